What follows belongs to an exercise in optimizing a design on an open flow for small area; a production flow would make more cautious choices. Only simulation tests tie the RTL to the original design; equivalence was not proved. Order is by start time. A run may have started before the one above it ended, and the first run may already hold edits. Not every run is shown, and edits may drop behaviour that the tests do not exercise. Power figures rest on the tool's default switching activity, not on a simulated workload.

$ cat flow/design.v
localparam [2:0] PRIORITY_123 = 0;
localparam [2:0] PRIORITY_132 = 1;
localparam [2:0] PRIORITY_213 = 2;
localparam [2:0] PRIORITY_231 = 3;
localparam [2:0] PRIORITY_312 = 4;
localparam [2:0] PRIORITY_321 = 5;
localparam [1:0] ORIG_PORT_1_ID = 1;
localparam [1:0] ORIG_PORT_2_ID = 2;
localparam [1:0] ORIG_PORT_3_ID = 3;
localparam [1:0] ORIG_PORT_INVALID_ID = 0;
`timescale 1ns/1ps
module bank_sram_16x16_1rw1r (
    input               clk,
    input               clk_en,
    input   [9:0]       r_addr,
    input               r_valid,
    output  reg [15:0]  r_data_out,
    input   [9:0]       rw_addr,
    input   [15:0]      rw_data_in,
    input               rw_w_en, 
    input               rw_valid,
    output  reg [15:0]  rw_data_out
);
    reg [15:0] mem [0:15];
    always @ (posedge clk) begin
        if (clk_en) begin
            if (rw_valid & rw_w_en)
                mem[rw_addr[3:0]] <= rw_data_in;
            if (rw_valid & ~rw_w_en)
                rw_data_out <= mem[rw_addr[3:0]];
            if (r_valid)
                r_data_out <= mem[r_addr[3:0]];
        end
    end
endmodule
`timescale 1ns/1ps
module priority_fsm(
    input   wire            port1_valid,
    input   wire            port2_valid,
    input   wire            port3_valid,
    input   wire            clk,
    input   wire            reset_n,
    input   wire            halt, 
    output  reg     [2:0]   port_priority
);
localparam [2:0] PRIORITY_123 = 0;
localparam [2:0] PRIORITY_132 = 1;
localparam [2:0] PRIORITY_213 = 2;
localparam [2:0] PRIORITY_231 = 3;
localparam [2:0] PRIORITY_312 = 4;
localparam [2:0] PRIORITY_321 = 5;
localparam [1:0] ORIG_PORT_1_ID = 1;
localparam [1:0] ORIG_PORT_2_ID = 2;
localparam [1:0] ORIG_PORT_3_ID = 3;
localparam [1:0] ORIG_PORT_INVALID_ID = 0;
reg [2:0]  port_priority_nxt;
always @ (posedge clk, negedge reset_n) begin
    if(~reset_n) begin
        port_priority <= PRIORITY_123;
    end
    else if(~halt) begin
        port_priority <= port_priority_nxt;
    end
end
always @ (*) begin
    case({port1_valid, port2_valid, port3_valid})
        3'b000, 3'b111: begin
            port_priority_nxt = port_priority;
        end
        3'b001 :  begin
            case(port_priority)
                PRIORITY_123, PRIORITY_132, PRIORITY_312  :  port_priority_nxt = PRIORITY_312;
                PRIORITY_213, PRIORITY_231, PRIORITY_321 :  port_priority_nxt = PRIORITY_321;
                default : port_priority_nxt = port_priority;
            endcase
        end
        3'b010 : begin
            case(port_priority)
                PRIORITY_123, PRIORITY_132, PRIORITY_213  : port_priority_nxt = PRIORITY_213;
                PRIORITY_231, PRIORITY_321, PRIORITY_312 : port_priority_nxt = PRIORITY_231;
                default : port_priority_nxt = port_priority;
            endcase
        end
        3'b100 : begin
            case(port_priority)
                PRIORITY_123, PRIORITY_213, PRIORITY_231  : port_priority_nxt = PRIORITY_123;
                PRIORITY_132, PRIORITY_312, PRIORITY_321 : port_priority_nxt = PRIORITY_132;
                default : port_priority_nxt = port_priority;
            endcase
        end
        3'b110 : begin
            case(port_priority)
                PRIORITY_123, PRIORITY_312, PRIORITY_132 : port_priority_nxt = PRIORITY_123;
                PRIORITY_213, PRIORITY_321, PRIORITY_231 : port_priority_nxt = PRIORITY_213; 
                default : port_priority_nxt = port_priority;
            endcase
        end
        3'b101 : begin
            case(port_priority)
                PRIORITY_123, PRIORITY_132, PRIORITY_213 : port_priority_nxt = PRIORITY_132;
                PRIORITY_231, PRIORITY_321, PRIORITY_312 : port_priority_nxt = PRIORITY_312; 
                default : port_priority_nxt = port_priority;
            endcase
        end
        3'b011 : begin
            case(port_priority)
                PRIORITY_231, PRIORITY_213, PRIORITY_123 : port_priority_nxt = PRIORITY_231;
                PRIORITY_321, PRIORITY_312, PRIORITY_132 : port_priority_nxt = PRIORITY_321; 
                default : port_priority_nxt = port_priority;
            endcase
        end
        default : port_priority_nxt = port_priority;
    endcase
end
endmodule
`timescale 1ns/1ps
module port_prioritizer #(parameter WIDTH=8) (
    input   wire    [WIDTH-1:0]     port1_data,
    input   wire                    port1_valid,
    input   wire    [WIDTH-1:0]     port2_data,
    input   wire                    port2_valid,
    input   wire    [WIDTH-1:0]     port3_data,
    input   wire                    port3_valid,
    input   wire    [2:0]           port_priority,
    output  reg     [WIDTH-1:0]     priority1_data,
    output  reg                     priority1_valid,
    output  reg     [1:0]           priority1_orig_pid,  
    output  reg     [WIDTH-1:0]     priority2_data,
    output  reg                     priority2_valid,
    output  reg     [1:0]           priority2_orig_pid, 
    output  reg     [WIDTH-1:0]     priority3_data,
    output  reg                     priority3_valid,
    output  reg     [1:0]           priority3_orig_pid
);
localparam [2:0] PRIORITY_123 = 0;
localparam [2:0] PRIORITY_132 = 1;
localparam [2:0] PRIORITY_213 = 2;
localparam [2:0] PRIORITY_231 = 3;
localparam [2:0] PRIORITY_312 = 4;
localparam [2:0] PRIORITY_321 = 5;
localparam [1:0] ORIG_PORT_1_ID = 1;
localparam [1:0] ORIG_PORT_2_ID = 2;
localparam [1:0] ORIG_PORT_3_ID = 3;
localparam [1:0] ORIG_PORT_INVALID_ID = 0;
always @ (*) begin
    case (port_priority)
        PRIORITY_123 : begin
            priority1_data = port1_data;
            priority1_valid = port1_valid;
            priority1_orig_pid = ORIG_PORT_1_ID;
            priority2_data = port2_data;
            priority2_valid = port2_valid;
            priority2_orig_pid = ORIG_PORT_2_ID;
            priority3_data = port3_data;
            priority3_valid = port3_valid;
            priority3_orig_pid = ORIG_PORT_3_ID;
        end
        PRIORITY_132 : begin
            priority1_data = port1_data;
            priority1_valid = port1_valid;
            priority1_orig_pid = ORIG_PORT_1_ID;
            priority2_data = port3_data;
            priority2_valid = port3_valid;
            priority2_orig_pid = ORIG_PORT_3_ID;
            priority3_data = port2_data;
            priority3_valid = port2_valid;
            priority3_orig_pid = ORIG_PORT_2_ID;
        end
        PRIORITY_213 : begin
            priority1_data = port2_data;
            priority1_valid = port2_valid;
            priority1_orig_pid = ORIG_PORT_2_ID;
            priority2_data = port1_data;
            priority2_valid = port1_valid;
            priority2_orig_pid = ORIG_PORT_1_ID;
            priority3_data = port3_data;
            priority3_valid = port3_valid;
            priority3_orig_pid = ORIG_PORT_3_ID;
        end 
        PRIORITY_231 : begin
            priority1_data = port2_data;
            priority1_valid = port2_valid;
            priority1_orig_pid = ORIG_PORT_2_ID;
            priority2_data = port3_data;
            priority2_valid = port3_valid;
            priority2_orig_pid = ORIG_PORT_3_ID;
            priority3_data = port1_data;
            priority3_valid = port1_valid;
            priority3_orig_pid = ORIG_PORT_1_ID;
        end 
        PRIORITY_312 : begin
            priority1_data = port3_data;
            priority1_valid = port3_valid;
            priority1_orig_pid = ORIG_PORT_3_ID;
            priority2_data = port1_data;
            priority2_valid = port1_valid;
            priority2_orig_pid = ORIG_PORT_1_ID;
            priority3_data = port2_data;
            priority3_valid = port2_valid;
            priority3_orig_pid = ORIG_PORT_2_ID;
        end 
        PRIORITY_321 : begin
            priority1_data = port3_data;
            priority1_valid = port3_valid;
            priority1_orig_pid = ORIG_PORT_3_ID;
            priority2_data = port2_data;
            priority2_valid = port2_valid;
            priority2_orig_pid = ORIG_PORT_2_ID;
            priority3_data = port1_data;
            priority3_valid = port1_valid;
            priority3_orig_pid = ORIG_PORT_1_ID;
        end 
        default : begin
            priority1_data = port1_data;
            priority1_valid = port1_valid;
            priority1_orig_pid = ORIG_PORT_1_ID;
            priority2_data = port2_data;
            priority2_valid = port2_valid;
            priority2_orig_pid = ORIG_PORT_2_ID;
            priority3_data = port3_data;
            priority3_valid = port3_valid;
            priority3_orig_pid = ORIG_PORT_3_ID;
        end
    endcase
end
endmodule
`timescale 1ns/1ps
module port_deprioritizer #(parameter WIDTH = 8) (
    input   wire    [1:0]           port1_orig_id,
    input   wire    [1:0]           port2_orig_id,
    input   wire    [1:0]           port3_orig_id,
    input   wire    [WIDTH-1:0]     port1_data_in,
    input   wire    [WIDTH-1:0]     port2_data_in,
    input   wire    [WIDTH-1:0]     port3_data_in,
    input   wire                    port1_valid_in,
    input   wire                    port2_valid_in,
    input   wire                    port3_valid_in,
    output  wire    [WIDTH-1:0]     port1_data_out,
    output  wire    [WIDTH-1:0]     port2_data_out,
    output  wire    [WIDTH-1:0]     port3_data_out,
    output  wire                    port1_valid_out,
    output  wire                    port2_valid_out,
    output  wire                    port3_valid_out
);
localparam [2:0] PRIORITY_123 = 0;
localparam [2:0] PRIORITY_132 = 1;
localparam [2:0] PRIORITY_213 = 2;
localparam [2:0] PRIORITY_231 = 3;
localparam [2:0] PRIORITY_312 = 4;
localparam [2:0] PRIORITY_321 = 5;
localparam [1:0] ORIG_PORT_1_ID = 1;
localparam [1:0] ORIG_PORT_2_ID = 2;
localparam [1:0] ORIG_PORT_3_ID = 3;
localparam [1:0] ORIG_PORT_INVALID_ID = 0;
    reg [WIDTH-1:0] pre_port1_data_from_pid1;  
    reg [WIDTH-1:0] pre_port2_data_from_pid1;  
    reg [WIDTH-1:0] pre_port3_data_from_pid1;  
    reg pre_port1_valid_from_pid1;
    reg pre_port2_valid_from_pid1;
    reg pre_port3_valid_from_pid1;
    always @(*) begin
        case (port1_orig_id) 
        ORIG_PORT_1_ID : begin
            pre_port1_data_from_pid1    = port1_data_in;
            pre_port2_data_from_pid1    = 0;
            pre_port3_data_from_pid1    = 0;
            pre_port1_valid_from_pid1   = port1_valid_in;
            pre_port2_valid_from_pid1   = 0;
            pre_port3_valid_from_pid1   = 0;
        end 
        ORIG_PORT_2_ID : begin
            pre_port1_data_from_pid1    = 0;
            pre_port2_data_from_pid1    = port1_data_in;
            pre_port3_data_from_pid1    = 0;
            pre_port1_valid_from_pid1   = 0;
            pre_port2_valid_from_pid1   = port1_valid_in;
            pre_port3_valid_from_pid1   = 0;
        end 
        ORIG_PORT_3_ID : begin
            pre_port1_data_from_pid1    = 0;
            pre_port2_data_from_pid1    = 0;
            pre_port3_data_from_pid1    = port1_data_in;
            pre_port1_valid_from_pid1   = 0;
            pre_port2_valid_from_pid1   = 0;
            pre_port3_valid_from_pid1   = port1_valid_in;
        end 
        ORIG_PORT_INVALID_ID : begin
            pre_port1_data_from_pid1    = 0;
            pre_port2_data_from_pid1    = 0;
            pre_port3_data_from_pid1    = 0;
            pre_port1_valid_from_pid1   = 0;
            pre_port2_valid_from_pid1   = 0;
            pre_port3_valid_from_pid1   = 0;
        end 
        default : begin
            pre_port1_data_from_pid1    = 0;
            pre_port2_data_from_pid1    = 0;
            pre_port3_data_from_pid1    = 0;
            pre_port1_valid_from_pid1   = 0;
            pre_port2_valid_from_pid1   = 0;
            pre_port3_valid_from_pid1   = 0;
        end
        endcase
    end
    reg [WIDTH-1:0] pre_port1_data_from_pid2;  
    reg [WIDTH-1:0] pre_port2_data_from_pid2;  
    reg [WIDTH-1:0] pre_port3_data_from_pid2;  
    reg pre_port1_valid_from_pid2;
    reg pre_port2_valid_from_pid2;
    reg pre_port3_valid_from_pid2;
    always @(*) begin
        case (port2_orig_id) 
        ORIG_PORT_1_ID : begin
            pre_port1_data_from_pid2    = port2_data_in;
            pre_port2_data_from_pid2    = 0;
            pre_port3_data_from_pid2    = 0;
            pre_port1_valid_from_pid2   = port2_valid_in;
            pre_port2_valid_from_pid2   = 0;
            pre_port3_valid_from_pid2   = 0;
        end 
        ORIG_PORT_2_ID : begin
            pre_port1_data_from_pid2    = 0;
            pre_port2_data_from_pid2    = port2_data_in;
            pre_port3_data_from_pid2    = 0;
            pre_port1_valid_from_pid2   = 0;
            pre_port2_valid_from_pid2   = port2_valid_in;
            pre_port3_valid_from_pid2   = 0;
        end 
        ORIG_PORT_3_ID : begin
            pre_port1_data_from_pid2    = 0;
            pre_port2_data_from_pid2    = 0;
            pre_port3_data_from_pid2    = port2_data_in;
            pre_port1_valid_from_pid2   = 0;
            pre_port2_valid_from_pid2   = 0;
            pre_port3_valid_from_pid2   = port2_valid_in;
        end 
        ORIG_PORT_INVALID_ID : begin
            pre_port1_data_from_pid2    = 0;
            pre_port2_data_from_pid2    = 0;
            pre_port3_data_from_pid2    = 0;
            pre_port1_valid_from_pid2   = 0;
            pre_port2_valid_from_pid2   = 0;
            pre_port3_valid_from_pid2   = 0;
        end 
        default : begin
            pre_port1_data_from_pid2    = 0;
            pre_port2_data_from_pid2    = 0;
            pre_port3_data_from_pid2    = 0;
            pre_port1_valid_from_pid2   = 0;
            pre_port2_valid_from_pid2   = 0;
            pre_port3_valid_from_pid2   = 0;
        end
        endcase
    end
    reg [WIDTH-1:0] pre_port1_data_from_pid3;  
    reg [WIDTH-1:0] pre_port2_data_from_pid3;  
    reg [WIDTH-1:0] pre_port3_data_from_pid3;  
    reg pre_port1_valid_from_pid3;
    reg pre_port2_valid_from_pid3;
    reg pre_port3_valid_from_pid3;
    always @(*) begin
        case (port3_orig_id) 
        ORIG_PORT_1_ID : begin
            pre_port1_data_from_pid3    = port3_data_in;
            pre_port2_data_from_pid3    = 0;
            pre_port3_data_from_pid3    = 0;
            pre_port1_valid_from_pid3   = port3_valid_in;
            pre_port2_valid_from_pid3   = 0;
            pre_port3_valid_from_pid3   = 0;
        end 
        ORIG_PORT_2_ID : begin
            pre_port1_data_from_pid3    = 0;
            pre_port2_data_from_pid3    = port3_data_in;
            pre_port3_data_from_pid3    = 0;
            pre_port1_valid_from_pid3   = 0;
            pre_port2_valid_from_pid3   = port3_valid_in;
            pre_port3_valid_from_pid3   = 0;
        end 
        ORIG_PORT_3_ID : begin
            pre_port1_data_from_pid3    = 0;
            pre_port2_data_from_pid3    = 0;
            pre_port3_data_from_pid3    = port3_data_in;
            pre_port1_valid_from_pid3   = 0;
            pre_port2_valid_from_pid3   = 0;
            pre_port3_valid_from_pid3   = port3_valid_in;
        end 
        ORIG_PORT_INVALID_ID : begin
            pre_port1_data_from_pid3    = 0;
            pre_port2_data_from_pid3    = 0;
            pre_port3_data_from_pid3    = 0;
            pre_port1_valid_from_pid3   = 0;
            pre_port2_valid_from_pid3   = 0;
            pre_port3_valid_from_pid3   = 0;
        end 
        default : begin
            pre_port1_data_from_pid3    = 0;
            pre_port2_data_from_pid3    = 0;
            pre_port3_data_from_pid3    = 0;
            pre_port1_valid_from_pid3   = 0;
            pre_port2_valid_from_pid3   = 0;
            pre_port3_valid_from_pid3   = 0;
        end
        endcase
    end
    assign port1_data_out = pre_port1_data_from_pid1 | pre_port1_data_from_pid2 | pre_port1_data_from_pid3;
    assign port2_data_out = pre_port2_data_from_pid1 | pre_port2_data_from_pid2 | pre_port2_data_from_pid3; 
    assign port3_data_out = pre_port3_data_from_pid1 | pre_port3_data_from_pid2 | pre_port3_data_from_pid3; 
    assign port1_valid_out = pre_port1_valid_from_pid1 | pre_port1_valid_from_pid2 | pre_port1_valid_from_pid3;
    assign port2_valid_out = pre_port2_valid_from_pid1 | pre_port2_valid_from_pid2 | pre_port2_valid_from_pid3;
    assign port3_valid_out = pre_port3_valid_from_pid1 | pre_port3_valid_from_pid2 | pre_port3_valid_from_pid3;
endmodule
`timescale 1ns / 1ps
module validity_mask(
    input   wire    [1:0]       BANK_ID,
    input   wire    [1:0]       port1_req_tag_in,
    input   wire    [1:0]       port2_req_tag_in,
    input   wire    [1:0]       port3_req_tag_in,
    input   wire    [11:0]      port1_addr,
    input   wire    [11:0]      port2_addr,
    input   wire    [11:0]      port3_addr,
    input   wire    [15:0]      port1_data_in,
    input   wire    [15:0]      port2_data_in,
    input   wire    [15:0]      port3_data_in,
    input   wire    [0:0]       port1_wen,
    input   wire    [0:0]       port2_wen,
    input   wire    [0:0]       port3_wen,
    input   wire    [0:0]       port1_valid,
    input   wire    [0:0]       port2_valid,
    input   wire    [0:0]       port3_valid,
    output  reg     [1:0]       masked_port1_req_tag_in,
    output  reg     [1:0]       masked_port2_req_tag_in,
    output  reg     [1:0]       masked_port3_req_tag_in,
    output  reg     [9:0]       masked_port1_addr,
    output  reg     [9:0]       masked_port2_addr,
    output  reg     [9:0]       masked_port3_addr,
    output  reg     [15:0]      masked_port1_data_in,
    output  reg     [15:0]      masked_port2_data_in,
    output  reg     [15:0]      masked_port3_data_in,
    output  reg     [0:0]       masked_port1_wen,
    output  reg     [0:0]       masked_port2_wen,
    output  reg     [0:0]       masked_port3_wen,
    output  reg     [0:0]       masked_port1_valid,
    output  reg     [0:0]       masked_port2_valid,
    output  reg     [0:0]       masked_port3_valid
);
wire port1_match = (port1_addr[1:0] === BANK_ID) & port1_valid;
wire port2_match = (port2_addr[1:0] === BANK_ID) & port2_valid;
wire port3_match = (port3_addr[1:0] === BANK_ID) & port3_valid;
always @ (*) begin
    case (port1_match)
        1'b1        :   begin
            masked_port1_req_tag_in = port1_req_tag_in;
            masked_port1_addr       = port1_addr[11:2];   
            masked_port1_data_in    = port1_data_in;
            masked_port1_wen        = port1_wen;
            masked_port1_valid      = port1_valid;  
        end    
        default     :   begin
            masked_port1_req_tag_in = 0;
            masked_port1_addr       = 0;
            masked_port1_data_in    = 0;
            masked_port1_wen        = 0;
            masked_port1_valid      = 0;
        end 
    endcase
    case (port2_match)
        1'b1        :   begin
            masked_port2_req_tag_in = port2_req_tag_in;
            masked_port2_addr       = port2_addr[11:2];   
            masked_port2_data_in    = port2_data_in;
            masked_port2_wen        = port2_wen;
            masked_port2_valid      = port2_valid;  
        end    
        default     :   begin
            masked_port2_req_tag_in = 0;
            masked_port2_addr       = 0;
            masked_port2_data_in    = 0;
            masked_port2_wen        = 0;
            masked_port2_valid      = 0;
        end 
    endcase
    case (port3_match)
        1'b1        :   begin
            masked_port3_req_tag_in = port3_req_tag_in;
            masked_port3_addr       = port3_addr[11:2];   
            masked_port3_data_in    = port3_data_in;
            masked_port3_wen        = port3_wen;
            masked_port3_valid      = port3_valid;  
        end    
        default     :   begin
            masked_port3_req_tag_in = 0;
            masked_port3_addr       = 0;
            masked_port3_data_in    = 0;
            masked_port3_wen        = 0;
            masked_port3_valid      = 0;
        end 
    endcase
end
endmodule
`timescale 1ns / 1ps
module validity_filter #(parameter WIDTH=8) (
    input   wire    [WIDTH-1:0]     port1_in,
    input   wire    [1:0]           port1_req_tag_in,
    input   wire                    port1_in_valid,
    input   wire    [WIDTH-1:0]     port2_in,
    input   wire    [1:0]           port2_req_tag_in,
    input   wire                    port2_in_valid,
    input   wire    [WIDTH-1:0]     port3_in,
    input   wire    [1:0]           port3_req_tag_in,
    input   wire                    port3_in_valid,
    output  reg     [1:0]           port1_id,
    output  reg     [1:0]           port1_req_tag_out,                 
    output  reg     [WIDTH-1:0]     port1_out,
    output  reg                     port1_out_valid,
    output  reg     [1:0]           port2_id,
    output  reg     [1:0]           port2_req_tag_out,
    output  reg     [WIDTH-1:0]     port2_out,
    output  reg                     port2_out_valid,
    output  reg     [1:0]           port3_id,
    output  reg     [1:0]           port3_req_tag_out,
    output  reg     [WIDTH-1:0]     port3_out,
    output  reg                     port3_out_valid    
);
localparam PORT_ID_1       = 1;
localparam PORT_ID_2       = 2;    
localparam PORT_ID_3       = 3;
localparam PORT_ID_INVALID = 0;
    always @ (*) begin
        casez({port1_in_valid, port2_in_valid, port3_in_valid})
            3'b1??  :   begin
                port1_out           = port1_in;
                port1_out_valid     = port1_in_valid;
                port1_id            = PORT_ID_1;
                port1_req_tag_out   = port1_req_tag_in;
            end
            3'b01?  : begin
                port1_out           = port2_in;
                port1_out_valid     = port2_in_valid;
                port1_id            = PORT_ID_2;
                port1_req_tag_out   = port2_req_tag_in;
            end
            3'b001 : begin
                port1_out           = port3_in;
                port1_out_valid     = port3_in_valid;
                port1_id            = PORT_ID_3;
                port1_req_tag_out   = port3_req_tag_in;
            end
            default : begin
                port1_out           = 0;
                port1_out_valid     = 0;
                port1_id            = 0;
                port1_req_tag_out   = 0;
            end    
        endcase
        casez({port1_in_valid, port2_in_valid, port3_in_valid})
            3'b11?  :   begin
                port2_out           = port2_in;
                port2_out_valid     = port2_in_valid;
                port2_id            = PORT_ID_2;
                port2_req_tag_out   = port2_req_tag_in;
            end
            3'b011, 3'b101  : begin
                port2_out           = port3_in;
                port2_out_valid     = port3_in_valid;
                port2_id            = PORT_ID_3;
                port2_req_tag_out   = port3_req_tag_in;
            end
            default : begin
                port2_out           = 0;
                port2_out_valid     = 0;
                port2_id            = 0;
                port2_req_tag_out   = 0;
            end    
        endcase
        case(&({port1_in_valid, port2_in_valid, port3_in_valid}))
            1'b1    :   begin
                port3_out           = port3_in;
                port3_out_valid     = port3_in_valid;
                port3_id            = PORT_ID_3;
                port3_req_tag_out   = port3_req_tag_in;
            end
            default : begin
                port3_out           = 0;
                port3_out_valid     = 0;
                port3_id            = 0;
                port3_req_tag_out   = 0;
            end
        endcase
    end
endmodule
`timescale 1ns / 1ps
module queue_steerer(
    input   wire    [1:0]       port1_req_tag_in,
    input   wire    [1:0]       port2_req_tag_in,
    input   wire    [1:0]       port3_req_tag_in,
    input   wire    [1:0]       port1_id,
    input   wire    [1:0]       port2_id,
    input   wire    [1:0]       port3_id,
    input   wire    [9:0]       port1_addr,
    input   wire    [9:0]       port2_addr,
    input   wire    [9:0]       port3_addr,
    input   wire    [15:0]      port1_datain,
    input   wire    [15:0]      port2_datain,
    input   wire    [15:0]      port3_datain,
    input   wire    [0:0]       port1_wen,
    input   wire    [0:0]       port2_wen,
    input   wire    [0:0]       port3_wen,
    input   wire    [0:0]       port1_valid,
    input   wire    [0:0]       port2_valid,
    input   wire    [0:0]       port3_valid,
    output  wire     [9:0]       rw1_addr,
    output  wire     [9:0]       rw2_addr,
    output  wire     [9:0]       rw3_addr,
    output  wire     [9:0]       r1_addr,
    output  wire     [9:0]       r2_addr,
    output  wire     [15:0]      rw1_datain,
    output  wire     [15:0]      rw2_datain,
    output  wire     [15:0]      rw3_datain,
    output  wire     [15:0]      r1_datain,
    output  wire     [15:0]      r2_datain,
    output  wire     [0:0]      rw1_wen,
    output  wire     [0:0]      rw2_wen,
    output  wire     [0:0]      rw3_wen,
    output  wire     [0:0]      r1_wen,
    output  wire     [0:0]      r2_wen,
    output  wire     [0:0]      rw1_valid,
    output  wire     [0:0]      rw2_valid,
    output  wire     [0:0]      rw3_valid,
    output  wire     [0:0]      r1_valid,
    output  wire     [0:0]      r2_valid,
    output  reg      [1:0]      rw1_port_id,
    output  reg      [1:0]      rw2_port_id,
    output  reg      [1:0]      rw3_port_id,
    output  reg      [1:0]      r1_port_id,
    output  reg      [1:0]      r2_port_id,
    output  wire     [1:0]      rw1_req_tag_out,
    output  wire     [1:0]      rw2_req_tag_out,
    output  wire     [1:0]      rw3_req_tag_out,
    output  wire     [1:0]      r1_req_tag_out,
    output  wire     [1:0]      r2_req_tag_out
  );
  wire [29:0] port1_in;
  wire [29:0] port2_in;
  wire [29:0] port3_in;
  assign port1_in = {port1_addr, port1_datain, port1_wen, port1_valid, port1_req_tag_in};
  assign port2_in = {port2_addr, port2_datain, port2_wen, port2_valid, port2_req_tag_in};
  assign port3_in = {port3_addr, port3_datain, port3_wen, port3_valid, port3_req_tag_in};
  reg [29:0] rw1_out;
  reg [29:0] rw2_out;
  reg [29:0] rw3_out;
  reg [29:0] r1_out;
  reg [29:0] r2_out;
  assign {rw1_addr, rw1_datain, rw1_wen, rw1_valid, rw1_req_tag_out}   = rw1_out;
  assign {rw2_addr, rw2_datain, rw2_wen, rw2_valid, rw2_req_tag_out}   = rw2_out;
  assign {rw3_addr, rw3_datain, rw3_wen, rw3_valid, rw3_req_tag_out}   = rw3_out;
  assign {r1_addr, r1_datain, r1_wen, r1_valid, r1_req_tag_out}       = r1_out;
  assign {r2_addr, r2_datain, r2_wen, r2_valid, r2_req_tag_out}       = r2_out;
  always @ (*)
  begin
    case({
             port1_wen,
             port2_wen,
             port3_wen
           })
      3'b000 :
      begin
        rw1_out         = port1_in;
        rw1_port_id     = port1_id;
        rw2_out         = 0;
        rw2_port_id     = 0;
        rw3_out         = 0;
        rw3_port_id     = 0;
        r1_out          = port2_in;
        r1_port_id      = port2_id;
        r2_out          = port3_in;
        r2_port_id      = port3_id;
      end
      3'b100 :
      begin
        rw1_out         = port1_in;
        rw1_port_id     = port1_id;
        rw2_out         = 0;
        rw2_port_id     = 0;
        rw3_out         = 0;
        rw3_port_id     = 0;
        r1_out          = port2_in;
        r1_port_id      = port2_id;
        r2_out          = port3_in;
        r2_port_id      = port3_id;
      end
      3'b001 :
      begin
        rw1_out         = port3_in;
        rw1_port_id     = port3_id;
        rw2_out         = 0;
        rw2_port_id     = 0;
        rw3_out         = 0;
        rw3_port_id     = 0;
        r1_out          = port1_in;
        r1_port_id      = port1_id;
        r2_out          = port2_in;
        r2_port_id      = port2_id;
      end
      3'b010 :
      begin
        rw1_out         = port2_in;
        rw1_port_id     = port2_id;
        rw2_out         = 0;
        rw2_port_id     = 0;
        rw3_out         = 0;
        rw3_port_id     = 0;
        r1_out          = port1_in;
        r1_port_id      = port1_id;
        r2_out          = port3_in;
        r2_port_id      = port3_id;
      end
      3'b011 :
      begin
        rw1_out         = port2_in;
        rw1_port_id     = port2_id;
        rw2_out         = port3_in;
        rw2_port_id     = port3_id;
        rw3_out         = 0;
        rw3_port_id     = 0;
        r1_out          = port1_in;
        r1_port_id      = port1_id;
        r2_out          = 0;
        r2_port_id      = 0;
      end
      3'b101 :
      begin
        rw1_out         = port1_in;
        rw1_port_id     = port1_id;
        rw2_out         = port3_in;
        rw2_port_id     = port3_id;
        rw3_out         = 0;
        rw3_port_id     = 0;
        r1_out          = port2_in;
        r1_port_id      = port2_id;
        r2_out          = 0;
        r2_port_id      = 0;
      end
      3'b110 :
      begin
        rw1_out         = port1_in;
        rw1_port_id     = port1_id;
        rw2_out         = port2_in;
        rw2_port_id     = port2_id;
        rw3_out         = 0;
        rw3_port_id     = 0;
        r1_out          = port3_in;
        r1_port_id      = port3_id;
        r2_out          = 0;
        r2_port_id      = 0;
      end
      3'b111 :
      begin
        rw1_out         = port1_in;
        rw1_port_id     = port1_id;
        rw2_out         = port2_in;
        rw2_port_id     = port2_id;
        rw3_out         = port3_in;
        rw3_port_id     = port3_id;
        r1_out          = 0;
        r1_port_id      = 0;
        r2_out          = 0;
        r2_port_id      = 0;
      end
      default:
      begin
        rw1_out         = 0;
        rw1_port_id     = 0;
        rw2_out         = 0;
        rw2_port_id     = 0;
        rw3_out         = 0;
        rw3_port_id     = 0;
        r1_out          = 0;
        r1_port_id      = 0;
        r2_out          = 0;
        r2_port_id      = 0;
      end
    endcase
  end
endmodule
`timescale 1ns / 1ps
module port_r_serializer #(parameter WIDTH=8)(
    input   wire    [WIDTH-1:0]     entry1_data,
    input   wire                    entry1_valid,
    input   wire    [WIDTH-1:0]     entry2_data,
    input   wire                    entry2_valid,
    input   wire                    clk,
    input   wire                    reset_n,                 
    input   wire                    clk_en,  
    output  reg     [WIDTH-1:0]     sout_data,
    output  reg                     sout_valid,
    output  reg                     freeze_inputs  
);
reg     [WIDTH-1:0] queue1_data;
reg                 queue1_valid;
reg [0:0] state;
reg [0:0] state_nxt;
always @ (posedge clk, negedge reset_n) begin
    if(~reset_n) begin
        queue1_data     <= 0;
        queue1_valid    <= 0;
    end
    else if (~clk_en) begin  
    end
    else if (state === 0 & state_nxt === 1) begin  
        queue1_data     <= entry2_data;
        queue1_valid    <= entry2_valid;
    end
    else if (state === 1) begin  
        queue1_data     <= 0;
        queue1_valid    <= 0;
    end
    else begin
        queue1_data     <= 0;
        queue1_valid    <= 0;
    end
end
always @ (*) begin
    case(state) 
        0 : begin
            sout_data = entry1_data;
            sout_valid = entry1_valid;
            freeze_inputs = 0;  
        end
        1 : begin                     
            sout_data = queue1_data;
            sout_valid = queue1_valid;
            freeze_inputs = 1;  
        end
        default : begin
            sout_data = entry1_data;
            sout_valid = entry1_valid;
            freeze_inputs = 0; 
        end 
    endcase
end
always @ (posedge clk, negedge reset_n) begin
    if(~reset_n) begin
        state <= 0;
    end
    else if (clk_en) begin
        state <= state_nxt;
    end
end
always @ (*) begin
    case(state) 
        0 : begin
            state_nxt = entry2_valid ? 1 : 0;             
        end
        1 : begin
            state_nxt = 0;          
        end
        default : state_nxt = 0;
    endcase
end
endmodule
`timescale 1ns / 1ps
module port_rw_serializer #(parameter WIDTH=8) (
    input   wire    [WIDTH-1:0]     entry1_data,
    input   wire                    entry1_valid,
    input   wire    [WIDTH-1:0]     entry2_data,
    input   wire                    entry2_valid,
    input   wire    [WIDTH-1:0]     entry3_data,
    input   wire                    entry3_valid,
    input   wire                    clk,
    input   wire                    reset_n,                 
    input   wire                    clk_en,  
    output  reg     [WIDTH-1:0]     sout_data,
    output  reg                     sout_valid,
    output  reg                     freeze_inputs  
);
reg     [WIDTH-1:0] queue1_data;
reg                 queue1_valid;
reg     [WIDTH-1:0] queue2_data;
reg                 queue2_valid;
reg [0:0] state;
reg [0:0] state_nxt;
always @ (posedge clk, negedge reset_n) begin
    if(~reset_n) begin
        queue1_data     <= 0;
        queue1_valid    <= 0;
        queue2_data     <= 0;
        queue2_valid    <= 0;
    end
    else if (~clk_en) begin  
    end
    else if (state === 0 & state_nxt === 1) begin  
        queue1_data     <= entry2_data;
        queue1_valid    <= entry2_valid;
        queue2_data     <= entry3_data;
        queue2_valid    <= entry3_valid;
    end
    else if (state === 1) begin  
        queue1_data     <= queue2_data;
        queue1_valid    <= queue2_valid;
        queue2_data     <= 0;
        queue2_valid    <= 0;
    end
    else begin
        queue1_data     <= 0;
        queue1_valid    <= 0;
        queue2_data     <= 0;
        queue2_valid    <= 0;
    end
end
always @ (*) begin
    case(state) 
        0 : begin
            sout_data = entry1_data;
            sout_valid = entry1_valid;
            freeze_inputs = 0;  
        end
        1 : begin                     
            sout_data = queue1_data;
            sout_valid = queue1_valid;
            freeze_inputs = 1;  
        end
        default : begin
            sout_data = entry1_data;
            sout_valid = entry1_valid;
            freeze_inputs = 0;  
        end 
    endcase
end
always @ (posedge clk, negedge reset_n) begin
    if(~reset_n) begin
        state <= 0;
    end
    else if (clk_en) begin
        state <= state_nxt;
    end
end
always @ (*) begin
    case(state) 
        0 : begin
            state_nxt = entry2_valid ? 1 : 0;             
        end
        1 : begin
            state_nxt = queue2_valid ? 1 : 0;          
        end
        default : state_nxt = 0;
    endcase
end
endmodule
`timescale 1ns / 1ps
module port_deserializer #(parameter WIDTH=8) (
    input   wire    [WIDTH-1:0]     sin_data,
    input   wire                    sin_valid,
    input   wire    [1:0]           entry_id,
    output  reg    [WIDTH-1:0]     port1_data,
    output  reg                    port1_valid,
    output  reg    [WIDTH-1:0]     port2_data,
    output  reg                    port2_valid,
    output  reg    [WIDTH-1:0]     port3_data,
    output  reg                    port3_valid
);
always @ (*) begin
    casez (entry_id)
        1 : begin
            port1_data  = sin_data;
            port1_valid = sin_valid;
            port2_data  = 0;
            port2_valid = 0;
            port3_data  = 0;
            port3_valid = 0;
        end
        2 : begin
            port1_data  = 0;
            port1_valid = 0;
            port2_data  = sin_data;
            port2_valid = sin_valid;
            port3_data  = 0;
            port3_valid = 0;
        end
        3 : begin
            port1_data  = 0;
            port1_valid = 0;
            port2_data  = 0;
            port2_valid = 0;
            port3_data  = sin_data;
            port3_valid = sin_valid;
        end
        default: begin
            port1_data  = 0;
            port1_valid = 0;
            port2_data  = 0;
            port2_valid = 0;
            port3_data  = 0;
            port3_valid = 0;
        end
    endcase
end
endmodule
`timescale 1ns / 1ps
module bank_out_arb(
        input   wire    [15:0]      rw1_data,
        input   wire    [15:0]      rw2_data,
        input   wire    [15:0]      rw3_data,
        input   wire                rw1_valid,
        input   wire                rw2_valid,
        input   wire                rw3_valid,
        input   wire    [1:0]       rw1_req_tag,
        input   wire    [1:0]       rw2_req_tag,
        input   wire    [1:0]       rw3_req_tag,
        input   wire    [15:0]      r1_data,
        input   wire    [15:0]      r2_data,
        input   wire    [15:0]      r3_data,
        input   wire                r1_valid,
        input   wire                r2_valid,
        input   wire                r3_valid,
        input   wire    [1:0]       r1_req_tag,
        input   wire    [1:0]       r2_req_tag,
        input   wire    [1:0]       r3_req_tag,
        output  wire    [15:0]      port1_data,
        output  wire    [15:0]      port2_data,
        output  wire    [15:0]      port3_data,
        output  wire                port1_valid,
        output  wire                port2_valid,
        output  wire                port3_valid,
        output  wire    [1:0]       port1_req_tag,
        output  wire    [1:0]       port2_req_tag,
        output  wire    [1:0]       port3_req_tag
    );
    wire [18:0] rw1_in;
    wire [18:0] rw2_in;
    wire [18:0] rw3_in;
    assign rw1_in   = {rw1_valid, rw1_data, rw1_req_tag};
    assign rw2_in   = {rw2_valid, rw2_data, rw2_req_tag};
    assign rw3_in   = {rw3_valid, rw3_data, rw3_req_tag};
    wire [18:0] r1_in;
    wire [18:0] r2_in;
    wire [18:0] r3_in;
    assign r1_in    = {r1_valid, r1_data, r1_req_tag};
    assign r2_in    = {r2_valid, r2_data, r2_req_tag};
    assign r3_in    = {r3_valid, r3_data, r3_req_tag};
    reg [18:0] port1_out;
    reg [18:0] port2_out;
    reg [18:0] port3_out;
    assign {port1_valid, port1_data, port1_req_tag} = port1_out;
    assign {port2_valid, port2_data, port2_req_tag} = port2_out;
    assign {port3_valid, port3_data, port3_req_tag} = port3_out;
    always @ (*) begin
        case ({rw1_valid, r1_valid})        
            2'b01 : begin
                port1_out = r1_in;
            end
            2'b10 : begin
                port1_out = rw1_in;
            end    
            2'b11: begin
                port1_out = r1_in;
            end
            default : begin
                port1_out = 0;
            end
        endcase
        case ({rw2_valid, r2_valid})
            2'b01 : begin
                port2_out = r2_in;
            end
            2'b10 : begin
                port2_out = rw2_in;
            end    
            2'b11: begin
                port2_out = r2_in;
            end
            default : begin
                port2_out = 0;
            end
        endcase
        case ({rw3_valid, r3_valid})
            2'b01 : begin
                port3_out = r3_in;
            end
            2'b10 : begin
                port3_out = rw3_in;
            end    
            2'b11: begin
                port3_out = r3_in;
            end
            default: begin
                port3_out = 0;
            end
        endcase
    end
endmodule
`timescale 1ns / 1ps
module memory_bank_logic (
    input   wire    [1:0]       BANK_ID,
    input   wire    [1:0]       port1_req_tag_in,
    input   wire    [1:0]       port2_req_tag_in,
    input   wire    [1:0]       port3_req_tag_in,
    input   wire    [11:0]      port1_addr,
    input   wire    [11:0]      port2_addr,
    input   wire    [11:0]      port3_addr,
    input   wire    [15:0]      port1_data_in,
    input   wire    [15:0]      port2_data_in,
    input   wire    [15:0]      port3_data_in,
    input   wire    [0:0]       port1_wen,
    input   wire    [0:0]       port2_wen,
    input   wire    [0:0]       port3_wen,
    input   wire    [0:0]       port1_valid,
    input   wire    [0:0]       port2_valid,
    input   wire    [0:0]       port3_valid,
    input   wire                clk,
    input   wire                clk_en,  
    input   wire                reset_n,
    output  reg     [1:0]       port1_req_tag_out,
    output  reg     [1:0]       port2_req_tag_out,
    output  reg     [1:0]       port3_req_tag_out,
    output  reg     [15:0]      port1_data_out,
    output  reg     [15:0]      port2_data_out,
    output  reg     [15:0]      port3_data_out,
    output  reg     [0:0]       port1_valid_out,
    output  reg     [0:0]       port2_valid_out,
    output  reg     [0:0]       port3_valid_out,
    output  wire                freeze_inputs,
    input   wire    [15:0]      sram_rw_dout,
    input   wire    [15:0]      sram_r_dout,
    output  wire    [9:0]       postrs_addr,
    output  wire                postrs_valid,
    output  wire    [9:0]       postrws_addr,  
    output  wire    [15:0]      postrws_data_in,
    output  wire                postrws_valid,
    output  wire                postrws_w_en
);
wire    [1:0]       masked_port1_req_tag_in;
wire    [1:0]       masked_port2_req_tag_in;
wire    [1:0]       masked_port3_req_tag_in;
wire    [9:0]       masked_port1_addr;
wire    [9:0]       masked_port2_addr;
wire    [9:0]       masked_port3_addr;
wire    [15:0]      masked_port1_data_in;
wire    [15:0]      masked_port2_data_in;
wire    [15:0]      masked_port3_data_in;
wire    [0:0]       masked_port1_wen;
wire    [0:0]       masked_port2_wen;
wire    [0:0]       masked_port3_wen;
wire    [0:0]       masked_port1_valid;
wire    [0:0]       masked_port2_valid;
wire    [0:0]       masked_port3_valid;
wire [1:0]  port1_id;
wire [1:0]  port2_id;
wire [1:0]  port3_id;
wire    [1:0]       postvf_port1_req_tag;
wire    [1:0]       postvf_port2_req_tag;
wire    [1:0]       postvf_port3_req_tag;
wire    [9:0]       postvf_port1_addr;
wire    [9:0]       postvf_port2_addr;
wire    [9:0]       postvf_port3_addr;
wire    [15:0]      postvf_port1_data_in;
wire    [15:0]      postvf_port2_data_in;
wire    [15:0]      postvf_port3_data_in;
wire    [0:0]       postvf_port1_wen;
wire    [0:0]       postvf_port2_wen;
wire    [0:0]       postvf_port3_wen;
wire    [0:0]       postvf_port1_valid;
wire    [0:0]       postvf_port2_valid;
wire    [0:0]       postvf_port3_valid;
wire     [9:0]      postqs_rw1_addr;
wire     [9:0]      postqs_rw2_addr;
wire     [9:0]      postqs_rw3_addr;
wire     [9:0]      postqs_r1_addr;
wire     [9:0]      postqs_r2_addr;
wire     [15:0]     postqs_rw1_datain;
wire     [15:0]     postqs_rw2_datain;
wire     [15:0]     postqs_rw3_datain;
wire     [15:0]     postqs_r1_datain;
wire     [15:0]     postqs_r2_datain;
wire     [0:0]      postqs_rw1_wen;
wire     [0:0]      postqs_rw2_wen;
wire     [0:0]      postqs_rw3_wen;
wire     [0:0]      postqs_r1_wen;
wire     [0:0]      postqs_r2_wen;
wire     [0:0]      postqs_rw1_valid;
wire     [0:0]      postqs_rw2_valid;
wire     [0:0]      postqs_rw3_valid;
wire     [0:0]      postqs_r1_valid;
wire     [0:0]      postqs_r2_valid;
wire     [1:0]      postqs_rw1_port_id;
wire     [1:0]      postqs_rw2_port_id;
wire     [1:0]      postqs_rw3_port_id;
wire     [1:0]      postqs_r1_port_id;
wire     [1:0]      postqs_r2_port_id;
wire     [1:0]      postqs_rw1_req_tag;
wire     [1:0]      postqs_rw2_req_tag;
wire     [1:0]      postqs_rw3_req_tag;
wire     [1:0]      postqs_r1_req_tag;
wire     [1:0]      postqs_r2_req_tag;
wire    [1:0]       postrs_req_tag;  
wire    [1:0]       postrs_port_id;
wire    [1:0]       postrws_req_tag;  
wire    [1:0]       postrws_port_id;
wire rs_freeze_inputs;
wire rws_freeze_inputs;
reg     [1:0]       postpf_r_req_tag;
reg     [1:0]       postpf_r_port_id;
reg                 postpf_r_valid;
reg     [1:0]       postpf_rw_req_tag;
reg     [1:0]       postpf_rw_port_id;
reg                 postpf_rw_valid;
wire    [1:0]       postrwds_port1_req_tag;
wire    [15:0]      postrwds_port1_dout;
wire                postrwds_port1_valid;
wire    [1:0]       postrwds_port2_req_tag;
wire    [15:0]      postrwds_port2_dout;
wire                postrwds_port2_valid;
wire    [1:0]       postrwds_port3_req_tag;
wire    [15:0]      postrwds_port3_dout;
wire                postrwds_port3_valid;
wire    [1:0]       postrds_port1_req_tag;
wire    [15:0]      postrds_port1_dout;
wire                postrds_port1_valid;
wire    [1:0]       postrds_port2_req_tag;
wire    [15:0]      postrds_port2_dout;
wire                postrds_port2_valid;
wire    [1:0]       postrds_port3_req_tag;
wire    [15:0]      postrds_port3_dout;
wire                postrds_port3_valid;
wire    [1:0]       postboa_port1_req_tag_out;
wire    [1:0]       postboa_port2_req_tag_out;
wire    [1:0]       postboa_port3_req_tag_out;
wire    [15:0]      postboa_port1_data_out;
wire    [15:0]      postboa_port2_data_out;
wire    [15:0]      postboa_port3_data_out;
wire                postboa_port1_valid_out;
wire                postboa_port2_valid_out;
wire                postboa_port3_valid_out;
assign freeze_inputs = rws_freeze_inputs | rs_freeze_inputs;
validity_mask vld_mask(
    .BANK_ID(BANK_ID),
    .port1_req_tag_in(port1_req_tag_in),
    .port2_req_tag_in(port2_req_tag_in),
    .port3_req_tag_in(port3_req_tag_in),
    .port1_addr(port1_addr),
    .port2_addr(port2_addr),
    .port3_addr(port3_addr),
    .port1_data_in(port1_data_in),
    .port2_data_in(port2_data_in),
    .port3_data_in(port3_data_in),
    .port1_wen(port1_wen),
    .port2_wen(port2_wen),
    .port3_wen(port3_wen),
    .port1_valid(port1_valid),
    .port2_valid(port2_valid),
    .port3_valid(port3_valid),
    .masked_port1_req_tag_in(masked_port1_req_tag_in),
    .masked_port2_req_tag_in(masked_port2_req_tag_in),
    .masked_port3_req_tag_in(masked_port3_req_tag_in),
    .masked_port1_addr(masked_port1_addr),
    .masked_port2_addr(masked_port2_addr),
    .masked_port3_addr(masked_port3_addr),
    .masked_port1_data_in(masked_port1_data_in),
    .masked_port2_data_in(masked_port2_data_in),
    .masked_port3_data_in(masked_port3_data_in),
    .masked_port1_wen(masked_port1_wen),
    .masked_port2_wen(masked_port2_wen),
    .masked_port3_wen(masked_port3_wen),
    .masked_port1_valid(masked_port1_valid),
    .masked_port2_valid(masked_port2_valid),
    .masked_port3_valid(masked_port3_valid) 
);
validity_filter #(.WIDTH(27)) vld_filter (
    .port1_in ({masked_port1_addr, masked_port1_data_in, masked_port1_wen}),
    .port2_in ({masked_port2_addr, masked_port2_data_in, masked_port2_wen}),
    .port3_in ({masked_port3_addr, masked_port3_data_in, masked_port3_wen}),
    .port1_req_tag_in (masked_port1_req_tag_in),
    .port2_req_tag_in (masked_port2_req_tag_in),
    .port3_req_tag_in (masked_port3_req_tag_in),
    .port1_in_valid (masked_port1_valid),
    .port2_in_valid (masked_port2_valid),
    .port3_in_valid (masked_port3_valid),
    .port1_id (port1_id),
    .port2_id (port2_id),
    .port3_id (port3_id),
    .port1_req_tag_out (postvf_port1_req_tag),
    .port2_req_tag_out (postvf_port2_req_tag),
    .port3_req_tag_out (postvf_port3_req_tag),
    .port1_out ({postvf_port1_addr, postvf_port1_data_in, postvf_port1_wen}),
    .port2_out ({postvf_port2_addr, postvf_port2_data_in, postvf_port2_wen}),
    .port3_out ({postvf_port3_addr, postvf_port3_data_in, postvf_port3_wen}),
    .port1_out_valid (postvf_port1_valid),
    .port2_out_valid (postvf_port2_valid),
    .port3_out_valid (postvf_port3_valid)
);
queue_steerer qs (
    .port1_req_tag_in (postvf_port1_req_tag),
    .port2_req_tag_in (postvf_port2_req_tag),
    .port3_req_tag_in (postvf_port3_req_tag),
    .port1_id (port1_id),
    .port2_id (port2_id),
    .port3_id (port3_id),
    .port1_addr (postvf_port1_addr),
    .port2_addr (postvf_port2_addr),
    .port3_addr (postvf_port3_addr),
    .port1_datain (postvf_port1_data_in),
    .port2_datain (postvf_port2_data_in),
    .port3_datain (postvf_port3_data_in),
    .port1_wen (postvf_port1_wen),
    .port2_wen (postvf_port2_wen),
    .port3_wen (postvf_port3_wen),
    .port1_valid (postvf_port1_valid),
    .port2_valid (postvf_port2_valid),
    .port3_valid (postvf_port3_valid),
    .rw1_addr (postqs_rw1_addr),
    .rw2_addr (postqs_rw2_addr),
    .rw3_addr (postqs_rw3_addr),
    .r1_addr (postqs_r1_addr),
    .r2_addr (postqs_r2_addr),
    .rw1_datain (postqs_rw1_datain),
    .rw2_datain (postqs_rw2_datain),
    .rw3_datain (postqs_rw3_datain),
    .r1_datain (),
    .r2_datain (),
    .rw1_wen (postqs_rw1_wen),
    .rw2_wen (postqs_rw2_wen),
    .rw3_wen (postqs_rw3_wen),
    .r1_wen (postqs_r1_wen),
    .r2_wen (postqs_r2_wen),
    .rw1_valid (postqs_rw1_valid),
    .rw2_valid (postqs_rw2_valid),
    .rw3_valid (postqs_rw3_valid),
    .r1_valid (postqs_r1_valid),
    .r2_valid (postqs_r2_valid),
    .rw1_port_id (postqs_rw1_port_id),
    .rw2_port_id (postqs_rw2_port_id),
    .rw3_port_id (postqs_rw3_port_id),
    .r1_port_id (postqs_r1_port_id),
    .r2_port_id (postqs_r2_port_id),
    .rw1_req_tag_out (postqs_rw1_req_tag),
    .rw2_req_tag_out (postqs_rw2_req_tag),
    .rw3_req_tag_out (postqs_rw3_req_tag),
    .r1_req_tag_out (postqs_r1_req_tag),
    .r2_req_tag_out (postqs_r2_req_tag)
);
wire reset_n_fa;
buf(reset_n_fa, reset_n);
port_r_serializer #(.WIDTH(14)) r_serializer (
    .entry1_data ({postqs_r1_req_tag, postqs_r1_port_id, postqs_r1_addr}),
    .entry2_data ({postqs_r2_req_tag, postqs_r2_port_id, postqs_r2_addr}),
    .entry1_valid (postqs_r1_valid & ~freeze_inputs),
    .entry2_valid (postqs_r2_valid & ~freeze_inputs),
    .clk (clk),
    .reset_n (reset_n_fa),
    .clk_en (clk_en),
    .sout_data ({postrs_req_tag, postrs_port_id, postrs_addr}),
    .sout_valid (postrs_valid),
    .freeze_inputs  (rs_freeze_inputs)
);
port_rw_serializer #(.WIDTH (31)) rw_serializer (
    .entry1_data ({postqs_rw1_req_tag, postqs_rw1_port_id, postqs_rw1_addr, postqs_rw1_datain, postqs_rw1_wen}),
    .entry2_data ({postqs_rw2_req_tag, postqs_rw2_port_id, postqs_rw2_addr, postqs_rw2_datain, postqs_rw2_wen}),
    .entry3_data ({postqs_rw3_req_tag, postqs_rw3_port_id, postqs_rw3_addr, postqs_rw3_datain, postqs_rw3_wen}),
    .entry1_valid (postqs_rw1_valid & ~freeze_inputs),
    .entry2_valid (postqs_rw2_valid & ~freeze_inputs),
    .entry3_valid (postqs_rw3_valid & ~freeze_inputs),
    .clk (clk),
    .reset_n (reset_n_fa),
    .clk_en (clk_en),
    .sout_data ({postrws_req_tag, postrws_port_id, postrws_addr, postrws_data_in, postrws_w_en}),
    .sout_valid (postrws_valid),
    .freeze_inputs  (rws_freeze_inputs)
);
wire reset_n_fb;
buf(reset_n_fb, reset_n);
always @ (posedge clk, negedge reset_n_fb) begin
    if(!reset_n_fb) begin
        postpf_r_req_tag    <= 0;
        postpf_r_port_id    <= 0;
        postpf_r_valid      <= 0;
        postpf_rw_req_tag   <= 0;    
        postpf_rw_port_id   <= 0;    
        postpf_rw_valid     <= 0;
    end 
    else if (clk_en) begin
        postpf_r_req_tag    <= postrs_req_tag;
        postpf_r_port_id    <= postrs_port_id;
        postpf_r_valid      <= postrs_valid;
        postpf_rw_req_tag   <= postrws_req_tag;    
        postpf_rw_port_id   <= postrws_port_id;    
        postpf_rw_valid     <= postrws_valid & ~postrws_w_en;
    end
end
port_deserializer #(.WIDTH(18)) r_deserializer (
    .sin_data ({postpf_r_req_tag, sram_r_dout}),
    .sin_valid (postpf_r_valid),
    .entry_id (postpf_r_port_id),
    .port1_data  ({postrds_port1_req_tag, postrds_port1_dout}),
    .port2_data  ({postrds_port2_req_tag, postrds_port2_dout}),
    .port3_data  ({postrds_port3_req_tag, postrds_port3_dout}),
    .port1_valid (postrds_port1_valid),
    .port2_valid (postrds_port2_valid ),
    .port3_valid (postrds_port3_valid)
);
port_deserializer #(.WIDTH(18)) rw_deserializer (
    .sin_data ({postpf_rw_req_tag, sram_rw_dout}),
    .sin_valid (postpf_rw_valid),
    .entry_id (postpf_rw_port_id),
    .port1_data  ({postrwds_port1_req_tag, postrwds_port1_dout}),
    .port2_data  ({postrwds_port2_req_tag, postrwds_port2_dout}),
    .port3_data  ({postrwds_port3_req_tag, postrwds_port3_dout}),
    .port1_valid (postrwds_port1_valid),
    .port2_valid (postrwds_port2_valid),
    .port3_valid (postrwds_port3_valid)
);
bank_out_arb output_arb (
  .rw1_data (postrwds_port1_dout),
  .rw2_data (postrwds_port2_dout),
  .rw3_data (postrwds_port3_dout),
  .rw1_valid (postrwds_port1_valid),
  .rw2_valid (postrwds_port2_valid),
  .rw3_valid (postrwds_port3_valid),
  .rw1_req_tag (postrwds_port1_req_tag),
  .rw2_req_tag (postrwds_port2_req_tag),
  .rw3_req_tag (postrwds_port3_req_tag),
  .r1_data (postrds_port1_dout),
  .r2_data (postrds_port2_dout),
  .r3_data (postrds_port3_dout),
  .r1_valid (postrds_port1_valid),
  .r2_valid (postrds_port2_valid),
  .r3_valid (postrds_port3_valid),
  .r1_req_tag (postrds_port1_req_tag),
  .r2_req_tag (postrds_port2_req_tag),
  .r3_req_tag (postrds_port3_req_tag),
  .port1_data    (postboa_port1_data_out),
  .port2_data    (postboa_port2_data_out),
  .port3_data    (postboa_port3_data_out ),
  .port1_valid   (postboa_port1_valid_out),
  .port2_valid   (postboa_port2_valid_out),
  .port3_valid   (postboa_port3_valid_out),
  .port1_req_tag (postboa_port1_req_tag_out),
  .port2_req_tag (postboa_port2_req_tag_out),
  .port3_req_tag (postboa_port3_req_tag_out)
);
always @ (posedge clk, negedge reset_n_fb) begin
    if(~reset_n_fb) begin
        port1_req_tag_out   <=  0;
        port2_req_tag_out   <=  0;
        port3_req_tag_out   <=  0;
        port1_data_out      <=  0;
        port2_data_out      <=  0;
        port3_data_out      <=  0;
        port1_valid_out     <=  0;
        port2_valid_out     <=  0;
        port3_valid_out     <=  0;
    end
    else if (clk_en) begin
        port1_req_tag_out   <=  postboa_port1_req_tag_out;
        port2_req_tag_out   <=  postboa_port2_req_tag_out;
        port3_req_tag_out   <=  postboa_port3_req_tag_out;
        port1_data_out      <=  postboa_port1_data_out;
        port2_data_out      <=  postboa_port2_data_out;
        port3_data_out      <=  postboa_port3_data_out;
        port1_valid_out     <=  postboa_port1_valid_out;
        port2_valid_out     <=  postboa_port2_valid_out;
        port3_valid_out     <=  postboa_port3_valid_out;
    end
end
endmodule
`timescale 1ns/1ps
module mask #(parameter WIDTH=8) (
    input   wire    [WIDTH-1:0]     data_in,
    input   wire                    force_zero,  
    output  wire    [WIDTH-1:0]     data_out
);
    assign data_out = data_in & {WIDTH{~force_zero}};
endmodule
module memory_banks_cluster (
    input   wire    [1:0]       port1_req_tag_in,
    input   wire    [1:0]       port2_req_tag_in,
    input   wire    [1:0]       port3_req_tag_in,
    input   wire    [11:0]      port1_addr,
    input   wire    [11:0]      port2_addr,
    input   wire    [11:0]      port3_addr,
    input   wire    [15:0]      port1_data_in,
    input   wire    [15:0]      port2_data_in,
    input   wire    [15:0]      port3_data_in,
    input   wire                port1_wen,
    input   wire                port2_wen,
    input   wire                port3_wen,
    input   wire                port1_valid,
    input   wire                port2_valid,
    input   wire                port3_valid,
    input   wire                clk,
    input   wire                reset_n,
    input   wire                halt, 
    output  reg     [1:0]       port1_req_tag_out,
    output  reg     [1:0]       port2_req_tag_out,
    output  reg     [1:0]       port3_req_tag_out,
    output  reg     [15:0]      port1_data_out,
    output  reg     [15:0]      port2_data_out,
    output  reg     [15:0]      port3_data_out,
    output  reg                 port1_valid_out,
    output  reg                 port2_valid_out,
    output  reg                 port3_valid_out,
    output  wire                freeze_inputs
);  
    wire bank_clk_en = ~halt;
    wire    [1:0]       masked_port1_req_tag_in;
    wire    [1:0]       masked_port2_req_tag_in;
    wire    [1:0]       masked_port3_req_tag_in;
    wire    [11:0]      masked_port1_addr;
    wire    [11:0]      masked_port2_addr;
    wire    [11:0]      masked_port3_addr;
    wire    [15:0]      masked_port1_data_in;
    wire    [15:0]      masked_port2_data_in;
    wire    [15:0]      masked_port3_data_in;
    wire    [0:0]       masked_port1_wen;
    wire    [0:0]       masked_port2_wen;
    wire    [0:0]       masked_port3_wen;
    wire    [0:0]       masked_port1_valid;
    wire    [0:0]       masked_port2_valid;
    wire    [0:0]       masked_port3_valid;
    mask #(.WIDTH(32)) port1_mask (
        .data_in({port1_req_tag_in, port1_addr, port1_data_in, port1_wen, port1_valid}),
        .force_zero(freeze_inputs),
        .data_out({masked_port1_req_tag_in, masked_port1_addr, masked_port1_data_in, masked_port1_wen, masked_port1_valid})
    );
    mask #(.WIDTH(32)) port2_mask (
        .data_in({port2_req_tag_in, port2_addr, port2_data_in, port2_wen, port2_valid}),
        .force_zero(freeze_inputs),
        .data_out({masked_port2_req_tag_in, masked_port2_addr, masked_port2_data_in, masked_port2_wen, masked_port2_valid})
    );
    mask #(.WIDTH(32)) port3_mask (
        .data_in({port3_req_tag_in, port3_addr, port3_data_in, port3_wen, port3_valid}),
        .force_zero(freeze_inputs),
        .data_out({masked_port3_req_tag_in, masked_port3_addr, masked_port3_data_in, masked_port3_wen, masked_port3_valid})
    );
    assign freeze_inputs = (|postb_freeze_inputs) | halt;
    localparam NUM_BANKS = 4;
    wire    [NUM_BANKS*2-1:0]  bank_ids = {2'b00, 2'b01, 2'b10, 2'b11};
    wire    [NUM_BANKS*2-1:0]  postb_port1_req_tag_out;
    wire    [NUM_BANKS*2-1:0]  postb_port2_req_tag_out;
    wire    [NUM_BANKS*2-1:0]  postb_port3_req_tag_out;
    wire    [NUM_BANKS*16-1:0] postb_port1_data_out;
    wire    [NUM_BANKS*16-1:0] postb_port2_data_out;
    wire    [NUM_BANKS*16-1:0] postb_port3_data_out;
    wire    [NUM_BANKS*1-1:0]  postb_port1_valid_out;
    wire    [NUM_BANKS*1-1:0]  postb_port2_valid_out;
    wire    [NUM_BANKS*1-1:0]  postb_port3_valid_out;
    wire    [3:0]   postb_freeze_inputs;
    wire    [NUM_BANKS*10-1:0] postrs_addr;
    wire    [NUM_BANKS*1-1:0]  postrs_valid;
    wire    [NUM_BANKS*10-1:0] postrws_addr;
    wire    [NUM_BANKS*16-1:0] postrws_data_in;
    wire    [NUM_BANKS*1-1:0]  postrws_valid;
    wire    [NUM_BANKS*1-1:0]  postrws_w_en;
    wire    [NUM_BANKS*16-1:0]  sram_r_dout;
    wire    [NUM_BANKS*16-1:0]  sram_rw_dout;
    memory_bank_logic bank [3:0] (
        .BANK_ID(bank_ids),
        .port1_req_tag_in (masked_port1_req_tag_in),
        .port2_req_tag_in (masked_port2_req_tag_in),
        .port3_req_tag_in (masked_port3_req_tag_in),
        .port1_addr (masked_port1_addr),
        .port2_addr (masked_port2_addr),
        .port3_addr (masked_port3_addr),
        .port1_data_in (masked_port1_data_in),
        .port2_data_in (masked_port2_data_in),
        .port3_data_in (masked_port3_data_in),
        .port1_wen (masked_port1_wen),
        .port2_wen (masked_port2_wen),
        .port3_wen (masked_port3_wen),
        .port1_valid (masked_port1_valid),
        .port2_valid (masked_port2_valid),
        .port3_valid (masked_port3_valid),
        .clk (clk ),
        .clk_en (bank_clk_en),
        .reset_n (reset_n ),
        .port1_req_tag_out (postb_port1_req_tag_out),
        .port2_req_tag_out (postb_port2_req_tag_out),
        .port3_req_tag_out (postb_port3_req_tag_out),
        .port1_data_out (postb_port1_data_out),
        .port2_data_out (postb_port2_data_out),
        .port3_data_out (postb_port3_data_out),
        .port1_valid_out (postb_port1_valid_out),
        .port2_valid_out (postb_port2_valid_out),
        .port3_valid_out (postb_port3_valid_out),
        .freeze_inputs (postb_freeze_inputs),
        .sram_rw_dout (sram_rw_dout),
        .sram_r_dout (sram_r_dout),
        .postrs_addr (postrs_addr),
        .postrs_valid (postrs_valid),
        .postrws_addr (postrws_addr),
        .postrws_data_in (postrws_data_in),
        .postrws_valid (postrws_valid),
        .postrws_w_en  (postrws_w_en)
    );
    bank_sram_16x16_1rw1r sram [3:0] (
        .clk (clk),
        .clk_en (bank_clk_en),
        .r_addr (postrs_addr ),
        .r_valid (postrs_valid ),
        .r_data_out (sram_r_dout ),
        .rw_addr (postrws_addr ),
        .rw_data_in (postrws_data_in),
        .rw_w_en (postrws_w_en),
        .rw_valid (postrws_valid),
        .rw_data_out  (sram_rw_dout)
    );
    always @ (*) begin
        case ({postb_port1_valid_out})
            4'b0000:    begin
                port1_req_tag_out   =   2'h0;
                port1_data_out      =   16'h0;
                port1_valid_out     =   1'h0;
            end
            4'b0001:    begin  
                port1_req_tag_out   =   postb_port1_req_tag_out[(NUM_BANKS-3)*2-1 -: 2];
                port1_data_out      =   postb_port1_data_out[(NUM_BANKS-3)*16-1 -: 16];
                port1_valid_out     =   postb_port1_valid_out[(NUM_BANKS-3)*1-1 -: 1];
            end
            4'b0010:    begin  
                port1_req_tag_out   =   postb_port1_req_tag_out[(NUM_BANKS-2)*2-1 -: 2];
                port1_data_out      =   postb_port1_data_out[(NUM_BANKS-2)*16-1 -: 16];
                port1_valid_out     =   postb_port1_valid_out[(NUM_BANKS-2)*1-1 -: 1];
            end
            4'b0100:    begin  
                port1_req_tag_out   =   postb_port1_req_tag_out[(NUM_BANKS-1)*2-1 -: 2];
                port1_data_out      =   postb_port1_data_out[(NUM_BANKS-1)*16-1 -: 16];
                port1_valid_out     =   postb_port1_valid_out[(NUM_BANKS-1)*1-1 -: 1];
            end
            4'b1000:    begin  
                port1_req_tag_out   =   postb_port1_req_tag_out[(NUM_BANKS-0)*2-1 -: 2];
                port1_data_out      =   postb_port1_data_out[(NUM_BANKS-0)*16-1 -: 16];
                port1_valid_out     =   postb_port1_valid_out[(NUM_BANKS-0)*1-1 -: 1];
            end
            default: begin
                port1_req_tag_out   =   2'h0;
                port1_data_out      =   16'h0;
                port1_valid_out     =   1'h0;
            end
        endcase
    end
    always @ (*) begin
        case ({postb_port2_valid_out})
            4'b0000:    begin
                port2_req_tag_out   =   2'h0;
                port2_data_out      =   16'h0;
                port2_valid_out     =   1'h0;
            end
            4'b0001:    begin  
                port2_req_tag_out   =   postb_port2_req_tag_out[(NUM_BANKS-3)*2-1 -: 2];
                port2_data_out      =   postb_port2_data_out[(NUM_BANKS-3)*16-1 -: 16];
                port2_valid_out     =   postb_port2_valid_out[(NUM_BANKS-3)*1-1 -: 1];
            end
            4'b0010:    begin  
                port2_req_tag_out   =   postb_port2_req_tag_out[(NUM_BANKS-2)*2-1 -: 2];
                port2_data_out      =   postb_port2_data_out[(NUM_BANKS-2)*16-1 -: 16];
                port2_valid_out     =   postb_port2_valid_out[(NUM_BANKS-2)*1-1 -: 1];
            end
            4'b0100:    begin  
                port2_req_tag_out   =   postb_port2_req_tag_out[(NUM_BANKS-1)*2-1 -: 2];
                port2_data_out      =   postb_port2_data_out[(NUM_BANKS-1)*16-1 -: 16];
                port2_valid_out     =   postb_port2_valid_out[(NUM_BANKS-1)*1-1 -: 1];
            end
            4'b1000:    begin  
                port2_req_tag_out   =   postb_port2_req_tag_out[(NUM_BANKS-0)*2-1 -: 2];
                port2_data_out      =   postb_port2_data_out[(NUM_BANKS-0)*16-1 -: 16];
                port2_valid_out     =   postb_port2_valid_out[(NUM_BANKS-0)*1-1 -: 1];
            end
            default: begin
                port2_req_tag_out   =   2'h0;
                port2_data_out      =   16'h0;
                port2_valid_out     =   1'h0;
            end
        endcase
    end
    always @ (*) begin
        case ({postb_port3_valid_out})
            4'b0000:    begin
                port3_req_tag_out   =   2'h0;
                port3_data_out      =   16'h0;
                port3_valid_out     =   1'h0;
            end
            4'b0001:    begin  
                port3_req_tag_out   =   postb_port3_req_tag_out[(NUM_BANKS-3)*2-1 -: 2];
                port3_data_out      =   postb_port3_data_out[(NUM_BANKS-3)*16-1 -: 16];
                port3_valid_out     =   postb_port3_valid_out[(NUM_BANKS-3)*1-1 -: 1];
            end
            4'b0010:    begin  
                port3_req_tag_out   =   postb_port3_req_tag_out[(NUM_BANKS-2)*2-1 -: 2];
                port3_data_out      =   postb_port3_data_out[(NUM_BANKS-2)*16-1 -: 16];
                port3_valid_out     =   postb_port3_valid_out[(NUM_BANKS-2)*1-1 -: 1];
            end
            4'b0100:    begin  
                port3_req_tag_out   =   postb_port3_req_tag_out[(NUM_BANKS-1)*2-1 -: 2];
                port3_data_out      =   postb_port3_data_out[(NUM_BANKS-1)*16-1 -: 16];
                port3_valid_out     =   postb_port3_valid_out[(NUM_BANKS-1)*1-1 -: 1];
            end
            4'b1000:    begin  
                port3_req_tag_out   =   postb_port3_req_tag_out[(NUM_BANKS-0)*2-1 -: 2];
                port3_data_out      =   postb_port3_data_out[(NUM_BANKS-0)*16-1 -: 16];
                port3_valid_out     =   postb_port3_valid_out[(NUM_BANKS-0)*1-1 -: 1];
            end
            default: begin
                port3_req_tag_out   =   2'h0;
                port3_data_out      =   16'h0;
                port3_valid_out     =   1'h0;
            end
        endcase
    end
endmodule
`timescale 1ns/1ps
module triple_ported_memory (
    input   wire    [11:0]      port1_addr,
    input   wire    [11:0]      port2_addr,
    input   wire    [11:0]      port3_addr,
    input   wire    [15:0]      port1_data_in,
    input   wire    [15:0]      port2_data_in,
    input   wire    [15:0]      port3_data_in,
    input   wire                port1_wen,  
    input   wire                port2_wen,
    input   wire                port3_wen,
    input   wire                port1_valid_in,
    input   wire                port2_valid_in,
    input   wire                port3_valid_in,
    input   wire                clk,
    input   wire                reset_n,
    input   wire                halt, 
    output  wire    [15:0]      port1_data_out,
    output  wire    [15:0]      port2_data_out,
    output  wire    [15:0]      port3_data_out,    
    output  wire                port1_valid_out,
    output  wire                port2_valid_out,
    output  wire                port3_valid_out,
    output  wire                freeze_inputs
);
reg    [11:0]      port1_addr_reg;
reg    [11:0]      port2_addr_reg;
reg    [11:0]      port3_addr_reg;
reg    [15:0]      port1_data_in_reg;
reg    [15:0]      port2_data_in_reg;
reg    [15:0]      port3_data_in_reg;
reg                port1_wen_reg; 
reg                port2_wen_reg;
reg                port3_wen_reg;
reg                port1_valid_in_reg;
reg                port2_valid_in_reg;
reg                port3_valid_in_reg;
always @ (posedge clk, negedge reset_n) begin
    if(~reset_n) begin
        port1_addr_reg      <= 0;
        port2_addr_reg      <= 0;
        port3_addr_reg      <= 0;
        port1_data_in_reg   <= 0;
        port2_data_in_reg   <= 0;
        port3_data_in_reg   <= 0;
        port1_wen_reg       <= 0; 
        port2_wen_reg       <= 0;
        port3_wen_reg       <= 0;
        port1_valid_in_reg  <= 0;
        port2_valid_in_reg  <= 0;
        port3_valid_in_reg  <= 0;
    end
    else if(~postbc_freeze_inputs) begin
        port1_addr_reg      <= port1_addr;
        port2_addr_reg      <= port2_addr;
        port3_addr_reg      <= port3_addr;
        port1_data_in_reg   <= port1_data_in;
        port2_data_in_reg   <= port2_data_in;
        port3_data_in_reg   <= port3_data_in;
        port1_wen_reg       <= port1_wen;
        port2_wen_reg       <= port2_wen;
        port3_wen_reg       <= port3_wen;
        port1_valid_in_reg  <= port1_valid_in;
        port2_valid_in_reg  <= port2_valid_in;
        port3_valid_in_reg  <= port3_valid_in;
    end
end
wire [2:0] port_priority;
wire    postbc_freeze_inputs;
priority_fsm priority_generator(
    .port1_valid(port1_valid_in_reg),
    .port2_valid(port2_valid_in_reg),
    .port3_valid(port3_valid_in_reg),
    .clk(clk),
    .reset_n(reset_n),
    .halt(postbc_freeze_inputs),
    .port_priority(port_priority)
);
wire    [11:0]      postp_port1_addr;
wire    [11:0]      postp_port2_addr;
wire    [11:0]      postp_port3_addr;
wire    [15:0]      postp_port1_data_in;
wire    [15:0]      postp_port2_data_in;
wire    [15:0]      postp_port3_data_in;
wire                postp_port1_wen; 
wire                postp_port2_wen;
wire                postp_port3_wen;
wire                postp_port1_valid_in;
wire                postp_port2_valid_in;
wire                postp_port3_valid_in;
wire    [1:0]       port1_original_pid;
wire    [1:0]       port2_original_pid;
wire    [1:0]       port3_original_pid;
port_prioritizer #(.WIDTH(29)) prioritizer (
    .port1_data({port1_addr_reg, port1_data_in_reg, port1_wen_reg}),
    .port1_valid(port1_valid_in_reg),
    .port2_data({port2_addr_reg, port2_data_in_reg, port2_wen_reg}),
    .port2_valid(port2_valid_in_reg),
    .port3_data({port3_addr_reg, port3_data_in_reg, port3_wen_reg}),
    .port3_valid(port3_valid_in_reg),
    .port_priority(port_priority),
    .priority1_data({postp_port1_addr, postp_port1_data_in, postp_port1_wen}),
    .priority1_valid(postp_port1_valid_in),
    .priority1_orig_pid(port1_original_pid),
    .priority2_data({postp_port2_addr, postp_port2_data_in, postp_port2_wen}),
    .priority2_valid(postp_port2_valid_in),
    .priority2_orig_pid(port2_original_pid),
    .priority3_data({postp_port3_addr, postp_port3_data_in, postp_port3_wen}),
    .priority3_valid(postp_port3_valid_in),
    .priority3_orig_pid(port3_original_pid)
);
wire    [1:0]       postbc_port1_orig_id;
wire    [1:0]       postbc_port2_orig_id;
wire    [1:0]       postbc_port3_orig_id;
wire    [15:0]      postbc_port1_data;
wire    [15:0]      postbc_port2_data;
wire    [15:0]      postbc_port3_data;
wire                postbc_port1_valid;
wire                postbc_port2_valid;
wire                postbc_port3_valid;
assign freeze_inputs = postbc_freeze_inputs;
memory_banks_cluster bank_cluster(
    .port1_req_tag_in(port1_original_pid),
    .port2_req_tag_in(port2_original_pid),
    .port3_req_tag_in(port3_original_pid),
    .port1_addr(postp_port1_addr),
    .port2_addr(postp_port2_addr),
    .port3_addr(postp_port3_addr),
    .port1_data_in(postp_port1_data_in),
    .port2_data_in(postp_port2_data_in),
    .port3_data_in(postp_port3_data_in),
    .port1_wen(postp_port1_wen),
    .port2_wen(postp_port2_wen),
    .port3_wen(postp_port3_wen),
    .port1_valid(postp_port1_valid_in),
    .port2_valid(postp_port2_valid_in),
    .port3_valid(postp_port3_valid_in),
    .clk(clk),
    .reset_n(reset_n),
    .halt(halt),
    .port1_req_tag_out(postbc_port1_orig_id),
    .port2_req_tag_out(postbc_port2_orig_id),
    .port3_req_tag_out(postbc_port3_orig_id),
    .port1_data_out(postbc_port1_data),
    .port2_data_out(postbc_port2_data),
    .port3_data_out(postbc_port3_data),
    .port1_valid_out(postbc_port1_valid),
    .port2_valid_out(postbc_port2_valid),
    .port3_valid_out(postbc_port3_valid),
    .freeze_inputs(postbc_freeze_inputs)
);  
port_deprioritizer #(.WIDTH(16)) deprioritizer(
    .port1_orig_id (postbc_port1_orig_id),
    .port2_orig_id (postbc_port2_orig_id),
    .port3_orig_id (postbc_port3_orig_id),
    .port1_data_in (postbc_port1_data),
    .port2_data_in (postbc_port2_data),
    .port3_data_in (postbc_port3_data),
    .port1_valid_in (postbc_port1_valid),
    .port2_valid_in (postbc_port2_valid),
    .port3_valid_in (postbc_port3_valid),
    .port1_data_out (port1_data_out),
    .port2_data_out (port2_data_out),
    .port3_data_out (port3_data_out),
    .port1_valid_out (port1_valid_out),
    .port2_valid_out (port2_valid_out),
    .port3_valid_out (port3_valid_out)
);
endmodule
$ cat flow/run.sh
#!/bin/bash
# synth_recipe.tcl (not shown) runs the flow's synth.tcl, then flattens the netlist and writes it again
# the make line also repeats each setting of config.mk as NAME=value (left out here)
make -C /OpenROAD-flow-scripts/flow DESIGN_CONFIG=/design/flow/config.mk WORK_HOME=/design/flow/orfs CLKGATE_MAP_FILE= SYNTH_SCRIPT=/design/flow/synth_recipe.tcl finish
$ cat flow/config.mk
export PLATFORM = sky130hd
export DESIGN_NAME = triple_ported_memory
export DESIGN_NICKNAME = triple_ported_memory
export VERILOG_FILES = /design/flow/design.v
export SDC_FILE = /design/flow/constraint.sdc
export NUM_CORES = 4
export LEC_CHECK = 0
export CAP_MARGIN = 20
export CORE_MARGIN = 2
export CORE_UTILIZATION = 45
export PLACE_DENSITY = 0.6
export SLEW_MARGIN = 20
$ cat flow/constraint.sdc
create_clock -name core_clock -period 8.0 [get_ports {clk}]
set_input_delay 1.6000 -clock core_clock [delete_from_list [all_inputs] [get_ports {clk}]]
set_output_delay 1.6000 -clock core_clock [all_outputs]
set_load 0.01 [all_outputs]
==> results of run 1 <==
## power groups by stage
stage,logic (mW),registers (mW),clock network (mW)
2_1_floorplan,6.27,11.1,0
3_3_place_gp,11.0,11.5,0
3_5_place_dp,11.2,11.5,0
4_1_cts,11.2,11.4,8.93
5_1_grt,12.0,11.4,9.29
6_report,11.7,11.4,8.86
## placed cells by master, fill, tap and decap left out, types with 211 or more instances in the layout
master       n
nor2_1     313
a21oi_1    560
edfxtp_1  1152
dfrtp_1    578
nand2_1   1396
mux2i_1    578
a22oi_1    385
buf_4      408
o21ai_0    660
a211oi_1   211
o22ai_1    271
nand3_1    243
## synthesized netlist by cell type (all sizes together), types with 14 or more instances
cell     count
nor2b       41
a221o       64
or3         16
nor4        49
inv        201
a32oi       53
mux2i      579
nor3       130
o2111ai     23
o221ai      71
clkbuf     555
buf        222
o211ai      89
o31ai       23
a211o       17
a21boi      18
a22o        41
a22oi      387
edfxtp    1152
or4         44
o22ai      272
a21oi      571
dfrtp      587
mux2       144
o2111a      21
nor2       359
a222oi     117
a32o        37
or4b        14
and3        16
nand4       52
and2        15
nand2b      25
o22a        55
nand3      245
a31oi       80
a21o        18
nand2     1399
a211oi     213
a221oi      82
o21ai      676
## critical path, cell delays in order (launching register included)
cell and delay (ns):
dfrtp_4 0.80, or3b_2 0.60, a32o_1 0.30, nand2_1 0.73
nand3_1 0.56, a21oi_1 0.39, o31ai_2 0.23, a222oi_1 0.65
mux2_2 0.32, nand2_1 0.46, nor3b_2 1.07, buf_4 0.40
## through the flow
| stage | hold slack [ns] | instances | worst slack [ns] | utilization [%] | total power [mW] |
|---|---|---|---|---|---|
| detailed placement | 0.464 | 11400 | 0.606 | 48.1 | 22.7 |
| floorplan | 0.445 | 8906 | 2.08 | - | 17.3 |
| finish | 0.476 | 11700 | 1.08 | 51.1 | 32.0 |
| global placement | 0.456 | 11400 | 0.609 | 48.0 | 22.6 |
| global route | 0.502 | 11700 | 0.876 | 51.1 | 32.7 |
| CTS | 0.478 | 11700 | 1.15 | 51.1 | 31.5 |
## cells by family (layout without fill, tap and decap cells)
kind of cell / count (synthesis) / count (layout)
compound gates: 3009 / 3009
xor+xnor: 3 / 3
fa+ha+maj: 2 / 2
buf+inv: 982 / 1114
flops: 1739 / 1739
mux: 725 / 725
other cells: 0 / 9
simple gates: 2446 / 2446
## metal layers
metal  vias to the layer above  GRT usage (%)
li1                      34200              -
met1                     39400           44.6
met2                      4648           53.2
met3                      1040           7.23
met4                        22           19.0
met5                         -              0
## how the worst max path moves through the flow
stage	start	to	slack [ns]	cells past startpoint
3_3_place_gp	halt	bank_cluster.sram[2].mem[14][5]	0.61	13
2_1_floorplan	halt	bank_cluster.sram[0].mem[1][0]	2.08	15
4_1_cts	priority_generator.port_priority[1]	bank_cluster.sram[0].mem[4][10]	1.15	11
5_1_grt	priority_generator.port_priority[1]	bank_cluster.sram[0].mem[4][6]	0.88	11
6_report	priority_generator.port_priority[1]	bank_cluster.sram[0].mem[4][6]	1.08	11
3_5_place_dp	halt	bank_cluster.sram[0].mem[4][13]	0.61	12
## final cells by class
type                    count  area (um^2)
repair buffers            568         4990
clock buffers             264         5380
flip-flops and latches   1739        49300
multi-input cells        6185        39700
clock inverters            77          803
well taps                2688         3360
fillers                 18100        99700
inverters                 205          772
diodes                      9         22.5
==> flow_summary.yaml, run 1 <==
status:
  status: "finished clean"
worst_hold_path:
  hp-class: "register to register"
  min_from: "bank_cluster.bank[2].r_serializer.queue1_data[1]"
  min_to: "bank_cluster.bank[2].r_serializer.queue1_data[1]"
  hold_depth: 1
pwr:
  max-vdd-ir-drop_mv: 0.199
  clock_power_share_pct: 27.7
  p_leak_nw: 37.2
  seq_power_share_pct: 35.7
  switchingPower_mw: 13.2
  pwr-share-comb_pct: 36.6
  p_sw_share_pct: 41.4
  p_per_area_nw_per_um2: 306
  power.internal_mw: 18.7
detailed_routing:
  antenna_left: 0
  wl_met3_um: 35300
  wire_per_inst_um: 31.3
  vias: 79300
  top_layer_used: "met5"
  remaining_drc_errors: 0
  drt_first_pass_iters: 11
  drtIter0Drc: 11400
  dr_wl_met2_um: 166000
  wl_met1_um: 142000
  via_per_inst: 6.76
  wirelength_um: 368000
grt:
  grt_pass1_wl_um: 527000
  grtUsageTotal_pct: 34.2
  grt.overflow.total: 0
  antenna_found_initial: 16
  grt_max_degree: 202
  grt_pass1_vias: 74800
clocking:
  clkSinkCount: 1739
  ctsHoldBuffers: 0
  htreeDepth: 4
  cts_max_path_buffers: 3
  post_cts_buffers: 0
  cts_buffers: 188
  clkLatencyLatePin_ns: 0.86
  cts-root-buf: "clkbuf_16"
  ctsResizeCount: 0
  path_clk_slew_ns: 0.06
  cts_tree: "built"
synth:
  syn_nets: 8999
  yosys_most_used_dff: "edfxtp_1"
  yosys.area.top_type: "edfxtp_1"
  synth_area_um2: 92100
  synthMuxAreaShare_pct: 8.11
  ys_warn_count: 14
  synth.ff_latch_count: 1739
  ys_seq_area_share_pct: 53.5
  synth_top_family_by_area: "compound AO/OA/AOI/OAI gates"
  synth_simple_gate_area_share_pct: 11.8
  synth_compound_area_share_pct: 22.1
  ys_async_sr_fraction_pct: 33.8
  synth.area.top_cells: "edfxtp_1 (38%), dfrtp_1 (16%), mux2i_1 (6.3%)"
  syn_area_per_cell_um2: 10.3
  synth_top_area_share_pct: 37.6
  synth-edff-count: 1152
  synth_cells: 8906
  synth_xor_area_share_pct: 0.0285
  ys_types: 107
  synth_fa_ha_area_share_pct: 0.0217
sta:
  rsz0062_at_grt: "no"
  tightestPinTransition_ns: 1.29
  period_share_pct: 86.6
  finalCriticalPeriod_ns: 6.92
  hold_viol: 0
  drv_slew: 0
  max_freq_ghz: 0.144
  fin_worst_skew_ns: 0.0307
  finalSetupViolCount: 0
  slew_headroom_pct: 14.1
  fin_setup_tns_ns: 0
setup_path:
  r2r_end: "bank_cluster.sram[0].mem[4][6]"
  worstSetupPathType: "register to register"
  cp_data_required_time_ns: 8.53
  rr_startpoint: "priority_generator.port_priority[1]"
  reg2reg_slack_ns: 1.08
  worstPathMaxFanout: 69
  cp_data_arrival_time_ns: 7.45
  end_kind: "register"
  r2r_cells: 11
  startpoint_type: "register"
place:
  dpl_cell_area_um2: 98000
  place_hpwl_um: 240000
  place.gp.congestion: 1.00
  portBuffers: 126
cells_and_area:
  final_cell_area_um2: 104000
  largest_reg_flops: 1024
  area_delta_synth_final_pct: 13.3
  final_layout_size_suffix_gt1_share_pct: 12.0
  fin_nets: 8980
die:
  die_area_um2: 208000
  initial_core_util_pct: 45.1
  core_area_um2: 204000
  die_w_um: 456
  ios: 145
  die_height_um: 456
  rows: 166
run:
  cap_violations: 0
==> run 2, diff against run 1 <==
==> flow/design.v (replaced) <==
`timescale 1ns/1ps
module triple_ported_memory (
    input   wire    [11:0]      port1_addr,
    input   wire    [11:0]      port2_addr,
    input   wire    [11:0]      port3_addr,
    input   wire    [15:0]      port1_data_in,
    input   wire    [15:0]      port2_data_in,
    input   wire    [15:0]      port3_data_in,
    input   wire                port1_wen,
    input   wire                port2_wen,
    input   wire                port3_wen,
    input   wire                port1_valid_in,
    input   wire                port2_valid_in,
    input   wire                port3_valid_in,
    input   wire                clk,
    input   wire                reset_n,
    input   wire                halt,
    output  wire    [15:0]      port1_data_out,
    output  wire    [15:0]      port2_data_out,
    output  wire    [15:0]      port3_data_out,
    output  wire                port1_valid_out,
    output  wire                port2_valid_out,
    output  wire                port3_valid_out,
    output  wire                freeze_inputs
);
reg  [2:0]  iv;
reg  [2:0]  iw;
reg  [5:0]  ia1, ia2, ia3;
reg  [15:0] id1, id2, id3;
reg         b12, b13, b23;
reg         p1v, p1w;
reg  [5:0]  p1a;
reg  [15:0] p1d;
reg  [1:0]  p1p;
reg         p2v;
reg  [5:0]  p2a;
reg  [15:0] p2d;
reg  [2:0]  rv;
reg  [15:0] rd1, rd2, rd3;
reg  [2:0]  ov;
reg  [15:0] od1, od2, od3;
reg  [15:0] m0 [0:15];
reg  [15:0] m1 [0:15];
reg  [15:0] m2 [0:15];
reg  [15:0] m3 [0:15];
wire busy = p1v;
wire act  = ~halt;
wire fire = ~halt & ~busy;
assign freeze_inputs = halt | busy;
assign port1_valid_out = ov[0];
assign port2_valid_out = ov[1];
assign port3_valid_out = ov[2];
assign port1_data_out  = od1;
assign port2_data_out  = od2;
assign port3_data_out  = od3;
always @(posedge clk or negedge reset_n) begin
    if (!reset_n)
        iv <= 3'b000;
    else if (fire)
        iv <= {port3_valid_in, port2_valid_in, port1_valid_in};
end
always @(posedge clk) begin
    if (fire) begin
        iw  <= {port3_wen, port2_wen, port1_wen};
        ia1 <= port1_addr[5:0];
        ia2 <= port2_addr[5:0];
        ia3 <= port3_addr[5:0];
        id1 <= port1_data_in;
        id2 <= port2_data_in;
        id3 <= port3_data_in;
    end
end
always @(posedge clk or negedge reset_n) begin
    if (!reset_n) begin
        b12 <= 1'b1;
        b13 <= 1'b1;
        b23 <= 1'b1;
    end
    else if (fire) begin
        if (iv[0] ^ iv[1]) b12 <= iv[0];
        if (iv[0] ^ iv[2]) b13 <= iv[0];
        if (iv[1] ^ iv[2]) b23 <= iv[1];
    end
end
wire [1:0] k1 = ia1[1:0];
wire [1:0] k2 = ia2[1:0];
wire [1:0] k3 = ia3[1:0];
wire s12 = iv[0] & iv[1] & (k1 == k2);
wire s13 = iv[0] & iv[2] & (k1 == k3);
wire s23 = iv[1] & iv[2] & (k2 == k3);
wire w21 = s12 & ~b12 & iw[1];    
wire w31 = s13 & ~b13 & iw[2];
wire w12 = s12 &  b12 & iw[0];
wire w32 = s23 & ~b23 & iw[2];
wire w13 = s13 &  b13 & iw[0];
wire w23 = s23 &  b23 & iw[1];
wire r21 = s12 & ~b12 & ~iw[1];
wire r31 = s13 & ~b13 & ~iw[2];
wire r12 = s12 &  b12 & ~iw[0];
wire r32 = s23 & ~b23 & ~iw[2];
wire r13 = s13 &  b13 & ~iw[0];
wire r23 = s23 &  b23 & ~iw[1];
wire aw1 = (s12 & iw[1]) | (s13 & iw[2]);
wire aw2 = (s12 & iw[0]) | (s23 & iw[2]);
wire aw3 = (s13 & iw[0]) | (s23 & iw[1]);
function [1:0] stage;
    input w, wa, wb, ra, rb, aw;
    begin
        if (w)
            stage = {wa & wb, wa ^ wb};
        else if (aw)
            stage = {1'b0, ra | rb};
        else
            stage = {1'b0, ra & rb};
    end
endfunction
wire [1:0] st1 = stage(iw[0], w21, w31, r21, r31, aw1);
wire [1:0] st2 = stage(iw[1], w12, w32, r12, r32, aw2);
wire [1:0] st3 = stage(iw[2], w13, w23, r13, r23, aw3);
wire n1 = iv[0] & (st1 == 2'd0);
wire n2 = iv[1] & (st2 == 2'd0);
wire n3 = iv[2] & (st3 == 2'd0);
wire q1 = iv[0] & (st1 == 2'd1);
wire q2 = iv[1] & (st2 == 2'd1);
wire q3 = iv[2] & (st3 == 2'd1);
wire u1 = iv[0] & (st1 == 2'd2);
wire u2 = iv[1] & (st2 == 2'd2);
wire u3 = iv[2] & (st3 == 2'd2);
always @(posedge clk or negedge reset_n) begin
    if (!reset_n) begin
        p1v <= 1'b0;
        p2v <= 1'b0;
    end
    else if (act) begin
        if (busy) begin
            p1v <= p2v;
            p2v <= 1'b0;
        end
        else begin
            p1v <= q1 | q2 | q3;
            p2v <= u1 | u2 | u3;
        end
    end
end
always @(posedge clk) begin
    if (act) begin
        if (busy) begin
            p1w <= 1'b1;
            p1a <= p2a;
            p1d <= p2d;
        end
        else begin
            p1w <= q1 ? iw[0] : q2 ? iw[1] : iw[2];
            p1a <= q1 ? ia1 : q2 ? ia2 : ia3;
            p1d <= q1 ? id1 : q2 ? id2 : id3;
            p1p <= q1 ? 2'd1 : q2 ? 2'd2 : 2'd3;
            p2a <= u1 ? ia1 : u2 ? ia2 : ia3;
            p2d <= u1 ? id1 : u2 ? id2 : id3;
        end
    end
end
wire wn1 = n1 & iw[0];
wire wn2 = n2 & iw[1];
wire wn3 = n3 & iw[2];
genvar b;
generate
    for (b = 0; b < 4; b = b + 1) begin : bank
        wire sel1 = fire & wn1 & (k1 == b);
        wire sel2 = fire & wn2 & (k2 == b);
        wire sel3 = fire & wn3 & (k3 == b);
        wire selp = act & busy & p1w & (p1a[1:0] == b);
        wire        we   = sel1 | sel2 | sel3 | selp;
        wire [3:0]  row  = busy ? p1a[5:2] : sel1 ? ia1[5:2] : sel2 ? ia2[5:2] : ia3[5:2];
        wire [15:0] data = busy ? p1d : sel1 ? id1 : sel2 ? id2 : id3;
        if (b == 0) begin : w0
            always @(posedge clk) if (we) m0[row] <= data;
        end
        if (b == 1) begin : w1
            always @(posedge clk) if (we) m1[row] <= data;
        end
        if (b == 2) begin : w2
            always @(posedge clk) if (we) m2[row] <= data;
        end
        if (b == 3) begin : w3
            always @(posedge clk) if (we) m3[row] <= data;
        end
    end
endgenerate
function [15:0] rdmem;
    input [5:0] a;
    begin
        case (a[1:0])
            2'd0: rdmem = m0[a[5:2]];
            2'd1: rdmem = m1[a[5:2]];
            2'd2: rdmem = m2[a[5:2]];
            default: rdmem = m3[a[5:2]];
        endcase
    end
endfunction
wire [5:0] ra1 = busy ? p1a : ia1;
wire [5:0] ra2 = busy ? p1a : ia2;
wire [5:0] ra3 = busy ? p1a : ia3;
wire pr = p1v & ~p1w;
wire [2:0] rnow = busy ? {pr & (p1p == 2'd3), pr & (p1p == 2'd2), pr & (p1p == 2'd1)}
                       : {n3 & ~iw[2], n2 & ~iw[1], n1 & ~iw[0]};
always @(posedge clk or negedge reset_n) begin
    if (!reset_n) begin
        rv <= 3'b000;
        ov <= 3'b000;
    end
    else if (act) begin
        rv <= rnow;
        ov <= rv;
    end
end
always @(posedge clk) begin
    if (act) begin
        rd1 <= rdmem(ra1);
        rd2 <= rdmem(ra2);
        rd3 <= rdmem(ra3);
        od1 <= rd1;
        od2 <= rd2;
        od3 <= rd3;
    end
end
endmodule
==> run 2 against run 1 <==
  * First-iteration DRC count down 43%
  * Area after synthesis down 27%
  * Global-route usage down 4.9 points
  * Synthesized cell count down 55%
  * Largest cell class unchanged
  * Critical endpoint is now m3[12][9]
  * Wire length down 40%
  * Sequential share of layout area up 2.5 points
  * Sequential power down 33%
  * Maximum frequency up 28%
  * Still clean on timing, DRC and antenna
  * Design area down 28%
  * Non-clock buffer count down 292
  * Highest routed layer unchanged
  * Critical path type unchanged
  * Combinational power down 81%
==> flow_summary.yaml, run 2 <==
die:
  initial_core_util_pct: 45.3
  ios: 145
  rows: 141
  die_area_um2: 152000
  core_area_um2: 148000
  die_height_um: 390
  die_w_um: 390
synth:
  yosysMostFrequentCell: "edfxtp_1"
  synth_top_family_by_area: "multiplexers"
  yosys_most_used_dff: "edfxtp_1"
  synth_top_area_share_pct: 55.5
  synth.area.top_cells: "edfxtp_1 (55%), mux4_2 (26%), a22oi_1 (2.2%)"
  synth_compound_area_share_pct: 7.43
  yosys.area.top_type: "edfxtp_1"
  synth.ff_latch_count: 1250
  syn_nets: 4149
  synth_cells: 4050
  synth_fa_ha_area_share_pct: 0.112
  synth_commonest_cells: "edfxtp_1 (1236), mux4_2 (768), nand2_1 (221)"
  synth-edff-count: 1236
  synth_simple_gate_area_share_pct: 6.27
  ys_seq_area_share_pct: 56.0
  syn_area_per_cell_um2: 16.5
  synthMuxAreaShare_pct: 27.4
  synth_area_um2: 66900
  synth_xor_area_share_pct: 0.0786
  ys_warn_count: 1
  ys_types: 73
  ys_async_sr_fraction_pct: 1.12
sta:
  fin_setup_tns_ns: 0
  max_freq_ghz: 0.185
  rsz0062_at_grt: "no"
  finalSetupViolCount: 0
  holdWs_ns: 0.414
  slew_headroom_pct: 17.3
  hold_viol: 0
  finalCriticalPeriod_ns: 5.41
  fin_worst_skew_ns: 0.0340
  tightestPinTransition_ns: 1.24
  period_share_pct: 67.7
  drv_slew: 0
detailed_routing:
  drtIter0Drc: 6519
  wire_per_inst_um: 36.2
  vias: 43600
  drt_first_pass_iters: 6
  via_per_inst: 7.09
  remaining_drc_errors: 0
  wirelength_um: 222000
  antenna_left: 0
grt:
  grtUsageMet1_pct: 38.7
  grt_max_degree: 138
  use_met2_pct: 44.4
  grt_pass1_wl_um: 312000
  groute.layer.met3.usage_pct: 8.62
  grt_pass1_vias: 42200
  gr-max-usage-layer: "met2"
  grt.overflow.total: 0
  grtUsageTotal_pct: 29.3
  antenna_found_initial: 19
cells_and_area:
  fin_nets: 4182
  final_cell_mix: "edfxtp_1 (1236), mux4_2 (768), nand2_1 (221)"
  area_delta_synth_final_pct: 12.7
  instances_no_fill: 6139
  final_layout_size_suffix_gt1_share_pct: 29.7
  layout_commonest_cell: "edfxtp_1"
  final_cell_area_um2: 75400
  fillCellCount: 11900
place:
  dpl_cell_area_um2: 70700
  place.gp.congestion: 0.904
  portBuffers: 126
  place_hpwl_um: 137000
  dp_cells: 5870
pwr:
  max-vdd-ir-drop_mv: 0.217
  p_per_area_nw_per_um2: 217
  p_leak_nw: 23.6
setup_path:
  crit_family: "simple AND/OR/NAND/NOR gates"
  cp_data_arrival_time_ns: 5.89
  slowest_stage: "a211oi_4"
  critPathBufInv: 1
  end_kind: "register"
  cp_data_required_time_ns: 8.48
  slowest_delay_ns: 0.94
  worstSetupPathType: "register to register"
  startpoint_type: "register"
  worstPathMaxFanout: 12
  crit_chain: "xnor2_1, nand3_1, nor3_1, ha_1, nand4bb_1, nor3_2, a21oi_1, nand2b_1, a211oi_4, buf_4"
clocking:
  cts_max_path_buffers: 3
  cts_tree: "built"
  post_cts_buffers: 0
  clkSinkCount: 1250
  cts-root-buf: "clkbuf_16"
  cts_buffers: 140
  ctsHoldBuffers: 0
  ctsResizeCount: 0
  path_clk_slew_ns: 0.06
  clkLatencyLatePin_ns: 0.81
  htreeDepth: 4
run:
  cap_violations: 0
worst_hold_path:
  hp-class: "register to register"
status:
  status: "finished clean"
run 2: changes by cell type after synthesis, sizes merged, moves of 133 or more:
cell	delta
nor2	-253
dfrtp	-576
inv	-187
nand2	-1178
a22oi	-190
mux2	-133
mux2i	-489
a21oi	-532
o22ai	-264
nand3	-208
o21ai	-458
nand4	+149
mux4	+766
clkbuf	-372
run 2: report_power, final:
group	internal (mW)	switching, mW	total [mW]	leakage [nW]
combinational	0.846	1.42	2.26	9.96
sequential	7.47	0.127	7.60	11.4
clock	3.79	2.74	6.52	2.21
total	12.1	4.28	16.4	23.6
run 2: area by class of cell:
cell class                 instances  area (um^2)  area share [%]
tap                             1930         2410            3.20
antenna                           17         42.5          0.0564
timing repair buffer             276         2490            3.31
clock buffer                     173         3690            4.90
multi-input combinational       2401        28300            37.5
inverter                          14         60.1          0.0797
clock inverter                    78          895            1.19
sequential                      1250        37500            49.7
run 2: path summary, 6_finish.rpt:
| path | from | endpoint | slack, ns | cells after the start |
|---|---|---|---|---|
| max in group asynchronous | reset_n | p1v | 6.32 | 1 |
| min reg2reg | rd1[8] | od1[8] | 0.41 | 0 |
| max reg2reg | ia3[1] | m3[12][9] | 2.59 | 10 |
| min in group asynchronous | reset_n | iv[2] | 1.20 | 1 |
| max | ia3[1] | m3[12][9] | 2.59 | 10 |
| min | rd1[8] | od1[8] | 0.41 | 0 |
run 2: cells by family after synthesis:
group,after synthesis
buffers and inverters,399
muxes,869
adders and majority gates,6
xor gates and xnor gates,6
DFF,1250
AOI/OAI and AO/OA,735
and+or+nand+nor,785
run 2: per-stage QoR:
| step | util, % | setup WS [ns] | power [mW] |
|---|---|---|---|
| after floorplan | - | 1.90 | 9.05 |
| after global placement | 47.9 | 2.12 | 9.94 |
| after detailed placement | 47.9 | 2.02 | 9.95 |
| after CTS | 51.0 | 2.62 | 16.4 |
| after global routing | 51.0 | 2.35 | 16.8 |
| final | 51.0 | 2.59 | 16.4 |
run 2: metal layers:
metal	vias up	share of wire (%)
li1	17600	-
met1	22700	37
met2	2721	46
met3	511	12
met4	12	5.3
met5	-	0.043
run 2: worst reg2reg max path, cell delays in order, from the launching register on:
cell and delay, ns:
edfxtp_1 0.80, xnor2_1 0.20, nand3_1 0.24, nor3_1 0.22, ha_1 0.27, nand4bb_1 0.65, nor3_2 0.66, a21oi_1 0.17
nand2b_1 0.57, a211oi_4 0.94, buf_4 0.38
==> run 3, diff against run 2 <==
--- a/flow/design.v
+++ b/flow/design.v
@@ -34,5 +34,5 @@
 reg  [1:0]  p1p;
 reg         p2v;
-reg  [5:0]  p2a;
+reg  [5:2]  p2a;
 reg  [15:0] p2d;
 reg  [2:0]  rv;
@@ -40,8 +40,5 @@
 reg  [2:0]  ov;
 reg  [15:0] od1, od2, od3;
-reg  [15:0] m0 [0:15];
-reg  [15:0] m1 [0:15];
-reg  [15:0] m2 [0:15];
-reg  [15:0] m3 [0:15];
+reg  [1023:0] mem;
 wire busy = p1v;
 wire act  = ~halt;
@@ -143,19 +140,32 @@
     end
 end
+wire [3:0] ps1 = {busy, ~busy & q3, ~busy & q2, ~busy & q1};
+wire [2:0] ps2 = {u3, u2, u1};
+wire [15:0] p1d_n;
+wire [3:0]  p1r_n;
+wire [15:0] p2d_n;
+wire [3:0]  p2r_n;
+genvar j;
+generate
+    for (j = 0; j < 16; j = j + 1) begin : pd
+        tpm_sel4 u1 (.s(ps1), .d({p2d[j], id3[j], id2[j], id1[j]}), .y(p1d_n[j]));
+        tpm_sel3 u2 (.s(ps2), .d({id3[j], id2[j], id1[j]}), .y(p2d_n[j]));
+    end
+    for (j = 0; j < 4; j = j + 1) begin : pa
+        tpm_sel4 u1 (.s(ps1), .d({p2a[j+2], ia3[j+2], ia2[j+2], ia1[j+2]}), .y(p1r_n[j]));
+        tpm_sel3 u2 (.s(ps2), .d({ia3[j+2], ia2[j+2], ia1[j+2]}), .y(p2r_n[j]));
+    end
+endgenerate
 always @(posedge clk) begin
     if (act) begin
-        if (busy) begin
-            p1w <= 1'b1;
-            p1a <= p2a;
-            p1d <= p2d;
-        end
-        else begin
-            p1w <= q1 ? iw[0] : q2 ? iw[1] : iw[2];
-            p1a <= q1 ? ia1 : q2 ? ia2 : ia3;
-            p1d <= q1 ? id1 : q2 ? id2 : id3;
-            p1p <= q1 ? 2'd1 : q2 ? 2'd2 : 2'd3;
-            p2a <= u1 ? ia1 : u2 ? ia2 : ia3;
-            p2d <= u1 ? id1 : u2 ? id2 : id3;
-        end
+        p1a[5:2] <= p1r_n;
+        p1d      <= p1d_n;
+    end
+    if (fire) begin
+        p1w      <= q1 ? iw[0] : q2 ? iw[1] : iw[2];
+        p1a[1:0] <= q1 ? k1 : q2 ? k2 : k3;
+        p1p      <= q1 ? 2'd1 : q2 ? 2'd2 : 2'd3;
+        p2a[5:2] <= p2r_n;
+        p2d      <= p2d_n;
     end
 end
@@ -163,45 +173,81 @@
 wire wn2 = n2 & iw[1];
 wire wn3 = n3 & iw[2];
-genvar b;
-generate
-    for (b = 0; b < 4; b = b + 1) begin : bank
-        wire sel1 = fire & wn1 & (k1 == b);
-        wire sel2 = fire & wn2 & (k2 == b);
-        wire sel3 = fire & wn3 & (k3 == b);
-        wire selp = act & busy & p1w & (p1a[1:0] == b);
-        wire        we   = sel1 | sel2 | sel3 | selp;
-        wire [3:0]  row  = busy ? p1a[5:2] : sel1 ? ia1[5:2] : sel2 ? ia2[5:2] : ia3[5:2];
-        wire [15:0] data = busy ? p1d : sel1 ? id1 : sel2 ? id2 : id3;
-        if (b == 0) begin : w0
-            always @(posedge clk) if (we) m0[row] <= data;
-        end
-        if (b == 1) begin : w1
-            always @(posedge clk) if (we) m1[row] <= data;
-        end
-        if (b == 2) begin : w2
-            always @(posedge clk) if (we) m2[row] <= data;
-        end
-        if (b == 3) begin : w3
-            always @(posedge clk) if (we) m3[row] <= data;
-        end
-    end
-endgenerate
-function [15:0] rdmem;
-    input [5:0] a;
-    begin
-        case (a[1:0])
-            2'd0: rdmem = m0[a[5:2]];
-            2'd1: rdmem = m1[a[5:2]];
-            2'd2: rdmem = m2[a[5:2]];
-            default: rdmem = m3[a[5:2]];
-        endcase
-    end
-endfunction
-wire [5:0] ra1 = busy ? p1a : ia1;
-wire [5:0] ra2 = busy ? p1a : ia2;
-wire [5:0] ra3 = busy ? p1a : ia3;
+wire [3:0]  wbe;
+wire [15:0] wrow [0:3];
+wire [15:0] wdat [0:3];
+genvar b, g;
+generate
+    for (b = 0; b < 4; b = b + 1) begin : wbank
+        wire [3:0] ws = {busy, ~busy & wn3 & (k3 == b), ~busy & wn2 & (k2 == b), ~busy & wn1 & (k1 == b)};
+        wire [3:0] row;
+        for (j = 0; j < 16; j = j + 1) begin : d
+            tpm_sel4 u (.s(ws), .d({p1d[j], id3[j], id2[j], id1[j]}), .y(wdat[b][j]));
+        end
+        for (j = 0; j < 4; j = j + 1) begin : r
+            tpm_sel4 u (.s(ws), .d({p1a[j+2], ia3[j+2], ia2[j+2], ia1[j+2]}), .y(row[j]));
+        end
+        assign wbe[b]  = act & (busy ? (p1w & (p1a[1:0] == b)) : |ws[2:0]);
+        assign wrow[b] = 16'd1 << row;
+    end
+    for (g = 0; g < 64; g = g + 1) begin : word
+        always @(posedge clk)
+            if (wbe[g % 4] & wrow[g % 4][g / 4])
+                mem[g*16 +: 16] <= wdat[g % 4];
+    end
+endgenerate
+wire rn1 = n1 & ~iw[0];
+wire rn2 = n2 & ~iw[1];
+wire rn3 = n3 & ~iw[2];
+wire isb2 = rn2 & rn1 & s12;
+wire isb3 = rn3 & ((rn1 & s13) | (rn2 & s23));
+wire [15:0] da [0:3];
+wire [15:0] db;
+generate
+    for (b = 0; b < 4; b = b + 1) begin : rbank
+        wire [3:0] as = {busy, ~busy & rn3 & ~isb3 & (k3 == b), ~busy & rn2 & ~isb2 & (k2 == b), ~busy & rn1 & (k1 == b)};
+        wire [3:0] row;
+        for (j = 0; j < 4; j = j + 1) begin : r
+            tpm_sel4 u (.s(as), .d({p1a[j+2], ia3[j+2], ia2[j+2], ia1[j+2]}), .y(row[j]));
+        end
+        wire [15:0] rsel = 16'd1 << row;
+        for (j = 0; j < 16; j = j + 1) begin : bt
+            wire [15:0] col;
+            for (g = 0; g < 16; g = g + 1) begin : w
+                assign col[g] = mem[(g*4+b)*16 + j];
+            end
+            tpm_sel16 u (.s(rsel), .d(col), .y(da[b][j]));
+        end
+    end
+endgenerate
+wire [5:0]  bad  = isb2 ? ia2 : ia3;
+wire [63:0] bsel = 64'd1 << bad;
+generate
+    for (j = 0; j < 16; j = j + 1) begin : bbit
+        wire [63:0] col;
+        for (g = 0; g < 64; g = g + 1) begin : w
+            assign col[g] = mem[g*16 + j];
+        end
+        tpm_sel64 u (.s(bsel), .d(col), .y(db[j]));
+    end
+endgenerate
+wire [1:0] rk1 = busy ? p1a[1:0] : k1;
+wire [1:0] rk2 = busy ? p1a[1:0] : k2;
+wire [1:0] rk3 = busy ? p1a[1:0] : k3;
+wire ub2 = isb2 & ~busy;
+wire ub3 = isb3 & ~busy;
+wire [3:0] h1 = 4'd1 << rk1;
+wire [3:0] h2 = ub2 ? 4'd0 : 4'd1 << rk2;
+wire [3:0] h3 = ub3 ? 4'd0 : 4'd1 << rk3;
+wire [15:0] rr1, rr2, rr3;
+generate
+    for (j = 0; j < 16; j = j + 1) begin : route
+        tpm_sel4 u1 (.s(h1), .d({da[3][j], da[2][j], da[1][j], da[0][j]}), .y(rr1[j]));
+        tpm_sel5 u2 (.s({ub2,  h2}), .d({db[j],  da[3][j], da[2][j], da[1][j], da[0][j]}), .y(rr2[j]));
+        tpm_sel5 u3 (.s({ub3,  h3}), .d({db[j],  da[3][j], da[2][j], da[1][j], da[0][j]}), .y(rr3[j]));
+    end
+endgenerate
 wire pr = p1v & ~p1w;
 wire [2:0] rnow = busy ? {pr & (p1p == 2'd3), pr & (p1p == 2'd2), pr & (p1p == 2'd1)}
-                       : {n3 & ~iw[2], n2 & ~iw[1], n1 & ~iw[0]};
+                       : {rn3, rn2, rn1};
 always @(posedge clk or negedge reset_n) begin
     if (!reset_n) begin
@@ -216,7 +262,7 @@
 always @(posedge clk) begin
     if (act) begin
-        rd1 <= rdmem(ra1);
-        rd2 <= rdmem(ra2);
-        rd3 <= rdmem(ra3);
+        rd1 <= rr1;
+        rd2 <= rr2;
+        rd3 <= rr3;
         od1 <= rd1;
         od2 <= rd2;
@@ -225,2 +271,30 @@
 end
 endmodule
+module tpm_sel8 (input wire [7:0] s, input wire [7:0] d, output wire y);
+    assign y = |(s & d);
+endmodule
+module tpm_sel16 (input wire [15:0] s, input wire [15:0] d, output wire y);
+    wire [1:0] p;
+    tpm_sel8 g0 (.s(s[7:0]),  .d(d[7:0]),  .y(p[0]));
+    tpm_sel8 g1 (.s(s[15:8]), .d(d[15:8]), .y(p[1]));
+    assign y = |p;
+endmodule
+module tpm_sel64 (input wire [63:0] s, input wire [63:0] d, output wire y);
+    wire [7:0] p;
+    genvar i;
+    generate
+        for (i = 0; i < 8; i = i + 1) begin : g
+            tpm_sel8 u (.s(s[8*i+7:8*i]), .d(d[8*i+7:8*i]), .y(p[i]));
+        end
+    endgenerate
+    assign y = |p;
+endmodule
+module tpm_sel5 (input wire [4:0] s, input wire [4:0] d, output wire y);
+    assign y = |(s & d);
+endmodule
+module tpm_sel4 (input wire [3:0] s, input wire [3:0] d, output wire y);
+    assign y = |(s & d);
+endmodule
+module tpm_sel3 (input wire [2:0] s, input wire [2:0] d, output wire y);
+    assign y = |(s & d);
+endmodule
--- a/flow/config.mk
+++ b/flow/config.mk
@@ -9,4 +9,8 @@
 export CORE_MARGIN = 2
 export CORE_UTILIZATION = 45
+export CTS_CLUSTER_DIAMETER = 100
+export CTS_CLUSTER_SIZE = 20
 export PLACE_DENSITY = 0.6
 export SLEW_MARGIN = 20
+export SYNTH_HIERARCHICAL = 1
+export SYNTH_MINIMUM_KEEP_SIZE = 0
==> run 3 against run 2 <==
  * Maximum frequency decreased by 12%
  * Die area is 18% lower
  * Register-to-register slack got worse by 0.75 ns
  * Critical path depth rose by 4
  * Via count up 0.33%
  * Combinational power decreased by 17%
  * Non-clock buffer count is 30 higher
  * Clock skew increased by 0.017 ns
  * Design area shrank 18%
  * Power is 18% lower
  * Largest cell class unchanged
  * Largest power group unchanged
==> flow_summary.yaml, run 3 <==
setup_path:
  startpoint_type: "register"
  path_depth: 14
  slowest_stage: "nor2_2"
  cp_data_required_time_ns: 8.54
  r2r_cells: 14
  reg2reg_slack_ns: 1.84
  r2r_end: "rd2[15]"
  crit_family: "simple AND/OR/NAND/NOR gates"
  rr_startpoint: "p1v"
  slowest_delay_ns: 0.89
  crit_chain: "inv_2, nand2_1, a311oi_1, nor3b_1, and2_1, a22oi_1, nand2_1, nand2b_1, nor2_2, a22oi_1, nand4_1, or2_1, a22oi_1, nand2_1"
  worstPathMaxFanout: 70
  critPathBufInv: 1
  end_kind: "register"
  cp_data_arrival_time_ns: 6.70
  worstSetupPathType: "register to register"
pwr:
  p_per_area_nw_per_um2: 217
  pwr-share-comb_pct: 14.0
  seq_power_share_pct: 56.8
  clock_power_share_pct: 29.2
  p_sw_share_pct: 27.9
  design_power_total_mw: 13.4
  p_leak_nw: 19.7
  power.internal_mw: 9.64
  switchingPower_mw: 3.73
  max-vdd-ir-drop_mv: 0.167
synth:
  synth-edff-count: 1234
  ys_types: 67
  ys_async_sr_fraction_pct: 1.12
  synth.ff_latch_count: 1248
  synth_top_area_share_pct: 67.7
  synth_area_um2: 54700
  synth_commonest_cells: "a22oi_1 (1320), edfxtp_1 (1234), nand4_1 (259)"
  syn_area_per_cell_um2: 14.3
  synth.area.top_cells: "edfxtp_1 (68%), a22oi_1 (18%), nand4_1 (3.0%)"
  ys_seq_area_share_pct: 68.3
  synth_cells: 3833
  syn_nets: 3932
  yosysMostFrequentCell: "a22oi_1"
  yosys.area.top_type: "edfxtp_1"
  ys_warn_count: 7
  yosys_most_used_dff: "edfxtp_1"
clocking:
  ctsResizeCount: 0
  path_clk_slew_ns: 0.09
  post_cts_buffers: 0
  cts-root-buf: "clkbuf_16"
  cts_buffers: 73
  htreeDepth: 3
  ctsHoldBuffers: 0
  cts_tree: "built"
  clkSinkCount: 1248
  cts_max_path_buffers: 3
  clkLatencyLatePin_ns: 0.71
status:
  status: "finished clean"
detailed_routing:
  via_per_inst: 7.55
  drtIter0Drc: 9006
  wirelength_um: 273000
  vias: 43700
  wire_per_inst_um: 47.2
  drt_first_pass_iters: 9
  antenna_left: 0
  remaining_drc_errors: 0
grt:
  groute.layer.met3.usage_pct: 18.4
  gr-max-usage-layer: "met2"
  antenna_found_initial: 13
  grtUsageMet1_pct: 56.0
  grt_max_degree: 75
  grtUsageTotal_pct: 42.8
  grt.overflow.total: 0
  grt_pass1_vias: 39500
  use_met2_pct: 58.3
  grt_pass1_wl_um: 357000
die:
  ios: 145
  die_area_um2: 124000
  initial_core_util_pct: 45.5
  core_area_um2: 120000
  die_height_um: 353
  rows: 127
  die_w_um: 353
sta:
  period_share_pct: 77.0
  tightestPinTransition_ns: 1.36
  slew_headroom_pct: 9.59
  hold_viol: 0
  finalCriticalPeriod_ns: 6.16
  finalSetupViolCount: 0
  max_freq_ghz: 0.162
  drv_slew: 0
  fin_setup_tns_ns: 0
  fin_worst_skew_ns: 0.0510
  rsz0062_at_grt: "no"
worst_hold_path:
  min_to: "od2[12]"
  min_from: "rd2[12]"
  hp-class: "register to register"
  hold_depth: 0
cells_and_area:
  fillCellCount: 10400
  post-route-util_pct: 51.3
  area_delta_synth_final_pct: 12.7
  fin_nets: 4258
  final_layout_size_suffix_gt1_share_pct: 9.68
  final_cell_mix: "a22oi_1 (1320), edfxtp_1 (1234), nand4_1 (259)"
  layout_commonest_cell: "a22oi_1"
  largest_reg_flops: 1024
  instances_no_fill: 5789
run:
  cap_violations: 0
place:
  dp_cells: 5690
  place_hpwl_um: 200000
  place.gp.congestion: 1.10
  portBuffers: 126
-- run 3: cell types whose count changed in the layout (fill, tap and decap cells not counted), moves of 70 or more --
cell,previous run,this run
a22oi_1,197,1320
nand3_1,37,108
a211oi_1,73,3
a21o_1,71,0
mux4_2,768,0
o21ai_0,210,6
-- run 3: layout make-up --
type	count	area, um^2	area share, %
diodes	5	12.5	0.0203
clock inverters	7	66.3	0.107
flip-flops and latches	1248	37400	60.6
well taps	1612	2020	3.27
multi-input cells	2491	17400	28.3
clock buffers	81	1920	3.11
repair buffers	306	2670	4.33
inverters	39	151	0.245
-- run 3: worst max path at each step --
stage                     startpoint      end  slack, ns
final                            p1v  rd2[15]       1.84
after global routing          ia2[1]  rd2[15]       1.78
after CTS                        p1v  rd2[15]       2.12
after detailed placement      ia2[0]  rd2[15]       2.12
after global placement        ia2[0]  rd1[15]       2.23
after floorplan                 halt    iv[0]       1.42
-- run 3: routing by layer --
metal	wire length (um)	vias to the layer above
met2	109000	3820
met5	149	-
met4	21700	6
met3	43200	573
li1	-	17200
met1	99300	22100
-- run 3: cell families (layout without fill, tap and decap cells) --
kind of cell / count (synthesis) / in the layout / synth area share, %
AO/OA/AOI/OAI: 1430 / 1430 / 19.9
XOR/XNOR: 6 / 6 / 0.0960
adder cells (fa/ha/maj): 6 / 6 / 0.137
buffers and inverters: 94 / 433 / 0.832
flip-flops: 1248 / 1248 / 68.3
multiplexers: 73 / 73 / 1.36
other: 0 / 5 / 0
AND/OR/NAND/NOR: 976 / 976 / 9.33
-- run 3: power groups by stage --
stage | Clock (mW) | Combinational [mW] | Sequential, mW
floorplan | 0 | 0.762 | 7.71
global placement | 0 | 1.73 | 7.74
detailed placement | 0 | 1.74 | 7.74
CTS | 3.91 | 1.74 | 7.59
global route | 4.11 | 1.88 | 7.62
finish | 3.90 | 1.87 | 7.60
-- run 3: per-module statistics from Yosys (local to each module, per instance), a selection --
module	cells inside	copies in the design	flops+latches	cell area, um^2
tpm_sel16	1	64	0	6.26
tpm_sel3	2	20	0	13.8
tpm_sel5	3	32	0	21.3
tpm_sel64	3	16	0	16.3
tpm_sel8	5	256	0	36.3
triple_ported_memory	1909	1	1248	41400
-- run 3: through the flow --
stage	setup slack, ns	cell area [um^2]	hold WS, ns
4_1_cts	2.12	61600	0.423
2_1_floorplan	1.42	54700	0.400
6_report	1.84	61700	0.421
5_1_grt	1.78	61700	0.429
3_5_place_dp	2.12	59600	0.405
3_3_place_gp	2.23	59600	0.401
==> run 4, diff against run 3 <==
--- a/flow/config.mk
+++ b/flow/config.mk
@@ -9,6 +9,4 @@
 export CORE_MARGIN = 2
 export CORE_UTILIZATION = 45
-export CTS_CLUSTER_DIAMETER = 100
-export CTS_CLUSTER_SIZE = 20
 export PLACE_DENSITY = 0.6
 export SLEW_MARGIN = 20
==> run 4 against run 3 <==
  * Still clean
  * Sequential cell count did not move
  * Die area stayed put
  * Critical path depth unchanged
  * Maximum frequency decreased by 0.85%
  * Clock skew down 0.024 ns
  * Via count grew 1.1%
  * Global-route usage rose by 0.39 points
  * Count of clock-buffer cells in the layout grew 92
  * Sequential share of layout area shrank 2.3 points
  * Hold slack got worse by 0.0055 ns
  * Design area rose by 3.9%
  * Non-clock buffer count fell by 1
  * Critical endpoint unchanged
  * Largest power group unchanged
  * Highest routed layer unchanged
==> flow_summary.yaml, run 4 <==
grt:
  grt_pass1_wl_um: 360000
  antenna_found_initial: 9
  grt.overflow.total: 0
  grt_max_degree: 75
  grt_pass1_vias: 40200
  grtUsageTotal_pct: 43.2
worst_hold_path:
  hold_depth: 0
  min_from: "rd3[9]"
  min_to: "od3[9]"
  hp-class: "register to register"
cells_and_area:
  post-route-util_pct: 53.3
  multi_input_area_um2: 17400
  area_delta_synth_final_pct: 17.1
  regArea_um2: 37400
  fillCellCount: 10200
  final_cell_mix: "a22oi_1 (1320), edfxtp_1 (1234), nand4_1 (259)"
  fin_nets: 4323
  largest_reg_flops: 1024
  final_layout_size_suffix_gt1_share_pct: 11.9
  layout_commonest_cell: "a22oi_1"
place:
  portBuffers: 126
  place_hpwl_um: 200000
  place.gp.congestion: 1.10
clocking:
  path_clk_slew_ns: 0.06
  htreeDepth: 4
  ctsHoldBuffers: 0
  cts_tree: "built"
  cts_buffers: 139
  ctsResizeCount: 0
  post_cts_buffers: 0
  cts_max_path_buffers: 3
  clkSinkCount: 1248
  cts-root-buf: "clkbuf_16"
  clkLatencyLatePin_ns: 0.78
sta:
  drv_slew: 0
  tightestPinTransition_ns: 1.42
  finalSetupViolCount: 0
  hold_viol: 0
  slew_headroom_pct: 4.03
  max_freq_ghz: 0.161
  fin_worst_skew_ns: 0.0272
  finalCriticalPeriod_ns: 6.21
  period_share_pct: 77.7
  fin_setup_tns_ns: 0
  rsz0062_at_grt: "no"
setup_path:
  crit_family: "simple AND/OR/NAND/NOR gates"
  critPathBufInv: 0
  slowest_delay_ns: 0.93
  cp_data_required_time_ns: 8.62
  slowest_stage: "nor2_2"
  crit_top_cell: "a22oi_1"
  worstPathMaxFanout: 16
  crit_chain: "xnor2_1, and3_1, a311oi_1, nor3b_1, and2_1, a22oi_1, nand2_1, nand2b_1, nor2_2, a22oi_1, nand4_1, or2_1, a22oi_1, nand2_1"
  end_kind: "register"
  rr_startpoint: "ia2[1]"
  worstSetupPathType: "register to register"
  cp_data_arrival_time_ns: 6.83
  r2r_end: "rd2[15]"
  path_depth: 14
  reg2reg_slack_ns: 1.79
  r2r_cells: 14
  startpoint_type: "register"
synth:
  synth_cells: 3833
  ys_seq_area_share_pct: 68.3
  ys_async_sr_fraction_pct: 1.12
  yosys_most_used_dff: "edfxtp_1"
  yosysMostFrequentCell: "a22oi_1"
  ys_warn_count: 7
  syn_nets: 3932
  yosys.area.top_type: "edfxtp_1"
  syn_area_per_cell_um2: 14.3
  synth-edff-count: 1234
  ys_types: 67
  synth.ff_latch_count: 1248
  synth.area.top_cells: "edfxtp_1 (68%), a22oi_1 (18%), nand4_1 (3.0%)"
  synth_top_area_share_pct: 67.7
  synth_area_um2: 54700
  synth_commonest_cells: "a22oi_1 (1320), edfxtp_1 (1234), nand4_1 (259)"
pwr:
  p_sw_share_pct: 26.6
  design_power_total_mw: 15.8
  seq_power_share_pct: 48.1
  p_per_area_nw_per_um2: 247
  p_leak_nw: 20.9
  max-vdd-ir-drop_mv: 0.236
  switchingPower_mw: 4.22
  pwr-share-comb_pct: 11.9
  clock_power_share_pct: 40.1
  power.internal_mw: 11.6
detailed_routing:
  vias: 44200
  via_per_inst: 7.43
  drt_first_pass_iters: 9
  wl_met1_um: 99400
  dr_wl_met2_um: 111000
  wirelength_um: 275000
  wl_met3_um: 43800
  antenna_left: 0
  drtIter0Drc: 9062
  top_layer_used: "met5"
  remaining_drc_errors: 0
  wire_per_inst_um: 46.3
die:
  initial_core_util_pct: 45.5
  rows: 127
  die_area_um2: 124000
  core_area_um2: 120000
  ios: 145
  die_height_um: 353
  die_w_um: 353
run:
  cap_violations: 0
status:
  status: "finished clean"
[run 4: logic make-up (layout without fill, tap and decap cells)]
logic type	Yosys count	after routing	share of synthesized area, %
AO/OA/AOI/OAI	1430	1430	19.9
flip-flops	1248	1248	68.3
AND/OR/NAND/NOR	976	976	9.33
buffers and inverters	94	587	0.832
multiplexers	73	73	1.36
adder cells (fa/ha/maj)	6	6	0.137
XOR/XNOR	6	6	0.0960
other	0	5	0
[run 4: worst max path at each step]
| stage | slack, ns | from | endpoint |
|---|---|---|---|
| 2_1_floorplan | 1.42 | halt | iv[0] |
| 3_3_place_gp | 2.23 | ia2[0] | rd1[15] |
| 3_5_place_dp | 2.12 | ia2[0] | rd2[15] |
| 4_1_cts | 2.11 | ia2[0] | rd2[15] |
| 5_1_grt | 1.79 | ia2[0] | rd2[15] |
| 6_report | 1.79 | ia2[1] | rd2[15] |
[run 4: cell type report]
type	count	share of cell area, %
antenna	5	0.0195
clock buffer	173	5.86
clock inverter	70	1.05
inverter	39	0.236
multi-input combinational	2491	27.2
sequential	1248	58.3
tap	1612	3.15
timing repair buffer	305	4.14
[run 4: power groups by stage]
stage,registers [mW],clock network (mW),logic [mW]
5_1_grt,7.63,6.61,1.88
2_1_floorplan,7.71,0,0.762
3_3_place_gp,7.74,0,1.73
6_report,7.61,6.35,1.88
3_5_place_dp,7.74,0,1.74
4_1_cts,7.61,6.35,1.74
[run 4: through the flow]
stage               hold slack (ns)  std cells  setup WS [ns]  cell area [um^2]
CTS                           0.418       5933           2.11             64000
detailed placement            0.405       5690           2.12             59600
global placement              0.401       5688           2.23             59600
floorplan                     0.400       3833           1.42             54700
finish                        0.416       5943           1.79             64100
global route                  0.423       5938           1.79             64100
[run 4: per-module statistics from Yosys (local to each module, per instance)]
module | copies in the design | cells
tpm_sel3 | 20 | 2
tpm_sel64 | 16 | 3
tpm_sel8 | 256 | 5
tpm_sel4 | 132 | 3
tpm_sel16 | 64 | 1
tpm_sel5 | 32 | 3
triple_ported_memory | 1 | 1909
[run 4: layer usage]
layer / GRT usage [%] / vias up
met3: 18.9 / 614
met5: 0 / -
met4: 27.4 / 4
li1: - / 17500
met2: 58.9 / 3783
met1: 56.2 / 22300
==> run 5, diff against run 4 <==
--- a/flow/config.mk
+++ b/flow/config.mk
@@ -9,4 +9,6 @@
 export CORE_MARGIN = 2
 export CORE_UTILIZATION = 45
+export CTS_CLUSTER_DIAMETER = 100
+export CTS_CLUSTER_SIZE = 24
 export PLACE_DENSITY = 0.6
 export SLEW_MARGIN = 20
==> run 5 against run 4 <==
  * Hold slack improved by 0.0041 ns
  * Still clean
  * Sequential power barely moved
  * Critical endpoint unchanged
  * Synthesized cell count did not move
  * Sequential cell count did not move
  * Largest power group unchanged
  * Combinational power barely moved
==> flow_summary.yaml, run 5 <==
status:
  status: "finished clean"
sta:
  max_freq_ghz: 0.162
  finalSetupViolCount: 0
  drv_slew: 0
  hold_viol: 0
  finalCriticalPeriod_ns: 6.17
  fin_setup_tns_ns: 0
  tightestPinTransition_ns: 1.37
  slew_headroom_pct: 8.43
  rsz0062_at_grt: "no"
  period_share_pct: 77.2
  fin_worst_skew_ns: 0.0508
  holdWs_ns: 0.420
synth:
  ys_types: 67
  synth.ff_latch_count: 1248
  synth.area.top_cells: "edfxtp_1 (68%), a22oi_1 (18%), nand4_1 (3.0%)"
  synth_area_um2: 54700
  synth_cells: 3833
  synth_commonest_cells: "a22oi_1 (1320), edfxtp_1 (1234), nand4_1 (259)"
  yosysMostFrequentCell: "a22oi_1"
  syn_area_per_cell_um2: 14.3
  syn_nets: 3932
  yosys_most_used_dff: "edfxtp_1"
  synth_top_area_share_pct: 67.7
  ys_seq_area_share_pct: 68.3
  yosys.area.top_type: "edfxtp_1"
  ys_async_sr_fraction_pct: 1.12
  synth-edff-count: 1234
  ys_warn_count: 7
clocking:
  clkLatencyLatePin_ns: 0.76
  post_cts_buffers: 0
  htreeDepth: 2
  path_clk_slew_ns: 0.10
  cts_tree: "built"
  clkSinkCount: 1248
  ctsResizeCount: 0
  cts_max_path_buffers: 3
  ctsHoldBuffers: 0
  cts-root-buf: "clkbuf_16"
  cts_buffers: 58
worst_hold_path:
  min_from: "rd1[4]"
  hp-class: "register to register"
die:
  die_height_um: 353
  initial_core_util_pct: 45.5
  ios: 145
  core_area_um2: 120000
  rows: 127
  die_w_um: 353
  die_area_um2: 124000
detailed_routing:
  antenna_left: 0
  remaining_drc_errors: 0
  drt_first_pass_iters: 7
  drtIter0Drc: 8493
  via_per_inst: 7.58
  wire_per_inst_um: 47.3
  wl_met3_um: 42600
  dr_wl_met2_um: 109000
  top_layer_used: "met5"
  vias: 43700
  wirelength_um: 273000
  wl_met1_um: 99100
pwr:
  power.internal_mw: 9.25
  max-vdd-ir-drop_mv: 0.181
  p_sw_share_pct: 28.2
  switchingPower_mw: 3.64
  clock_power_share_pct: 26.5
  pwr-share-comb_pct: 14.5
  p_leak_nw: 19.5
  seq_power_share_pct: 59.0
  p_per_area_nw_per_um2: 210
grt:
  grt_max_degree: 75
  grt.overflow.total: 0
  grt_pass1_wl_um: 356000
  grtUsageTotal_pct: 42.7
  grt_pass1_vias: 39500
  antenna_found_initial: 14
cells_and_area:
  fin_nets: 4244
  largest_reg_flops: 1024
  final_layout_size_suffix_gt1_share_pct: 9.29
  final_cell_mix: "a22oi_1 (1320), edfxtp_1 (1234), nand4_1 (259)"
  area_delta_synth_final_pct: 11.9
  layout_commonest_cell: "a22oi_1"
  instances_no_fill: 5770
  fillCellCount: 10400
setup_path:
  startpoint_type: "register"
  cp_data_arrival_time_ns: 6.77
  end_kind: "register"
  startpoint: "ia2[1]"
  worstPathMaxFanout: 16
  worstSetupPathType: "register to register"
  cp_data_required_time_ns: 8.59
  rr_startpoint: "ia2[1]"
place:
  place_hpwl_um: 200000
  dp_cells: 5690
  place.gp.congestion: 1.10
  portBuffers: 126
run:
  cap_violations: 0
[run 5: metrics by stage]
stage | worst slack (ns) | area (um^2) | power [mW] | utilization (%)
6_report | 1.83 | 61200 | 12.9 | 50.9
5_1_grt | 1.77 | 61200 | 13.1 | 50.9
4_1_cts | 2.12 | 61100 | 12.7 | 50.8
3_5_place_dp | 2.12 | 59600 | 9.48 | 49.5
3_3_place_gp | 2.23 | 59600 | 9.47 | 49.5
2_1_floorplan | 1.42 | 54700 | 8.47 | -
[run 5: modules after synthesis, one instance, submodules excluded]
module                cells inside  area, um^2  times used
tpm_sel8                         5        36.3         256
tpm_sel3                         2        13.8          20
tpm_sel64                        3        16.3          16
triple_ported_memory          1909       41400           1
tpm_sel5                         3        21.3          32
tpm_sel16                        1        6.26          64
tpm_sel4                         3        18.8         132
[run 5: power by group through the flow]
stage	combinational, mW	clock, mW	sequential [mW]
final	1.87	3.42	7.60
after global routing	1.88	3.61	7.62
after CTS	1.74	3.41	7.59
after detailed placement	1.74	0	7.74
after global placement	1.73	0	7.74
after floorplan	0.762	0	7.71
[run 5: final cells by class]
| class | instances | area (um^2) | area share [%] |
|---|---|---|---|
| diodes | 3 | 7.51 | 0.0123 |
| clock buffers | 66 | 1490 | 2.44 |
| clock inverters | 4 | 46.3 | 0.0756 |
| inverters | 39 | 151 | 0.247 |
| multi-input cells | 2491 | 17400 | 28.5 |
| flip-flops and latches | 1248 | 37400 | 61.1 |
| well taps | 1612 | 2020 | 3.29 |
| repair buffers | 307 | 2680 | 4.37 |
[run 5: metal layers]
| metal | global-route usage, % | vias up |
|---|---|---|
| li1 | - | 17200 |
| met1 | 55.9 | 22200 |
| met2 | 58.1 | 3790 |
| met3 | 17.9 | 564 |
| met4 | 27.3 | 4 |
| met5 | 0 | - |
[run 5: path summary, 6_finish.rpt]
path / end / slack [ns] / depth (start not counted)
min in group asynchronous: iv[0] / 1.29 / 1
max in group asynchronous: p1v / 6.21 / 1
max reg2reg: rd2[15] / 1.83 / 14
min reg2reg: od1[4] / 0.42 / 0
max: rd2[15] / 1.83 / 14
min: od1[4] / 0.42 / 0
[run 5: cells by family after synthesis]
logic type	Yosys count	share of synthesized area (%)
flip-flops	1248	68.3
adder cells (fa/ha/maj)	6	0.137
XOR/XNOR	6	0.0960
buffers and inverters	94	0.832
AO/OA/AOI/OAI	1430	19.9
multiplexers	73	1.36
AND/OR/NAND/NOR	976	9.33
[run 5: worst max-delay path, cell delays in order (launching register included)]
cell,delay [ns]
edfxtp_1,0.74
xnor2_1,0.21
and3_1,0.25
a311oi_1,0.47
nor3b_1,0.67
and2_1,0.30
a22oi_1,0.10
nand2_1,0.64
nand2b_1,0.30
nor2_2,0.91
a22oi_1,0.21
nand4_1,0.25
or2_1,0.64
a22oi_1,0.14
nand2_1,0.19

[re-timing with driven ports]
The results above use ideal ports. As a check the final layouts listed here were re-extracted and re-timed, cells and wires unchanged.
Step 1 (the two cells are an assumption about what drives the block):
set clk [get_ports {clk}]
set_driving_cell -lib_cell sky130_fd_sc_hd__clkbuf_16 $clk
set_driving_cell -lib_cell sky130_fd_sc_hd__buf_2 [delete_from_list [all_inputs] $clk]
Step 2, shift: input delay + t, output delay - t, t = (earliest + latest rising clock arrival at the registers) / 2. This alone moves slack from input paths to output paths.
Slacks: ideal / step 1 / step 2; pairs: ideal / step 1.
run	t (ns)	setup slack, ns	hold slack, ns	clock arrival spread, ns	cell pins on the clock port's net
run 1	0.929	1.076 / 1.076 / 0.474	0.476 / 0.476 / 0.476	0.030 / 0.031	1
run 2	0.875	2.587 / 2.587 / 2.015	0.414 / 0.414 / 0.414	0.043 / 0.043	1
run 3	0.772	1.839 / 1.839 / 1.839	0.421 / 0.421 / 0.421	0.051 / 0.051	1
run 4	0.848	1.787 / 1.787 / 1.787	0.416 / 0.416 / 0.416	0.032 / 0.032	1
run 5	0.817	1.826 / 1.826 / 1.826	0.420 / 0.420 / 0.420	0.055 / 0.055	1
After both steps setup and hold are still met in every run listed. For run 1, which loses most, drivers alone change the setup slack by 0.000 ns; drivers and shift together by -0.602 ns.
